This is an optimization exercise on Yosys and OpenROAD, whose aim is small area, not a production implementation. The RTL was checked by simulation tests, not by an equivalence proof against the original design. The runs stand in the order in which they began. Some may have run side by side, so a run need not build on the results above it, and the first need not be the original design. Not every run is shown, and edits may drop behaviour that the tests do not exercise. No driver is modelled on the clock port, so clocking that relies on it looks cheaper here than on a real chip.

File: config.mk
export PLATFORM = sky130hd
export DESIGN_NAME = router_top
export DESIGN_NICKNAME = router_top
export VERILOG_FILES = /design/flow/design.v
export SDC_FILE = /design/flow/constraint.sdc
export NUM_CORES = 4
export LEC_CHECK = 0
export CAP_MARGIN = 20
export CORE_MARGIN = 2
export CORE_UTILIZATION = 40
export PLACE_DENSITY = 0.6
export SLEW_MARGIN = 20
File: run.sh
#!/bin/bash
# synth_recipe.tcl (not shown) runs the flow's synth.tcl, then flattens the netlist and writes it again
# the make line also repeats each setting of config.mk as NAME=value (left out here)
make -C /OpenROAD-flow-scripts/flow DESIGN_CONFIG=/design/flow/config.mk WORK_HOME=/design/flow/orfs CLKGATE_MAP_FILE= SYNTH_SCRIPT=/design/flow/synth_recipe.tcl finish
File: constraint.sdc
create_clock -name core_clock -period 5.0 [get_ports {clk}]
set_input_delay 1.0000 -clock core_clock [delete_from_list [all_inputs] [get_ports {clk}]]
set_output_delay 1.0000 -clock core_clock [all_outputs]
set_load 0.01 [all_outputs]
File: design.v
module router_fifo(clk,resetn,soft_reset,write_enb,read_enb,d_in,lfd_state,empty,d_out,full);
	input clk,resetn,soft_reset,read_enb,write_enb,lfd_state;
	input [7:0]d_in;
	output empty,full;
	output reg [7:0]d_out;
	reg temp;
	reg [4:0]write_enb_ptr,read_enb_ptr;
	reg [6:0]count;
	reg [8:0] mem [15:0];
	integer i,j;
	assign full = (write_enb_ptr[4]!=read_enb_ptr[4])&&(write_enb_ptr[3:0]==read_enb_ptr[3:0]);
	assign empty = (write_enb_ptr==read_enb_ptr);
	always@(posedge clk)
		begin
			if(!resetn)
				begin
				temp<=0;
				end
			else
				begin
				temp<=lfd_state;
				end
		end
	always@(posedge clk)
		begin
			if(!resetn)
				begin
					for(i=0;i<16;i=i+1)
						begin
							mem[i]<=0;
							write_enb_ptr<=0;
						end
				end
			else if(soft_reset)
				begin
					for(j=0;j<16;j=j+1)
						begin
							mem[j]<=0;
							write_enb_ptr<=0;
						end
				end
			else if(write_enb && !full)
				begin 
					{mem[write_enb_ptr[3:0]][8],mem[write_enb_ptr[3:0]][7:0]}<={temp,d_in};
					write_enb_ptr<=write_enb_ptr+1'b1;
				end
			else
				write_enb_ptr<=write_enb_ptr;
		end
	always@(posedge clk)
		begin
				if(!resetn)
					begin
						d_out<=8'b0;
						read_enb_ptr<=0;
					end
				else if(soft_reset)
					begin
						d_out<=8'b0;
						read_enb_ptr<=0;
					end
				else if(read_enb && !empty)
					begin
						d_out<=mem[read_enb_ptr[3:0]][7:0];
						read_enb_ptr<=read_enb_ptr+1'b1;
					end
				else
					d_out<=8'b0;
		end
	always@(posedge clk)
		begin
			if(!resetn)
				count<=0;
			else if(soft_reset)
				count<=0;
			else if(read_enb && !empty)
				begin
					if(mem[read_enb_ptr[3:0]][8]==1)
						count<=mem[read_enb_ptr[3:0]][7:2]+1'b1;
					else
						count<=count-1'b1;
				end
			else
				count<=count;
		end 
endmodule
module router_fsm(clk,resetn,pkt_valid,d_in,fifo_full,empty_0,empty_1,
                  empty_2,soft_reset_0,soft_reset_1,soft_reset_2,parity_done,
						low_pkt_valid,write_enb_reg,detect_add,ld_state,laf_state,lfd_state,
						full_state,rst_int_reg,busy);
			input [1:0]d_in;
			input clk,resetn,pkt_valid,fifo_full,empty_0,empty_1,empty_2,soft_reset_0,
			      soft_reset_1,soft_reset_2,parity_done,low_pkt_valid;
			output write_enb_reg,detect_add,ld_state,laf_state,lfd_state,full_state,rst_int_reg,busy;
			parameter DECODE_ADDRESS = 3'b000,
			          LOAD_FIRST_DATA = 3'b001,
						 WAIT_TILL_EMPTY = 3'b010,
						 LOAD_DATA = 3'b011,
						 LOAD_PARITY = 3'b100,
						 FIFO_FULL_STATE = 3'b101,
						 LOAD_AFTER_FULL = 3'b110,
						 CHECK_PARITY_ERROR = 3'b111;
			reg [2:0]next_state,present_state;
			always@(posedge clk)
			   begin
				   if(!resetn)
					    present_state <= DECODE_ADDRESS;
					else if(((soft_reset_0) && (d_in[1:0]==2'b00)) || 
					        ((soft_reset_1) && (d_in[1:0]==2'b01)) || 
							  ((soft_reset_2) && (d_in[1:0]==2'b10)))
					    present_state <= DECODE_ADDRESS;
					else
					    present_state <= next_state;
				end
			always@(*)
			   begin
				  case(present_state)
				      DECODE_ADDRESS : begin
						                    if((pkt_valid && (d_in[1:0]==2'd0) && empty_0) ||
												     (pkt_valid && (d_in[1:0]==2'd1) && empty_1) ||
													  (pkt_valid && (d_in[1:0]==2'd2) && empty_2))
													  next_state = LOAD_FIRST_DATA;
												  else if((pkt_valid && (d_in[1:0]==2'd0) && !empty_0) ||
												          (pkt_valid && (d_in[1:0]==2'd1) && !empty_1) ||
													      (pkt_valid && (d_in[1:0]==2'd2) && !empty_2))
													  next_state = WAIT_TILL_EMPTY;
												  else
												     next_state = DECODE_ADDRESS;
					  					     end
						LOAD_FIRST_DATA : begin
						                     next_state = LOAD_DATA;
											   end
						WAIT_TILL_EMPTY : begin
						                     if((empty_0 && (d_in[1:0]==2'b00)) ||
													   (empty_1 && (d_in[1:0]==2'b01)) ||
														(empty_2 && (d_in[1:0]==2'b10)))
														next_state = LOAD_FIRST_DATA;
													else
													  next_state = WAIT_TILL_EMPTY;
											   end
					   LOAD_DATA : begin
						               if(fifo_full==1'b1)
											     next_state = FIFO_FULL_STATE;
											else if(!fifo_full && !pkt_valid)
											     next_state = LOAD_PARITY;
											else 
											     next_state = LOAD_DATA;
									   end
						LOAD_PARITY : begin
											  next_state = CHECK_PARITY_ERROR;
										  end
						FIFO_FULL_STATE : begin
						                      if(!fifo_full)
													     next_state = LOAD_AFTER_FULL;
													 else
													     next_state = FIFO_FULL_STATE;
											   end
					   LOAD_AFTER_FULL : begin
						                      if(!parity_done && low_pkt_valid)
													       next_state = LOAD_PARITY;
													 else if(!parity_done && !low_pkt_valid)
                                              next_state = LOAD_DATA;
                                        else if(parity_done == 1'b1)
                                              next_state = DECODE_ADDRESS;
                                        else
															 next_state = LOAD_AFTER_FULL;
											  end
						CHECK_PARITY_ERROR : begin
													   if(!fifo_full)
															next_state = DECODE_ADDRESS;
														else
														   next_state = FIFO_FULL_STATE;
													end
						default : next_state = DECODE_ADDRESS;
				  endcase
			   end
         assign detect_add = (present_state == DECODE_ADDRESS)?1'b1:1'b0;
		   assign lfd_state = (present_state == LOAD_FIRST_DATA)?1'b1:1'b0;
			assign ld_state = (present_state == LOAD_DATA)?1'b1:1'b0;
			assign write_enb_reg = ((present_state == LOAD_DATA) ||
											(present_state == LOAD_AFTER_FULL) || 
											(present_state == LOAD_PARITY))?1'b1:1'b0;
			assign full_state = (present_state == FIFO_FULL_STATE)?1'b1:1'b0;
			assign laf_state = (present_state == LOAD_AFTER_FULL)?1'b1:1'b0;
			assign rst_int_reg = (present_state == CHECK_PARITY_ERROR)?1'b1:1'b0;
			assign busy = ((present_state == LOAD_FIRST_DATA) || 
								(present_state == LOAD_PARITY) ||
								(present_state == FIFO_FULL_STATE) ||
								(present_state == LOAD_AFTER_FULL) ||
								(present_state == WAIT_TILL_EMPTY) ||
								(present_state == CHECK_PARITY_ERROR))?1'b1:1'b0;
endmodule
	module router_register(clk,resetn,pkt_valid,fifo_full,rst_int_reg,detect_add,
								ld_state,laf_state,full_state,lfd_state,parity_done,
								low_pkt_valid,error,d_out,d_in);
	input clk,resetn,pkt_valid,fifo_full,rst_int_reg,detect_add,
								ld_state,laf_state,full_state,lfd_state;
	input [7:0]d_in;
	output reg parity_done, low_pkt_valid,error;
	output reg [7:0]d_out;
	reg [7:0]header,full_state_byte,internal_parity,packet_parity;
	always@(posedge clk)
		begin
			if(!resetn)
				d_out<=8'b0;
			else if(lfd_state)
				d_out<=header;
			else if(ld_state && !fifo_full)
				d_out<=d_in;
			else if(laf_state)
				d_out<=full_state_byte;
			else
				d_out<=d_out;				
		end
	always@(posedge clk)
		begin
			if(!resetn)
				header<=8'b0;
			else if(detect_add && pkt_valid && d_in[1:0]!=2'b11)
				header<=d_in;
			else
				header<=header;
		end
	always@(posedge clk)
		begin
			if(!resetn)
				full_state_byte<=8'b0;
			else if(ld_state && fifo_full)
				full_state_byte<=d_in;
			else
				full_state_byte<=full_state_byte;
		end
	always@(posedge clk)
		begin
			if(!resetn)
				internal_parity<=8'b0;
			else if(detect_add)
				internal_parity<=8'b0;
			else if(lfd_state)
				internal_parity<=internal_parity^header;
			else if(pkt_valid && ld_state && !full_state)
				internal_parity<=internal_parity^d_in;
			else
				internal_parity<=internal_parity;
		end
	always@(posedge clk)
		begin
			if(!resetn)
				packet_parity<=8'b0;
			else if(ld_state && !pkt_valid)
				packet_parity<=d_in;
			else
				packet_parity<=packet_parity;
		end
	always@(posedge clk)
		begin
			if(!resetn)
				error<=1'b0;
			else
				begin
					if(parity_done)
						error<=(internal_parity!=packet_parity)?1'b1:1'b0;
				end	
		end
	always@(posedge clk)
		begin
			if(!resetn)
				parity_done<=1'b0;
			else if(ld_state && !full_state && !pkt_valid)
				parity_done<=1'b1;
			else if(laf_state && low_pkt_valid && !parity_done)
				parity_done<=1'b1;
			else
				begin
					if(detect_add)
						parity_done<=1'b0;
				end
		end
	always@(posedge clk)
		begin
			if(!resetn)
				low_pkt_valid<=1'b0;
			else
				begin
					if(rst_int_reg)
						low_pkt_valid<=1'b0;
					if(ld_state && !pkt_valid)
						low_pkt_valid<=1'b1;
				end
		end
endmodule
module router_syn(clk,resetn,d_in,write_enb_reg,detect_add,vld_out_0,vld_out_1,vld_out_2,read_enb_0,read_enb_1,read_enb_2,write_enb,fifo_full,empty_0,empty_1,empty_2,soft_reset_0,soft_reset_1,soft_reset_2,full_0,full_1,full_2);
	input clk,resetn,empty_0,empty_1,empty_2,full_0,full_1,full_2,detect_add,write_enb_reg,read_enb_0,read_enb_1,read_enb_2;
	input [1:0]d_in;
	output reg soft_reset_0,soft_reset_1,soft_reset_2,fifo_full;
	output reg [2:0] write_enb;
	output vld_out_0,vld_out_1,vld_out_2;
	reg [1:0]temp;
	reg [4:0]count;
	assign vld_out_0 = ~empty_0;
	assign vld_out_1 = ~empty_1;
	assign vld_out_2 = ~empty_2;
	always@(posedge clk)
		begin
			if(!resetn)
				temp<=0;
			else if(detect_add)
				temp<=d_in;
			else
				temp<=temp;
		end
	always@(*)
		begin
			case(temp)
				2'b00 : fifo_full = full_0;
				2'b01 : fifo_full = full_1;
				2'b10 : fifo_full = full_2;
				default : fifo_full = 1'b0;
			endcase
		end
	always@(*)
		begin
			if(write_enb_reg)
				begin
					case(temp)
						2'b00 : write_enb = 3'b001;
						2'b01 : write_enb = 3'b010;
						2'b10 : write_enb = 3'b100;
						default : write_enb = 3'b000;
					endcase
				end
			else
				write_enb = 3'b0;
		end
	always@(posedge clk)
		begin
			soft_reset_0<=1'b0;
			soft_reset_1<=1'b0;
			soft_reset_2<=1'b0;
			if(!resetn)
				count<=5'b0;
			else if(vld_out_0)
				begin
					if(!read_enb_0)
						begin
							if(count==5'd29)
								begin
									soft_reset_0<=1'b1;
									count<=5'b0;
								end
							else
								begin
									soft_reset_0<=1'b0;
									count<=count+5'b1;
								end
						end
					else
						count<=5'b0;
				end
			else if(vld_out_1)
				begin
					if(!read_enb_1)
						begin
							if(count==5'd29)
								begin
									soft_reset_1<=1'b1;
									count<=5'b0;
								end
							else
								begin
									soft_reset_1<=1'b0;
									count<=count+5'b1;
								end
						end
					else
						count<=5'b0;
				end
			else if(vld_out_2)
				begin
					if(!read_enb_2)
						begin
							if(count==5'd29)
								begin
									soft_reset_2<=1'b1;
									count<=5'b0;
								end
							else
								begin
									soft_reset_2<=1'b0;
									count<=count+5'b1;
								end
						end
					else
						count<=5'b0;
				end
			else
				count<=5'b0;
		end
endmodule
module router_top(clk,resetn,read_enb_0,read_enb_1,read_enb_2,d_in,pkt_valid,
		d_out_0,d_out_1,d_out_2,vld_out_0,vld_out_1,vld_out_2,
		error,busy);
	input clk,resetn,read_enb_0,read_enb_1,read_enb_2,pkt_valid;
	input [7:0]d_in;
	output vld_out_0,vld_out_1,vld_out_2,error,busy;
	output [7:0]d_out_0,d_out_1,d_out_2;
	wire [2:0]write_enb;
	wire [7:0]d_out;
	router_register register(clk,resetn,pkt_valid,fifo_full,rst_int_reg,detect_add,ld_state,laf_state,full_state,
				lfd_state,parity_done,low_pkt_valid,error,d_out,d_in);
	router_syn syn(clk,resetn,d_in[1:0],write_enb_reg,detect_add,vld_out_0,vld_out_1,vld_out_2,read_enb_0,read_enb_1,read_enb_2,
			write_enb,fifo_full,empty_0,empty_1,empty_2,soft_reset_0,soft_reset_1,soft_reset_2,full_0,full_1,full_2);
	router_fsm fsm(clk,resetn,pkt_valid,d_in[1:0],fifo_full,empty_0,empty_1,empty_2,soft_reset_0,soft_reset_1,soft_reset_2,
			parity_done,low_pkt_valid,write_enb_reg,detect_add,ld_state,laf_state,lfd_state,full_state,rst_int_reg,busy);
	router_fifo fifo_0(clk,resetn,soft_reset_0,write_enb[0],read_enb_0,d_out,lfd_state,empty_0,d_out_0,full_0);
	router_fifo fifo_1(clk,resetn,soft_reset_1,write_enb[1],read_enb_1,d_out,lfd_state,empty_1,d_out_1,full_1);
	router_fifo fifo_2(clk,resetn,soft_reset_2,write_enb[2],read_enb_2,d_out,lfd_state,empty_2,d_out_2,full_2);
endmodule
==> flow_summary.toml, run 1 <==
[outcome]
run_status = "finished clean"

[clocking]
h-tree-depth = 2
clkTransAtPathRegs_ns = 0.06
clock-sinks = 494
cts_buffers = 54
cts_tree = "built"
cts_setup_buffers = 0
cts_hold_buf = 0
clk_path_buf_depth = 3
postCtsResizedCells = 0
clk_root_buffer_cell = "clkbuf_16"
clock_latency_ns = 0.60

[final_layout]
fillCellCount = 4992
regArea_sq_mm = 0.01376
drive_gt1_share_pct = 17.28
areaGrowthSynthToFinish_pct = 12.39
layout.nets = 1659
multi_input_comb_area_sq_mm = 0.008362

[yosys]
postSynthCellCount = 1648
ys_types = 60
synth_top_cell_by_area = "edfxtp_1"
syn_area_sq_mm = 0.02281
synth-edff-count = 384
synth_fp_nets = 1679
synth_top_area_share_pct = 50.55
synth_top_cells_by_area = "edfxtp_1 (51%), mux4_2 (12%), dfxtp_1 (9.7%)"
ys.flop_type = "edfxtp_1"
ys_ff_latch = 494
yosysWarningCount = 23
synth_area_per_cell_sq_um = 13.84
async_flop_share_pct = 0
ys_seq_area_share_pct = 60.20

[die]
coreArea_sq_mm = 0.05639
io_pins = 43
start_util_pct = 40.46
die_w_um = 242.8
rows = 87
dieArea_sq_mm = 0.05896
die_h_um = 242.8

[timing]
slew_headroom_pct = 26.36
setup_violations = 0
slew_viol_final = 0
rsz0062_at_grt = "no"
hold_viol = 0
period_share_pct = 78.09
post-route-min-period_ns = 3.904
tightest_slew_ns = 1.105
fin_setup_tns_ns = 0
clock_skew_ns = 0.01901
fmax_mhz = 256.1

[worst_setup_path]
end_kind = "primary output"
cp_top_family = "flip-flops"
cp_num_buf_inv = 2
arrival_ns = 2.90
setup.worst_path.start_class = "flop"
slowest_delay_ns = 0.76
reg2reg_from = "fsm.present_state[1]$_SDFF_PP0_"
crit_type = "flop to primary output"
worst_path_max_delay_cell = "dfxtp_1"
required_ns = 4.00
worstPathMaxFanout = 12
crit_start = "fifo_1.read_enb_ptr[2]$_SDFFE_PP0P_"
crit_chain = "xnor2_1, nand4_1, nor2_1, inv_1, clkdlybuf4s50_1"

[route]
drtAntennaViolNets = 0
drt_wl_total_um = 52100
firstDrtPassIters = 5
wl_per_cell_um = 21.45
vias_per_cell = 5.448
num_vias = 13233
drc = 0
drt_iter0_markers = 1082

[placed_design]
finalWeightedCongestion = 0.7899
dp_hpwl_um = 32730
port_buffers = 42

[global_route]
first_global_vias = 13418
antenna_found_initial = 0
grt_use_total_pct = 17.97
grt-ovfl-total = 0
grt_pass1_wl_um = 81990
grt_start_max_net_pins = 50

[run]
max_cap_violations = 0

[worst_hold_path]
hold_start = "syn.count[0]$_SDFF_PN0_"
hold_path_class = "flop to flop"
[area by class of cell]
cell class / count / share of cell area (%)
multi-input combinational: 971 / 32.61
antenna: 1 / 0.009760
inverter: 25 / 0.3660
tap: 756 / 3.689
sequential: 494 / 53.67
timing repair buffer: 82 / 2.811
clock buffer: 70 / 5.827
clock inverter: 30 / 1.010
[per-stage QoR]
step | instances | area [sq um] | worst slack (ns) | util, % | hold WS, ns
2_1_floorplan | 1648 | 22810 | 2.053 | - | 0.4334
3_3_place_gp | 2328 | 23860 | 1.016 | 42.31 | 0.4441
3_5_place_dp | 2328 | 23860 | 0.9065 | 42.32 | 0.4695
4_1_cts | 2428 | 25610 | 1.059 | 45.43 | 0.4823
5_1_grt | 2428 | 25640 | 0.9282 | 45.47 | 0.5138
6_report | 2429 | 25640 | 1.096 | 45.47 | 0.4735
[registers in the layout (all words and copies together) (netlist names), 2 cells and up]
register,cells
fifo_1.mem,128
fifo_1.d_out,8
fifo_2.write_enb_ptr,5
register.header,8
fsm.present_state,3
fifo_2.d_out,8
syn.count,5
register.full_state_byte,8
register.d_out,8
register.internal_parity,8
fifo_2.mem,128
fifo_0.d_out,8
fifo_0.write_enb_ptr,5
fifo_1.write_enb_ptr,5
register.packet_parity,8
syn.temp,2
fifo_2.read_enb_ptr,5
fifo_0.read_enb_ptr,5
fifo_0.mem,128
fifo_1.read_enb_ptr,5
[worst paths after layout]
| path | end | slack [ns] | cells past startpoint |
|---|---|---|---|
| worst min register to register | syn.count[0]$_SDFF_PN0_ | 0.47 | 1 |
| worst min-delay path | syn.count[0]$_SDFF_PN0_ | 0.47 | 1 |
| worst max register to register | fifo_2.mem[5][3]$_SDFFCE_PN0P_ | 1.70 | 6 |
| worst max-delay path | vld_out_1 | 1.10 | 5 |
[placed cells by master (no fill, tap or decap), drive strengths merged, types with 24 or more instances in the layout]
cell             n
edfxtp         384
and3           251
and2           165
mux4           120
dfxtp          110
nand2           74
clkbuf          70
nor2            61
clkdlybuf4s50   42
buf             40
xor2            32
inv             26
xnor2           24
[kinds of logic (layout without fill, tap and decap cells)]
group / count (synthesis) / count (layout) / share of synthesized area, %
compound gates: 99 / 99 / 3.307
xor+xnor: 56 / 56 / 2.232
fa+ha+maj: 17 / 17 / 0.9324
buf+inv: 183 / 207 / 3.302
flops: 494 / 494 / 60.20
mux: 142 / 142 / 12.81
other cells: 0 / 1 / 0
simple gates: 657 / 657 / 17.22
[worst reg2reg max path, cell delays in order (launching register included)]
cell	delay, ns
dfxtp_1	0.62
nand3b_1	0.32
a21oi_1	0.41
o211ai_4	0.28
nor4b_4	0.88
nand2_1	0.13
nand2_1	0.31
[routing by layer]
layer,wire (um),share of wire [%],track usage (%),vias to the layer above
li1,-,-,-,6117
met1,23750,46,26.04,6684
met2,24450,47,28.52,352
met3,2689,5.2,2.222,80
met4,1208,2.3,5.106,0
met5,0,0,0,-
[Yosys cell counts (all sizes together) (22+ instances only)]
library cell / n
xnor2: 24
o21ai: 22
and3: 251
inv: 25
edfxtp: 384
and2: 165
dfxtp: 110
nor2: 61
mux2i: 22
nand2: 74
buf: 36
xor2: 32
clkbuf: 122
mux4: 120
Power of run 1 is not shown: the default activity estimate is doubtful for this run.
==> inputs of run 2 (changes only) <==
==> design.v (replaced) <==
module router_fifo(clk,resetn,soft_reset,write_enb,read_enb,d_in,empty,d_out,full);
	input clk,resetn,soft_reset,read_enb,write_enb;
	input [7:0]d_in;
	output empty,full;
	output [7:0]d_out;
	reg [4:0]count;
	reg rd_q;
	reg [7:0] mem [15:0];
	integer i;
	assign full  = count[4];
	assign empty = (count==5'd0);
	wire wr = write_enb && !full;
	wire rd = read_enb && !empty;
	always@(posedge clk)
		if(wr)
			begin
				mem[0]<=d_in;
				for(i=1;i<16;i=i+1)
					mem[i]<=mem[i-1];
			end
	always@(posedge clk)
		begin
			if(!resetn || soft_reset)
				begin
					count<=5'd0;
					rd_q<=1'b0;
				end
			else
				begin
					count<=count+{4'd0,wr}-{4'd0,rd};
					rd_q<=rd;
				end
		end
	assign d_out = rd_q ? mem[count[3:0]] : 8'b0;
endmodule
module router_fsm(clk,resetn,pkt_valid,d_in,fifo_full,empty_0,empty_1,
                  empty_2,soft_reset_0,soft_reset_1,soft_reset_2,parity_done,
                  low_pkt_valid,write_enb_reg,detect_add,ld_state,laf_state,lfd_state,
                  full_state,rst_int_reg,busy);
	input [1:0]d_in;
	input clk,resetn,pkt_valid,fifo_full,empty_0,empty_1,empty_2,soft_reset_0,
	      soft_reset_1,soft_reset_2,parity_done,low_pkt_valid;
	output write_enb_reg,detect_add,ld_state,laf_state,lfd_state,full_state,rst_int_reg,busy;
	parameter DECODE_ADDRESS     = 3'b000,
	          LOAD_FIRST_DATA    = 3'b001,
	          WAIT_TILL_EMPTY    = 3'b010,
	          LOAD_DATA          = 3'b011,
	          LOAD_PARITY        = 3'b100,
	          FIFO_FULL_STATE    = 3'b101,
	          LOAD_AFTER_FULL    = 3'b110,
	          CHECK_PARITY_ERROR = 3'b111;
	reg [2:0]next_state,present_state;
	wire sel_empty = (d_in==2'd0) ? empty_0 :
	                 (d_in==2'd1) ? empty_1 :
	                 (d_in==2'd2) ? empty_2 : 1'b0;
	wire addr_ok = (d_in!=2'd3);
	wire sr_hit = (soft_reset_0 && d_in==2'd0) ||
	              (soft_reset_1 && d_in==2'd1) ||
	              (soft_reset_2 && d_in==2'd2);
	always@(posedge clk)
		begin
			if(!resetn || sr_hit)
				present_state <= DECODE_ADDRESS;
			else
				present_state <= next_state;
		end
	always@(*)
		begin
			case(present_state)
				DECODE_ADDRESS :
					if(pkt_valid && addr_ok)
						next_state = sel_empty ? LOAD_FIRST_DATA : WAIT_TILL_EMPTY;
					else
						next_state = DECODE_ADDRESS;
				LOAD_FIRST_DATA :
					next_state = LOAD_DATA;
				WAIT_TILL_EMPTY :
					next_state = sel_empty ? LOAD_FIRST_DATA : WAIT_TILL_EMPTY;
				LOAD_DATA :
					if(fifo_full)
						next_state = FIFO_FULL_STATE;
					else if(!pkt_valid)
						next_state = LOAD_PARITY;
					else
						next_state = LOAD_DATA;
				LOAD_PARITY :
					next_state = CHECK_PARITY_ERROR;
				FIFO_FULL_STATE :
					next_state = fifo_full ? FIFO_FULL_STATE : LOAD_AFTER_FULL;
				LOAD_AFTER_FULL :
					if(parity_done)
						next_state = DECODE_ADDRESS;
					else if(low_pkt_valid)
						next_state = LOAD_PARITY;
					else
						next_state = LOAD_DATA;
				default :  
					next_state = fifo_full ? FIFO_FULL_STATE : DECODE_ADDRESS;
			endcase
		end
	assign detect_add    = (present_state == DECODE_ADDRESS);
	assign lfd_state     = (present_state == LOAD_FIRST_DATA);
	assign ld_state      = (present_state == LOAD_DATA);
	assign write_enb_reg = (present_state == LOAD_DATA) ||
	                       (present_state == LOAD_AFTER_FULL) ||
	                       (present_state == LOAD_PARITY);
	assign full_state    = (present_state == FIFO_FULL_STATE);
	assign laf_state     = (present_state == LOAD_AFTER_FULL);
	assign rst_int_reg   = (present_state == CHECK_PARITY_ERROR);
	assign busy          = !(detect_add || ld_state);
endmodule
module router_register(clk,resetn,pkt_valid,fifo_full,rst_int_reg,detect_add,
                       ld_state,laf_state,lfd_state,parity_done,
                       low_pkt_valid,error,d_out,d_in);
	input clk,resetn,pkt_valid,fifo_full,rst_int_reg,detect_add,
	      ld_state,laf_state,lfd_state;
	input [7:0]d_in;
	output reg parity_done,low_pkt_valid,error;
	output reg [7:0]d_out;
	reg [7:0]full_state_byte,internal_parity,packet_parity;
	always@(posedge clk)
		begin
			if(detect_add && pkt_valid && d_in[1:0]!=2'b11)
				d_out<=d_in;
			else if(ld_state && !fifo_full)
				d_out<=d_in;
			else if(laf_state)
				d_out<=full_state_byte;
		end
	always@(posedge clk)
		if(ld_state && fifo_full)
			full_state_byte<=d_in;
	always@(posedge clk)
		begin
			if(detect_add)
				internal_parity<=d_in;
			else if(pkt_valid && ld_state)
				internal_parity<=internal_parity^d_in;
		end
	always@(posedge clk)
		if(ld_state && !pkt_valid)
			packet_parity<=d_in;
	always@(posedge clk)
		begin
			if(!resetn)
				error<=1'b0;
			else if(parity_done)
				error<=(internal_parity!=packet_parity);
		end
	always@(posedge clk)
		begin
			if(!resetn)
				parity_done<=1'b0;
			else if(ld_state && !pkt_valid)
				parity_done<=1'b1;
			else if(laf_state && low_pkt_valid && !parity_done)
				parity_done<=1'b1;
			else if(detect_add)
				parity_done<=1'b0;
		end
	always@(posedge clk)
		begin
			if(!resetn)
				low_pkt_valid<=1'b0;
			else if(ld_state && !pkt_valid)
				low_pkt_valid<=1'b1;
			else if(rst_int_reg)
				low_pkt_valid<=1'b0;
		end
endmodule
module router_syn(clk,resetn,d_in,write_enb_reg,detect_add,vld_out_0,vld_out_1,vld_out_2,read_enb_0,read_enb_1,read_enb_2,write_enb,fifo_full,empty_0,empty_1,empty_2,soft_reset_0,soft_reset_1,soft_reset_2,full_0,full_1,full_2);
	input clk,resetn,empty_0,empty_1,empty_2,full_0,full_1,full_2,detect_add,write_enb_reg,read_enb_0,read_enb_1,read_enb_2;
	input [1:0]d_in;
	output reg soft_reset_0,soft_reset_1,soft_reset_2;
	output fifo_full;
	output [2:0] write_enb;
	output vld_out_0,vld_out_1,vld_out_2;
	reg [1:0]temp;
	reg [4:0]count;
	assign vld_out_0 = ~empty_0;
	assign vld_out_1 = ~empty_1;
	assign vld_out_2 = ~empty_2;
	always@(posedge clk)
		if(detect_add)
			temp<=d_in;
	assign fifo_full = (temp==2'b00) ? full_0 :
	                   (temp==2'b01) ? full_1 :
	                   (temp==2'b10) ? full_2 : 1'b0;
	assign write_enb[0] = write_enb_reg && (temp==2'b00);
	assign write_enb[1] = write_enb_reg && (temp==2'b01);
	assign write_enb[2] = write_enb_reg && (temp==2'b10);
	wire any  = vld_out_0 || vld_out_1 || vld_out_2;
	wire rd   = vld_out_0 ? read_enb_0 : vld_out_1 ? read_enb_1 : read_enb_2;
	wire tick = any && !rd;
	wire hit  = tick && (count==5'd29);
	always@(posedge clk)
		begin
			if(!resetn || !tick || hit)
				count<=5'b0;
			else
				count<=count+5'b1;
		end
	always@(posedge clk)
		begin
			if(!resetn)
				begin
					soft_reset_0<=1'b0;
					soft_reset_1<=1'b0;
					soft_reset_2<=1'b0;
				end
			else
				begin
					soft_reset_0<=hit && vld_out_0;
					soft_reset_1<=hit && !vld_out_0 && vld_out_1;
					soft_reset_2<=hit && !vld_out_0 && !vld_out_1;
				end
		end
endmodule
module router_top(clk,resetn,read_enb_0,read_enb_1,read_enb_2,d_in,pkt_valid,
		d_out_0,d_out_1,d_out_2,vld_out_0,vld_out_1,vld_out_2,
		error,busy);
	input clk,resetn,read_enb_0,read_enb_1,read_enb_2,pkt_valid;
	input [7:0]d_in;
	output vld_out_0,vld_out_1,vld_out_2,error,busy;
	output [7:0]d_out_0,d_out_1,d_out_2;
	wire [2:0]write_enb;
	wire [7:0]d_out;
	router_register register(clk,resetn,pkt_valid,fifo_full,rst_int_reg,detect_add,ld_state,laf_state,
				lfd_state,parity_done,low_pkt_valid,error,d_out,d_in);
	router_syn syn(clk,resetn,d_in[1:0],write_enb_reg,detect_add,vld_out_0,vld_out_1,vld_out_2,read_enb_0,read_enb_1,read_enb_2,
			write_enb,fifo_full,empty_0,empty_1,empty_2,soft_reset_0,soft_reset_1,soft_reset_2,full_0,full_1,full_2);
	router_fsm fsm(clk,resetn,pkt_valid,d_in[1:0],fifo_full,empty_0,empty_1,empty_2,soft_reset_0,soft_reset_1,soft_reset_2,
			parity_done,low_pkt_valid,write_enb_reg,detect_add,ld_state,laf_state,lfd_state,full_state,rst_int_reg,busy);
	router_fifo fifo_0(clk,resetn,soft_reset_0,write_enb[0],read_enb_0,d_out,empty_0,d_out_0,full_0);
	router_fifo fifo_1(clk,resetn,soft_reset_1,write_enb[1],read_enb_1,d_out,empty_1,d_out_1,full_1);
	router_fifo fifo_2(clk,resetn,soft_reset_2,write_enb[2],read_enb_2,d_out,empty_2,d_out_2,full_2);
endmodule
==> run 2 against run 1 <==
  * Still clean
  * Critical path depth is 3 higher
  * Wire length down 28%
  * Register-to-register slack worse by 0.15 ns
  * Count of clock-buffer cells in the layout is 12 lower
  * Cell count decreased by 24%
  * Sequential share of layout area is 9.8 points higher
  * Largest cell class unchanged
  * Highest routed layer unchanged
==> flow_summary.toml, run 2 <==
[yosys]
synth-edff-count = 418
syn_area_sq_mm = 0.01807
synth_top_cell_by_area = "edfxtp_1"
synth_top_area_share_pct = 69.46
ys.flop_type = "edfxtp_1"
netlist_top_cells_count = "edfxtp_1 (418), nand2_1 (57), o21ai_0 (56)"
ys_types = 72
synth_area_per_cell_sq_um = 15.61
postSynthCellCount = 1158
synth_fp_nets = 1203
yosysMostFrequentCell = "edfxtp_1"
yosysWarningCount = 24
async_flop_share_pct = 0
ys_ff_latch = 450
synth_top_cells_by_area = "edfxtp_1 (69%), dfxtp_1 (3.5%), ha_1 (1.9%)"
ys_seq_area_share_pct = 73.00

[clocking]
clk_root_buffer_cell = "clkbuf_16"
clkTransAtPathRegs_ns = 0.06
cts_hold_buf = 0
clock_latency_ns = 0.58
clock-sinks = 450
cts_setup_buffers = 0
clk_path_buf_depth = 3
postCtsResizedCells = 0
cts_tree = "built"
h-tree-depth = 2
cts_buffers = 47

[outcome]
run_status = "finished clean"

[final_layout]
layout.nets = 1254
final_cell_mix = "edfxtp_1 (418), nand2_1 (56), o21ai_0 (55)"
drive_gt1_share_pct = 10.91
areaGrowthSynthToFinish_pct = 15.07
final_area_sq_mm = 0.02079
final_common_cell = "edfxtp_1"
final_cells = 1838
largest_registers = "fifo_0.mem (128), fifo_1.mem (128), fifo_2.mem (128)"
antenna_cells = 0
fillCellCount = 3774

[die]
start_util_pct = 40.69
coreArea_sq_mm = 0.04441
rows = 77
io_pins = 43
die_h_um = 216.6
dieArea_sq_mm = 0.04689
die_w_um = 216.6

[worst_setup_path]
crit_type = "flop to primary output"
setup.worst_path.start_class = "flop"
end_kind = "primary output"
arrival_ns = 3.71
required_ns = 4.00
worstPathMaxFanout = 19

[timing]
tightest_slew_ns = 0.9606
clock_skew_ns = 0.02671
fin_hold_ws_ns = 0.4422
slew_viol_final = 0
hold_viol = 0
slew_headroom_pct = 35.96
period_share_pct = 94.17
fmax_mhz = 212.4
setup_slack_ns = 0.2916
post-route-min-period_ns = 4.708
setup_violations = 0
rsz0062_at_grt = "no"

[route]
drt_iter0_markers = 1318
drt_wl_total_um = 37630
num_vias = 10269
vias_per_cell = 5.587
firstDrtPassIters = 7
wl_per_cell_um = 20.47
drc = 0
drtAntennaViolNets = 0

[placed_design]
finalWeightedCongestion = 0.7892
dp.cells = 1752
dp_hpwl_um = 23390
place_area_sq_mm = 0.01919
port_buffers = 42
pre_cts_slack_ns = 0.9155

[global_route]
grt_use_total_pct = 16.10
grt-ovfl-total = 0
grt_start_max_net_pins = 129
antenna_found_initial = 0
first_global_vias = 10112
grt_pass1_wl_um = 59440

[run]
max_cap_violations = 0

[worst_hold_path]
hold_path_class = "flop to flop"
-- run 2: cell types whose count changed in the layout (fill, tap and decap cells not counted), sizes merged, moves of 42 or more --
cell / previous run / this run
dfxtp: 110 / 32
and2: 165 / 3
mux4: 120 / 4
and3: 251 / 7
a21oi: 7 / 49
-- run 2: worst max-delay path: stages (launching register included) --
cell and delay, ns:
dfxtp_1 0.34, inv_1 0.09, ha_1 0.65, buf_4 0.33, nor3_1 0.07, nand2_1 0.51
o21ai_0 0.23, a21oi_1 0.30, clkdlybuf4s50_1 0.59
-- run 2: worst paths after layout --
check / from / end / depth (start not counted) / slack [ns]
worst min register to register: fifo_1.mem[14][7]$_DFFE_PP_ / fifo_1.mem[15][7]$_DFFE_PP_ / 0 / 0.44
worst min-delay path: fifo_1.mem[14][7]$_DFFE_PP_ / fifo_1.mem[15][7]$_DFFE_PP_ / 0 / 0.44
worst max register to register: fifo_1.count[2]$_SDFF_PP0_ / fifo_1.count[4]$_SDFF_PP0_ / 15 / 1.55
worst max-delay path: fifo_0.count[3]$_SDFF_PP0_ / d_out_0[0] / 8 / 0.29
-- run 2: logic make-up after synthesis --
family / after synthesis / share of synthesized area [%]
AO/OA/AOI/OAI: 308 / 12.22
flip-flops: 450 / 73.00
buffers and inverters: 108 / 2.804
adder cells (fa/ha/maj): 31 / 2.271
XOR/XNOR: 28 / 1.357
multiplexers: 48 / 3.067
AND/OR/NAND/NOR: 185 / 5.276
-- run 2: area by class of cell --
class                   count  area (sq um)  area share [%]
well taps                 592         740.7           3.562
clock inverters            28         361.6           1.739
clock buffers              58          1237           5.951
multi-input cells         600          4471           21.50
inverters                  42         157.7          0.7582
repair buffers             68         628.1           3.021
flip-flops and latches    450         13200           63.47
-- run 2: layer usage --
metal	wire length, um	up-vias	GRT usage, %
met5	0	-	0
met4	783	0	4.726
met3	2478	57	3.340
met2	16470	363	23.27
met1	17890	5133	24.44
li1	-	4716	-
-- run 2: stage by stage --
stage / util, % / TNS [ns]
finish: 46.82 / 0
global route: 46.82 / 0
CTS: 46.81 / 0
detailed placement: 43.21 / 0
global placement: 43.20 / 0
floorplan: - / -137.05
Power of run 2 is not shown: the default activity estimate is doubtful for this run.
==> inputs of run 3 (changes only) <==
--- a/config.mk
+++ b/config.mk
@@ -7,6 +7,6 @@
 export LEC_CHECK = 0
 export CAP_MARGIN = 20
 export CORE_MARGIN = 2
-export CORE_UTILIZATION = 40
-export PLACE_DENSITY = 0.6
+export CORE_UTILIZATION = 70
+export PLACE_DENSITY = 0.8
 export SLEW_MARGIN = 20
==> run 3 against run 2 <==
  * Register-to-register slack worse by 0.12 ns
  * Count of clock-buffer cells in the layout up 2
  * Largest cell class unchanged
  * Still clean
  * Wire length down 1.3%
  * Critical path depth down 1
  * Utilization up 33 points
  * Die area down 42%
  * Non-clock buffer count down 1
  * Critical endpoint is now d_out_0[6]
  * Synthesized cell count unchanged
  * Critical path type unchanged
==> flow_summary.toml, run 3 <==
[timing]
slew_viol_final = 0
period_share_pct = 89.05
slew_headroom_pct = 34.22
hold_viol = 0
fin_setup_tns_ns = 0
clock_skew_ns = 0.01609
fmax_mhz = 224.6
rsz0062_at_grt = "no"
post-route-min-period_ns = 4.452
setup_violations = 0
tightest_slew_ns = 0.9867

[route]
vias_per_cell = 6.783
drt_wl_total_um = 37140
drtAntennaViolNets = 0
drt_iter0_markers = 1491
drc = 0
num_vias = 10642
wl_per_cell_um = 23.67
firstDrtPassIters = 8

[global_route]
first_global_vias = 10269
grt_start_max_net_pins = 129
antenna_found_initial = 0
grt_use_total_pct = 27.89
grt-ovfl-total = 0
grt_pass1_wl_um = 57590

[worst_setup_path]
crit_start = "fifo_0.count[2]$_SDFF_PP0_"
slowest_delay_ns = 0.61
worstPathMaxFanout = 17
setup.worst_path.start_class = "flop"
end_kind = "primary output"
regToRegSetupSlack_ns = 1.43
r2r_end = "fifo_2.count[4]$_SDFF_PP0_"
crit_chain = "inv_1, ha_1, o21ai_0, nand2_1, o21ai_0, a41oi_1, clkdlybuf4s50_1"
required_ns = 4.00
endpoint = "d_out_0[6]"
reg2reg_depth = 12
worst_path_max_delay_cell = "clkdlybuf4s50_1"
arrival_ns = 3.45
cpMostUsedCell = "o21ai_0"
crit_type = "flop to primary output"
reg2reg_from = "fifo_2.count[2]$_SDFF_PP0_"

[placed_design]
finalWeightedCongestion = 0.8226
port_buffers = 42
dp_hpwl_um = 22530

[die]
die_w_um = 164.7
io_pins = 43
coreArea_sq_mm = 0.02525
die_h_um = 164.7
rows = 58
dieArea_sq_mm = 0.02712
start_util_pct = 71.56

[clocking]
h-tree-depth = 2
cts_buffers = 44
postCtsResizedCells = 0
cts_tree = "built"
clk_path_buf_depth = 3
clk_root_buffer_cell = "clkbuf_16"
cts_hold_buf = 0
clock-sinks = 450
cts_setup_buffers = 0
clkTransAtPathRegs_ns = 0.06
clock_latency_ns = 0.54

[worst_hold_path]
hold_path_class = "flop to flop"
worstHoldPathCells = 0

[yosys]
netlist_top_cells_count = "edfxtp_1 (418), nand2_1 (57), o21ai_0 (56)"
yosysWarningCount = 24
ys_ff_latch = 450
syn_area_sq_mm = 0.01807
synth-edff-count = 418
yosysMostFrequentCell = "edfxtp_1"
ys.flop_type = "edfxtp_1"
postSynthCellCount = 1158
synth_top_cell_by_area = "edfxtp_1"
synth_fp_nets = 1203
async_flop_share_pct = 0
synth_area_per_cell_sq_um = 15.61
synth_top_area_share_pct = 69.46
ys_seq_area_share_pct = 73.00
ys_types = 72
synth_top_cells_by_area = "edfxtp_1 (69%), dfxtp_1 (3.5%), ha_1 (1.9%)"

[final_layout]
layout.nets = 1250
final_common_cell = "edfxtp_1"
final_cell_mix = "edfxtp_1 (418), nand2_1 (56), o21ai_0 (55)"
areaGrowthSynthToFinish_pct = 12.02
largest_registers = "fifo_0.mem (128), fifo_1.mem (128), fifo_2.mem (128)"
drive_gt1_share_pct = 10.10

[outcome]
run_status = "finished clean"

[run]
max_cap_violations = 0
run 3: cell counts after synthesis:
No cell type changed its count.
run 3: cell type report:
type	count	area [sq um]
Inverter	42	157.7
Timing Repair Buffer	67	620.6
Fill cell	1344	5011
Antenna cell	1	2.502
Tap cell	330	412.9
Clock buffer	60	1212
Multi-Input combinational cell	600	4473
Clock inverter	19	167.7
Sequential cell	450	13200
run 3: logic make-up (layout without fill, tap and decap cells):
family	Yosys count	in the layout	synth area share, %
xor gates and xnor gates	28	28	1.357
adders and majority gates	31	31	2.271
and+or+nand+nor	185	185	5.276
DFF	450	450	73.00
other	0	1	0
AOI/OAI and AO/OA	308	308	12.22
muxes	48	48	3.067
buffers and inverters	108	188	2.804
run 3: routing by layer:
layer  share of wire, %  vias up  wire, um  track usage (%)
met2                 49      586     18240            44.22
met5                  0        -         0                0
met3                7.6       62      2835            4.169
met4                2.1        0       767            8.656
met1                 41     5284     15300            40.95
li1                   -     4710         -                -
run 3: worst max-delay path: cells and delay by family (launching register included):
kind,cells,cell delay [ns]
flops,1,0.34
compound gates,3,0.75
buf+inv,2,0.74
simple gates,1,0.52
fa+ha+maj,1,0.57
run 3: worst min-delay path by stage:
stage / start / to / slack, ns
final: fifo_2.mem[13][4]$_DFFE_PN_ / fifo_2.mem[14][4]$_DFFE_PN_ / 0.44
after global routing: fifo_0.mem[2][3]$_DFFE_PP_ / fifo_0.mem[3][3]$_DFFE_PP_ / 0.44
after CTS: fifo_0.mem[2][3]$_DFFE_PP_ / fifo_0.mem[3][3]$_DFFE_PP_ / 0.44
after global placement: fifo_1.mem[9][3]$_DFFE_PP_ / fifo_1.mem[10][3]$_DFFE_PP_ / 0.42
after detailed placement: fifo_1.mem[0][7]$_DFFE_PP_ / fifo_1.mem[1][7]$_DFFE_PP_ / 0.43
after floorplan: fifo_1.mem[1][0]$_DFFE_PP_ / fifo_1.mem[2][0]$_DFFE_PP_ / 0.42
run 3: stage by stage:
step                setup slack (ns)  std cells  util (%)  instance area, sq um  hold slack, ns
floorplan                     -1.422       1158         -                 18200          0.4174
global placement               1.199       1489     74.63                 18850          0.4216
detailed placement             1.071       1489     74.65                 18850          0.4305
CTS                           0.4884       1568     80.11                 20230          0.4439
global route                  0.3473       1568     80.15                 20240          0.4445
finish                        0.5476       1569     80.16                 20240          0.4425
Power of run 3 is not shown: the default activity estimate is doubtful for this run.
==> inputs of run 4 (changes only) <==
--- a/design.v
+++ b/design.v
@@ -1,45 +1,40 @@
-module router_fifo(clk,resetn,soft_reset,write_enb,read_enb,d_in,empty,d_out,full);
-	input clk,resetn,soft_reset,read_enb,write_enb;
+module router_fifo(clk,resetn,soft_reset,write_enb_next,read_enb,d_in,empty,d_out,full);
+	input clk,resetn,soft_reset,read_enb,write_enb_next;
 	input [7:0]d_in;
 	output empty,full;
 	output [7:0]d_out;
 	reg [4:0]count;
-	reg rd_q;
+	reg rd_q, wr_q, wr_n;
 	reg [7:0] mem [15:0];
 	integer i;
 	assign full  = count[4];
 	assign empty = (count==5'd0);
-	wire wr = write_enb && !full;
 	wire rd = read_enb && !empty;
-	always@(posedge clk)
-		if(wr)
-			begin
-				mem[0]<=d_in;
-				for(i=1;i<16;i=i+1)
-					mem[i]<=mem[i-1];
-			end
-	always@(posedge clk)
-		begin
-			if(!resetn || soft_reset)
-				begin
-					count<=5'd0;
-					rd_q<=1'b0;
-				end
-			else
-				begin
-					count<=count+{4'd0,wr}-{4'd0,rd};
-					rd_q<=rd;
-				end
+	wire [4:0] count_next = (!resetn || soft_reset) ? 5'd0 : count+{4'd0,wr_q}-{4'd0,rd};
+	wire wr_next = write_enb_next && !count_next[4];
+	always@(posedge clk)
+		begin
+			mem[0]<=({8{wr_q}}&d_in)|({8{wr_n}}&mem[0]);
+			for(i=1;i<16;i=i+1)
+				mem[i]<=({8{wr_q}}&mem[i-1])|({8{wr_n}}&mem[i]);
+		end
+	always@(posedge clk)
+		begin
+			count<=count_next;
+			wr_q<=wr_next;
+			wr_n<=!wr_next;
+			rd_q<=resetn && !soft_reset && rd;
 		end
 	assign d_out = rd_q ? mem[count[3:0]] : 8'b0;
 endmodule
 module router_fsm(clk,resetn,pkt_valid,d_in,fifo_full,empty_0,empty_1,
                   empty_2,soft_reset_0,soft_reset_1,soft_reset_2,parity_done,
                   low_pkt_valid,write_enb_reg,detect_add,ld_state,laf_state,lfd_state,
-                  full_state,rst_int_reg,busy);
+                  full_state,rst_int_reg,busy,write_enb_reg_next);
 	input [1:0]d_in;
 	input clk,resetn,pkt_valid,fifo_full,empty_0,empty_1,empty_2,soft_reset_0,
 	      soft_reset_1,soft_reset_2,parity_done,low_pkt_valid;
+	output write_enb_reg_next;
 	output write_enb_reg,detect_add,ld_state,laf_state,lfd_state,full_state,rst_int_reg,busy;
 	parameter DECODE_ADDRESS     = 3'b000,
 	          LOAD_FIRST_DATA    = 3'b001,
@@ -57,13 +52,12 @@
 	wire sr_hit = (soft_reset_0 && d_in==2'd0) ||
 	              (soft_reset_1 && d_in==2'd1) ||
 	              (soft_reset_2 && d_in==2'd2);
-	always@(posedge clk)
-		begin
-			if(!resetn || sr_hit)
-				present_state <= DECODE_ADDRESS;
-			else
-				present_state <= next_state;
-		end
+	wire [2:0] state_d = (!resetn || sr_hit) ? DECODE_ADDRESS : next_state;
+	always@(posedge clk)
+		present_state <= state_d;
+	assign write_enb_reg_next = (state_d == LOAD_DATA) ||
+	                            (state_d == LOAD_AFTER_FULL) ||
+	                            (state_d == LOAD_PARITY);
 	always@(*)
 		begin
 			case(present_state)
@@ -168,21 +162,26 @@
 				low_pkt_valid<=1'b0;
 		end
 endmodule
-module router_syn(clk,resetn,d_in,write_enb_reg,detect_add,vld_out_0,vld_out_1,vld_out_2,read_enb_0,read_enb_1,read_enb_2,write_enb,fifo_full,empty_0,empty_1,empty_2,soft_reset_0,soft_reset_1,soft_reset_2,full_0,full_1,full_2);
+module router_syn(clk,resetn,d_in,write_enb_reg,detect_add,vld_out_0,vld_out_1,vld_out_2,read_enb_0,read_enb_1,read_enb_2,write_enb,fifo_full,empty_0,empty_1,empty_2,soft_reset_0,soft_reset_1,soft_reset_2,full_0,full_1,full_2,write_enb_reg_next,write_enb_next);
 	input clk,resetn,empty_0,empty_1,empty_2,full_0,full_1,full_2,detect_add,write_enb_reg,read_enb_0,read_enb_1,read_enb_2;
 	input [1:0]d_in;
 	output reg soft_reset_0,soft_reset_1,soft_reset_2;
 	output fifo_full;
 	output [2:0] write_enb;
 	output vld_out_0,vld_out_1,vld_out_2;
+	input write_enb_reg_next;
+	output [2:0] write_enb_next;
 	reg [1:0]temp;
 	reg [4:0]count;
 	assign vld_out_0 = ~empty_0;
 	assign vld_out_1 = ~empty_1;
 	assign vld_out_2 = ~empty_2;
-	always@(posedge clk)
-		if(detect_add)
-			temp<=d_in;
+	wire [1:0] temp_d = detect_add ? d_in : temp;
+	always@(posedge clk)
+		temp<=temp_d;
+	assign write_enb_next[0] = write_enb_reg_next && (temp_d==2'b00);
+	assign write_enb_next[1] = write_enb_reg_next && (temp_d==2'b01);
+	assign write_enb_next[2] = write_enb_reg_next && (temp_d==2'b10);
 	assign fifo_full = (temp==2'b00) ? full_0 :
 	                   (temp==2'b01) ? full_1 :
 	                   (temp==2'b10) ? full_2 : 1'b0;
@@ -223,15 +222,15 @@
 	input [7:0]d_in;
 	output vld_out_0,vld_out_1,vld_out_2,error,busy;
 	output [7:0]d_out_0,d_out_1,d_out_2;
-	wire [2:0]write_enb;
+	wire [2:0]write_enb, write_enb_next;
 	wire [7:0]d_out;
 	router_register register(clk,resetn,pkt_valid,fifo_full,rst_int_reg,detect_add,ld_state,laf_state,
 				lfd_state,parity_done,low_pkt_valid,error,d_out,d_in);
 	router_syn syn(clk,resetn,d_in[1:0],write_enb_reg,detect_add,vld_out_0,vld_out_1,vld_out_2,read_enb_0,read_enb_1,read_enb_2,
-			write_enb,fifo_full,empty_0,empty_1,empty_2,soft_reset_0,soft_reset_1,soft_reset_2,full_0,full_1,full_2);
+			write_enb,fifo_full,empty_0,empty_1,empty_2,soft_reset_0,soft_reset_1,soft_reset_2,full_0,full_1,full_2,write_enb_reg_next,write_enb_next);
 	router_fsm fsm(clk,resetn,pkt_valid,d_in[1:0],fifo_full,empty_0,empty_1,empty_2,soft_reset_0,soft_reset_1,soft_reset_2,
-			parity_done,low_pkt_valid,write_enb_reg,detect_add,ld_state,laf_state,lfd_state,full_state,rst_int_reg,busy);
-	router_fifo fifo_0(clk,resetn,soft_reset_0,write_enb[0],read_enb_0,d_out,empty_0,d_out_0,full_0);
-	router_fifo fifo_1(clk,resetn,soft_reset_1,write_enb[1],read_enb_1,d_out,empty_1,d_out_1,full_1);
-	router_fifo fifo_2(clk,resetn,soft_reset_2,write_enb[2],read_enb_2,d_out,empty_2,d_out_2,full_2);
-endmodule
+			parity_done,low_pkt_valid,write_enb_reg,detect_add,ld_state,laf_state,lfd_state,full_state,rst_int_reg,busy,write_enb_reg_next);
+	router_fifo fifo_0(clk,resetn,soft_reset_0,write_enb_next[0],read_enb_0,d_out,empty_0,d_out_0,full_0);
+	router_fifo fifo_1(clk,resetn,soft_reset_1,write_enb_next[1],read_enb_1,d_out,empty_1,d_out_1,full_1);
+	router_fifo fifo_2(clk,resetn,soft_reset_2,write_enb_next[2],read_enb_2,d_out,empty_2,d_out_2,full_2);
+endmodule
==> flow/run.sh (new file) <==
#!/bin/bash
# Standard ORFS layout (standard.sh) with three changes:
#  - synthesis is the standard synthesis script, with only the ABC
#    technology-mapping script replaced by an area-oriented one (registers,
#    their names and cell types are untouched: ABC maps combinational logic);
#  - clock tree synthesis without dummy loads;
#  - the port buffers use the smallest buffer cell.
set -euo pipefail
WORK=$(pwd)
FLOWDIR=$WORK/flow
cat > $WORK/my_synth.tcl <<EOT
proc abc {args} {
  set i [lsearch \$args -script]
  if {\$i >= 0} { lset args [expr {\$i+1}] $FLOWDIR/abc_area.script }
  yosys abc {*}\$args
}
source $WORK/synth_recipe.tcl
EOT
bash $WORK/standard.sh SYNTH_SCRIPT=$WORK/my_synth.tcl \
  "CTS_ARGS=-sink_clustering_enable -repair_clock_nets -dont_use_dummy_load -sink_clustering_size 32 -sink_clustering_max_diameter 80 -buf_list sky130_fd_sc_hd__clkbuf_16" \
  "BUFFER_PORTS_ARGS=-buffer_cell sky130_fd_sc_hd__buf_1" \
  finish > $WORK/standard_flow.log 2>&1
==> flow/abc_area.script (new file) <==
&get -n
&st
&dch -f
&nf -a -R 1000
&put
topo
==> standard.sh (new file) <==
#!/bin/bash
# synth_recipe.tcl (not shown) runs the flow's synth.tcl, then flattens the netlist and writes it again
# the make line also repeats each setting of config.mk as NAME=value (left out here)
make -C /OpenROAD-flow-scripts/flow DESIGN_CONFIG=/design/flow/config.mk WORK_HOME=/design/flow/orfs CLKGATE_MAP_FILE= SYNTH_SCRIPT=/design/flow/synth_recipe.tcl "${@:-finish}"
--- a/config.mk
+++ b/config.mk
@@ -8,5 +8,8 @@
 export CAP_MARGIN = 20
 export CORE_MARGIN = 2
 export CORE_UTILIZATION = 70
+export CTS_BUF_LIST = sky130_fd_sc_hd__clkbuf_8
+export CTS_CLUSTER_DIAMETER = 100
+export CTS_CLUSTER_SIZE = 30
 export PLACE_DENSITY = 0.8
 export SLEW_MARGIN = 20
removed: run.sh
==> run 4 against run 3 <==
  * Global-route usage increased by 2.7 points
  * Sequential cell count grew 6
  * Synthesized area decreased by 7.7%
  * Critical path type unchanged
  * Hold slack better by 0.029 ns
  * First-iteration DRC count grew 9.8%
  * Fmax is 11% higher
  * Synthesized cell count grew 22%
  * Clock skew up 0.045 ns
  * Count of clock-buffer cells in the layout down 42
  * Wire length increased by 5.3%
  * Cell area is 12% lower
  * Critical path depth is the same
==> flow_summary.toml, run 4 <==
[outcome]
run_status = "finished clean"

[clocking]
postCtsResizedCells = 0
cts_setup_buffers = 0
clkTransAtPathRegs_ns = 0.11
clock-sinks = 456
h-tree-depth = 1
clock_latency_ns = 0.54
cts_buffers = 18
clk_path_buf_depth = 3
cts_hold_buf = 0
cts_tree = "built"
clk_root_buffer_cell = "clkbuf_16"

[yosys]
synth_area_per_cell_sq_um = 11.81
synth_top_cell_by_area = "dfxtp_1"
yosysWarningCount = 25
synth_top_area_share_pct = 50.90
async_flop_share_pct = 0
ys_seq_area_share_pct = 56.66
postSynthCellCount = 1412
ys_types = 41
synth-edff-count = 32
ys_ff_latch = 456
syn_area_sq_mm = 0.01668
ys.flop_type = "dfxtp_1"
synth_fp_nets = 1457
synth_top_cells_by_area = "dfxtp_1 (51%), a22o_1 (21%), edfxtp_1 (5.8%)"
yosysMostFrequentCell = "dfxtp_1"
netlist_top_cells_count = "dfxtp_1 (424), a22o_1 (408), a22oi_1 (71)"

[timing]
rsz0062_at_grt = "no"
slew_viol_final = 0
tightest_slew_ns = 1.038
period_share_pct = 80.22
clock_skew_ns = 0.06126
post-route-min-period_ns = 4.011
fin_setup_tns_ns = 0
setup_violations = 0
fmax_mhz = 249.3
slew_headroom_pct = 30.78
hold_viol = 0

[worst_setup_path]
arrival_ns = 3.01
end_kind = "primary output"
crit_chain = "clkinv_1, and3_1, a222oi_1, nand2_1, a211oi_1, a31oi_1, buf_1"
regToRegSetupSlack_ns = 1.65
worstPathMaxFanout = 13
setup.worst_path.start_class = "flop"
cp_top_family = "compound AO/OA/AOI/OAI gates"
worst_path_max_delay_cell = "dfxtp_1"
crit_type = "flop to primary output"
cp_num_buf_inv = 2
required_ns = 4.00
slowest_delay_ns = 0.59

[final_layout]
final_common_cell = "dfxtp_1"
final_cell_mix = "dfxtp_1 (418), a22o_1 (408), a22oi_1 (71)"
fin_util_pct = 75.91
layout.nets = 1527
antenna_cells = 0
areaGrowthSynthToFinish_pct = 6.535
drive_gt1_share_pct = 2.162
largest_registers = "fifo_0.mem (128), fifo_1.mem (128), fifo_2.mem (128)"

[placed_design]
finalWeightedCongestion = 0.8672
port_buffers = 42
dp_hpwl_um = 24180

[route]
num_vias = 12632
firstDrtPassIters = 9
drtAntennaViolNets = 0
drt_iter0_markers = 1637
wl_per_cell_um = 21.73
vias_per_cell = 7.022
drt_wl_total_um = 39090
drc = 0

[die]
die_h_um = 158.3
coreArea_sq_mm = 0.02340
start_util_pct = 71.26
dieArea_sq_mm = 0.02507
rows = 56
io_pins = 43
die_w_um = 158.3

[global_route]
antenna_found_initial = 0
first_global_vias = 11412
grt-ovfl-total = 0
grt_pass1_wl_um = 61310
grt_start_max_net_pins = 106
grt_use_total_pct = 30.58

[run]
max_cap_violations = 0

[worst_hold_path]
hold_path_class = "flop to flop"
-- run 4: cell count changes after synthesis, moves of 35 or more --
cell	before	now
edfxtp_1	418	32
a22o_1	7	408
inv_1	35	0
clkinv_1	2	38
buf_2	39	0
dfxtp_1	32	424
o21ai_0	56	19
-- run 4: cell families (layout without fill, tap and decap cells) --
kind of cell    after synthesis  count (layout)  share of synthesized area [%]
compound gates              615             615                          30.79
simple gates                238             238                          7.315
fa+ha+maj                    31              31                          2.461
flops                       456             456                          56.66
buf+inv                      38             106                         0.8554
xor+xnor                     25              25                          1.313
mux                           9               9                         0.6003
-- run 4: per-layer routing --
| layer | global-route usage (%) | share of wire [%] |
|---|---|---|
| met1 | 44.58 | 45 |
| met2 | 46.87 | 45 |
| met3 | 3.729 | 7.4 |
| met4 | 11.75 | 3.5 |
| met5 | 0 | 0 |
-- run 4: through the flow --
step                      cells  setup WS, ns  area, sq um  hold slack [ns]
after floorplan            1412         1.029        16680           0.4334
after global placement     1781         1.790        17320           0.4480
after detailed placement   1781         1.640        17320           0.4568
after CTS                  1799         1.085        17770           0.4768
after global routing       1799        0.8666        17770           0.4935
final                      1799        0.9892        17770           0.4718
-- run 4: final cells by class --
cell class | count | area [sq um]
clock buffers | 18 | 450.4
fillers | 1646 | 5637
inverters | 38 | 142.6
multi-input cells | 918 | 7084
flip-flops and latches | 456 | 9472
well taps | 319 | 399.1
repair buffers | 50 | 217.7
-- run 4: path summary, 6_finish.rpt --
path                         startpoint                       to  cells past startpoint
max          fifo_0.count[1]$_SDFF_PP0_               d_out_0[5]                      7
min reg2reg     syn.count[0]$_SDFF_PP0_  syn.count[0]$_SDFF_PP0_                      1
min             syn.count[0]$_SDFF_PP0_  syn.count[0]$_SDFF_PP0_                      1
max reg2reg  fifo_1.count[1]$_SDFF_PP0_      fifo_1.wr_q$_DFF_P_                     17
Power of run 4 is not shown: the default activity estimate is doubtful for this run.
==> inputs of run 5 (changes only) <==
--- a/flow/run.sh
+++ b/flow/run.sh
@@ -17,6 +17,6 @@
 source $WORK/synth_recipe.tcl
 EOT
 bash $WORK/standard.sh SYNTH_SCRIPT=$WORK/my_synth.tcl \
-  "CTS_ARGS=-sink_clustering_enable -repair_clock_nets -dont_use_dummy_load -sink_clustering_size 32 -sink_clustering_max_diameter 80 -buf_list sky130_fd_sc_hd__clkbuf_16" \
+  "CTS_ARGS=-sink_clustering_enable -repair_clock_nets -dont_use_dummy_load -sink_clustering_size 16 -sink_clustering_max_diameter 60 -buf_list sky130_fd_sc_hd__clkbuf_8" \
   "BUFFER_PORTS_ARGS=-buffer_cell sky130_fd_sc_hd__buf_1" \
   finish > $WORK/standard_flow.log 2>&1
==> run 5 against run 4 <==
  * Still clean
  * Cell count grew 1.0%
  * Non-clock buffer count is the same
  * Global-route usage grew 0.32 points
  * Wire length grew 0.30%
  * Fmax grew 1.9%
  * Sequential share of layout area shrank 0.13 points
  * Setup slack gained 0.076 ns
==> flow_summary.toml, run 5 <==
[worst_setup_path]
reg2reg_from = "fifo_1.count[1]$_SDFF_PP0_"
crit_start = "fifo_0.count[2]$_SDFF_PP0_"
slowest_delay_ns = 0.41
crit_chain = "clkinv_1, ha_1, and2_0, a222oi_1, nand3_1, a211oi_1, a31oi_1, buf_1"
required_ns = 4.00
regToRegSetupSlack_ns = 1.54
crit_type = "flop to primary output"
r2r_end = "fifo_1.wr_q$_DFF_P_"
worstPathMaxFanout = 8
endpoint = "d_out_0[5]"
end_kind = "primary output"
worst_path_max_delay_cell = "dfxtp_1"
setup.worst_path.start_class = "flop"
arrival_ns = 2.93
reg2reg_depth = 17

[yosys]
syn_area_sq_mm = 0.01668
synth_top_area_share_pct = 50.90
yosys.area_share.simple_pct = 7.315
synth_top_cells_by_area = "dfxtp_1 (51%), a22o_1 (21%), edfxtp_1 (5.8%)"
postSynthCellCount = 1412
synth-edff-count = 32
ys_types = 41
synth_top_family_by_area = "compound AO/OA/AOI/OAI gates"
ys_ff_latch = 456
synthAdderAreaFrac_pct = 2.461
yosysWarningCount = 25
muxShareOfSynthArea_pct = 0.6002
ys_seq_area_share_pct = 56.66
synth-xor-area-share_pct = 1.313
synth_fp_nets = 1457
netlist_top_cells_count = "dfxtp_1 (424), a22o_1 (408), a22oi_1 (71)"
synth-compound-area-share_pct = 30.79
synth_area_per_cell_sq_um = 11.81
ys.flop_type = "dfxtp_1"
synth_top_cell_by_area = "dfxtp_1"
yosysMostFrequentCell = "dfxtp_1"
async_flop_share_pct = 0

[final_layout]
final_cell_mix = "dfxtp_1 (418), a22o_1 (408), a22oi_1 (71)"
antenna_cells = 0
areaGrowthSynthToFinish_pct = 6.805
regArea_sq_mm = 0.009472
drive_gt1_share_pct = 3.338
fin_util_pct = 76.11
layout.nets = 1545
fillCellCount = 1623
final_area_sq_mm = 0.01781
largest_registers = "fifo_0.mem (128), fifo_1.mem (128), fifo_2.mem (128)"
final_common_cell = "dfxtp_1"
multi_input_comb_area_sq_mm = 0.007084

[die]
coreArea_sq_mm = 0.02340
dieArea_sq_mm = 0.02507
io_pins = 43
start_util_pct = 71.26
die_h_um = 158.3
rows = 56
die_w_um = 158.3

[timing]
period_share_pct = 78.70
slew_viol_final = 0
rsz0062_at_grt = "no"
clock_skew_ns = 0.05539
post-route-min-period_ns = 3.935
fin_setup_tns_ns = 0
hold_viol = 0
setup_violations = 0
tightest_slew_ns = 1.002
slew_headroom_pct = 33.17
fmax_mhz = 254.1

[route]
wl_per_cell_um = 21.58
drt_wl_total_um = 39210
drc = 0
firstDrtPassIters = 6
vias_per_cell = 7.031
num_vias = 12775
drt_iter0_markers = 1733
drtAntennaViolNets = 0

[placed_design]
finalWeightedCongestion = 0.8672
place_area_sq_mm = 0.01732
port_buffers = 42
dp_hpwl_um = 24180

[clocking]
cts_buffers = 36
clk_path_buf_depth = 3
postCtsResizedCells = 0
cts_tree = "built"
cts_setup_buffers = 0
h-tree-depth = 2
clock_latency_ns = 0.57
cts_hold_buf = 0
clock-sinks = 456
clkTransAtPathRegs_ns = 0.09
clk_root_buffer_cell = "clkbuf_8"

[global_route]
first_global_vias = 11566
grt-ovfl-total = 0
antenna_found_initial = 0
grt_pass1_wl_um = 61580
grt_use_total_pct = 30.90
grt_start_max_net_pins = 106

[outcome]
run_status = "finished clean"

[worst_hold_path]
hold_path_class = "flop to flop"

[run]
max_cap_violations = 0
-- run 5: cell counts after synthesis --
No cell type changed its count.
-- run 5: cell type report --
| class | instances | area share (%) |
|---|---|---|
| sequential | 456 | 53.18 |
| timing repair buffer | 50 | 1.222 |
| tap | 319 | 2.241 |
| clock buffer | 36 | 2.782 |
| multi-input combinational | 918 | 39.78 |
| inverter | 38 | 0.8008 |
-- run 5: per-layer routing --
layer  part of all wire [%]  GRT usage (%)
met5                      0              0
met4                    3.3          12.70
met3                    7.4          4.001
met2                     45          47.08
met1                     44          44.81
-- run 5: kinds of logic (layout without fill, tap and decap cells) --
kind of cell / after synthesis / count (layout)
compound gates: 615 / 615
fa+ha+maj: 31 / 31
buf+inv: 38 / 124
flops: 456 / 456
xor+xnor: 25 / 25
mux: 9 / 9
simple gates: 238 / 238
-- run 5: worst min path at each step --
stage / start / endpoint / slack (ns) / depth (start not counted)
3_3_place_gp: syn.count[0]$_SDFF_PP0_ / syn.count[0]$_SDFF_PP0_ / 0.45 / 1
4_1_cts: fifo_2.mem[15][0]$_DFF_P_ / fifo_2.mem[15][0]$_DFF_P_ / 0.48 / 1
3_5_place_dp: fifo_1.mem[15][5]$_DFF_P_ / fifo_1.mem[15][5]$_DFF_P_ / 0.46 / 1
6_report: fifo_0.mem[15][7]$_DFF_P_ / fifo_0.mem[15][7]$_DFF_P_ / 0.48 / 1
2_1_floorplan: syn.count[0]$_SDFF_PP0_ / syn.count[0]$_SDFF_PP0_ / 0.43 / 1
5_1_grt: syn.count[0]$_SDFF_PP0_ / syn.count[0]$_SDFF_PP0_ / 0.50 / 1
-- run 5: critical path: cells and delay by family, from the launching register on --
family                   cells  cell delay, ns
AO/OA/AOI/OAI                3            0.80
adder cells (fa/ha/maj)      1            0.27
buffers and inverters        2            0.37
flip-flops                   1            0.41
AND/OR/NAND/NOR              2            0.53
-- run 5: per-stage QoR --
step                      worst slack, ns  cells  hold WS [ns]
after detailed placement            1.640   1781        0.4568
final                               1.065   1817        0.4788
after global placement              1.790   1781        0.4480
after CTS                           1.126   1817        0.4812
after global routing               0.9269   1817        0.4991
after floorplan                     1.029   1412        0.4334
Power of run 5 is not shown: the default activity estimate is doubtful for this run.
==> inputs of run 6 (changes only) <==
--- a/design.v
+++ b/design.v
@@ -10,7 +10,14 @@
 	assign full  = count[4];
 	assign empty = (count==5'd0);
 	wire rd = read_enb && !empty;
-	wire [4:0] count_next = (!resetn || soft_reset) ? 5'd0 : count+{4'd0,wr_q}-{4'd0,rd};
+	wire inc = wr_q && !rd, dec = rd && !wr_q;
+	wire [4:0] tog;
+	assign tog[0] = inc || dec;
+	assign tog[1] = (inc && count[0]) || (dec && !count[0]);
+	assign tog[2] = (inc && &count[1:0]) || (dec && !(|count[1:0]));
+	assign tog[3] = (inc && &count[2:0]) || (dec && !(|count[2:0]));
+	assign tog[4] = (inc && &count[3:0]) || (dec && !(|count[3:0]));
+	wire [4:0] count_next = (!resetn || soft_reset) ? 5'd0 : count^tog;
 	wire wr_next = write_enb_next && !count_next[4];
 	always@(posedge clk)
 		begin
==> run 6 against run 5 <==
  * Die area decreased by 2.2%
  * Count of clock-buffer cells in the layout shrank 1
  * Non-clock buffer count up 10
  * Still clean
  * Sequential share of layout area rose by 0.95 points
  * Fmax down 3.7%
  * Synthesized area is 2.2% lower
  * Setup slack got worse by 0.15 ns
==> flow_summary.toml, run 6 <==
[timing]
fin_setup_tns_ns = 0
slew_viol_final = 0
setup_slack_ns = 0.9134
period_share_pct = 81.73
fmax_mhz = 244.7
slew_headroom_pct = 23.06
post-route-min-period_ns = 4.087
setup_violations = 0
tightest_slew_ns = 1.145
rsz0062_at_grt = "no"
clock_skew_ns = 0.05522
hold_viol = 0

[placed_design]
finalWeightedCongestion = 0.8481
pre_cts_slack_ns = 1.489
dp_hpwl_um = 24030
port_buffers = 42

[final_layout]
areaGrowthSynthToFinish_pct = 7.337
layout.nets = 1506
final_common_cell = "dfxtp_1"
largest_registers = "fifo_0.mem (128), fifo_1.mem (128), fifo_2.mem (128)"
final_cell_mix = "dfxtp_1 (418), a22o_1 (395), a22oi_1 (79)"
drive_gt1_share_pct = 4.184
antenna_cells = 0
fillCellCount = 1573

[worst_hold_path]
hold_path_class = "flop to flop"
hold_start = "fifo_1.mem[10][1]$_DFF_P_"
hold_end = "fifo_1.mem[11][1]$_DFF_P_"
worstHoldPathCells = 1

[yosys]
synth_area_per_cell_sq_um = 11.75
async_flop_share_pct = 0
synth_fp_nets = 1409
syn_area_sq_mm = 0.01630
ys_seq_area_share_pct = 57.96
yosysMostFrequentCell = "dfxtp_1"
netlist_top_cells_count = "dfxtp_1 (424), a22o_1 (395), a22oi_1 (79)"
synth-edff-count = 32
synth_top_area_share_pct = 52.06
postSynthCellCount = 1387
yosysWarningCount = 25
synth_top_cell_by_area = "dfxtp_1"
ys_types = 38
ys_ff_latch = 456
synth_top_cells_by_area = "dfxtp_1 (52%), a22o_1 (21%), edfxtp_1 (5.9%)"
ys.flop_type = "dfxtp_1"

[die]
die_w_um = 156.6
start_util_pct = 71.57
rows = 55
coreArea_sq_mm = 0.02278
io_pins = 43
die_h_um = 156.6
dieArea_sq_mm = 0.02453

[clocking]
clk_path_buf_depth = 3
clock_latency_ns = 0.57
cts_hold_buf = 0
postCtsResizedCells = 0
cts_buffers = 35
clkTransAtPathRegs_ns = 0.10
cts_tree = "built"
h-tree-depth = 2
clk_root_buffer_cell = "clkbuf_8"
cts_setup_buffers = 0
clock-sinks = 456

[run]
max_cap_violations = 0

[route]
wl_per_cell_um = 21.51
num_vias = 12580
drt_wl_total_um = 38610
firstDrtPassIters = 6
drt_iter0_markers = 1713
vias_per_cell = 7.008
drtAntennaViolNets = 0
drc = 0

[worst_setup_path]
worstPathMaxFanout = 11
required_ns = 4.00
regToRegSetupSlack_ns = 1.67
crit_start = "fifo_1.count[0]$_SDFF_PP0_"
arrival_ns = 3.09
end_kind = "primary output"
reg2reg_depth = 12
reg2reg_from = "fifo_2.count[0]$_SDFF_PP0_"
crit_type = "flop to primary output"
r2r_end = "fifo_2.wr_n$_DFF_P_"
setup.worst_path.start_class = "flop"

[global_route]
first_global_vias = 11465
grt_start_max_net_pins = 97
antenna_found_initial = 0
grt-ovfl-total = 0
grt_use_total_pct = 30.82
grt_pass1_wl_um = 60950

[outcome]
run_status = "finished clean"
-- run 6: cell count changes after synthesis, moves of 9 or more --
cell      change
a221oi_1      -9
a22o_1       -13
and2_0        -9
and3_1       -36
clkinv_1     -25
ha_1         -20
nand2_1      +18
nand2b_1     +13
nor2_1       +32
nor3_1       +15
-- run 6: how the worst max path moves through the flow --
stage,to,slack (ns),depth (start not counted)
2_1_floorplan,fifo_2.wr_n$_DFF_P_,1.0,8
3_3_place_gp,d_out_0[0],1.62,7
3_5_place_dp,d_out_0[0],1.49,7
4_1_cts,d_out_0[0],0.89,7
5_1_grt,d_out_0[0],0.68,7
6_report,d_out_1[5],0.91,8
-- run 6: metrics by stage --
step | area (sq um) | instances | hold slack (ns) | utilization (%)
after detailed placement | 17000 | 1757 | 0.4547 | 74.62
final | 17500 | 1795 | 0.4601 | 76.83
after global placement | 17000 | 1757 | 0.4530 | 74.62
after floorplan | 16300 | 1387 | 0.4337 | -
after global routing | 17500 | 1795 | 0.4761 | 76.83
after CTS | 17480 | 1792 | 0.4570 | 76.74
-- run 6: layout make-up --
type	instances	area, sq um	share of cell area (%)
Clock buffer	35	481.7	2.753
Inverter	13	48.80	0.2789
Multi-Input combinational cell	918	6820	38.97
Sequential cell	456	9472	54.13
Tap cell	313	391.6	2.238
Timing Repair Buffer	60	285.3	1.630
-- run 6: cell families (layout without fill, tap and decap cells) --
| group | after synthesis | count (layout) | share of synthesized area, % |
|---|---|---|---|
| AO/OA/AOI/OAI | 607 | 607 | 31.16 |
| XOR/XNOR | 32 | 32 | 1.719 |
| adder cells (fa/ha/maj) | 8 | 8 | 0.6140 |
| buffers and inverters | 13 | 108 | 0.2993 |
| flip-flops | 456 | 456 | 57.96 |
| multiplexers | 13 | 13 | 0.8596 |
| AND/OR/NAND/NOR | 258 | 258 | 7.391 |
-- run 6: layer usage --
layer  vias up  GRT usage, %  wire [um]
li1       5823             -          -
met3        80         4.071       2754
met4         0         9.917       1037
met1      6187         45.66      17250
met2       490         47.05      17570
met5         -             0          0
-- run 6: worst max-delay path, stage by stage, from the launching register on --
cell,delay [ns]
dfxtp_1,0.56
nand2b_1,0.18
nor3_1,0.83
a22o_1,0.27
a21oi_1,0.04
nand4_1,0.11
a221oi_1,0.06
a31oi_1,0.28
buf_1,0.18
Power of run 6 is not shown: the default activity estimate is doubtful for this run.
==> inputs of run 7 (changes only) <==
--- a/design.v
+++ b/design.v
@@ -119,25 +119,16 @@
 	output reg parity_done,low_pkt_valid,error;
 	output reg [7:0]d_out;
 	reg [7:0]full_state_byte,internal_parity,packet_parity;
-	always@(posedge clk)
-		begin
-			if(detect_add && pkt_valid && d_in[1:0]!=2'b11)
-				d_out<=d_in;
-			else if(ld_state && !fifo_full)
-				d_out<=d_in;
-			else if(laf_state)
-				d_out<=full_state_byte;
-		end
+	wire ld_in = (detect_add && pkt_valid && d_in[1:0]!=2'b11) || (ld_state && !fifo_full);
+	wire hold  = !ld_in && !laf_state;
+	always@(posedge clk)
+		d_out <= ({8{ld_in}} & d_in) | ({8{laf_state}} & full_state_byte) | ({8{hold}} & d_out);
 	always@(posedge clk)
 		if(ld_state && fifo_full)
 			full_state_byte<=d_in;
-	always@(posedge clk)
-		begin
-			if(detect_add)
-				internal_parity<=d_in;
-			else if(pkt_valid && ld_state)
-				internal_parity<=internal_parity^d_in;
-		end
+	wire acc = detect_add || (pkt_valid && ld_state);
+	always@(posedge clk)
+		internal_parity <= ({8{!detect_add}} & internal_parity) ^ ({8{acc}} & d_in);
 	always@(posedge clk)
 		if(ld_state && !pkt_valid)
 			packet_parity<=d_in;
==> flow/abc_area.script (replaced) <==
strash
dch -f
map -a
mfs2 -a
&get -n
&st
&dch -f
&nf -a -R 1000
&put
topo
==> run 7 against run 6 <==
  * Largest cell class unchanged
  * Critical endpoint is now d_out_0[6]
  * Register-to-register slack gained 0.24 ns
  * Global-route usage increased by 0.39 points
  * Setup slack improved by 0.044 ns
==> flow_summary.toml, run 7 <==
[timing]
slew_headroom_pct = 22.72
setup_slack_ns = 0.9570
clock_skew_ns = 0.03562
fin_setup_tns_ns = 0
setup_violations = 0
fin_hold_ws_ns = 0.4823
post-route-min-period_ns = 4.043
period_share_pct = 80.86
rsz0062_at_grt = "no"
tightest_slew_ns = 1.150
slew_viol_final = 0
hold_viol = 0
fmax_mhz = 247.3

[worst_setup_path]
worst_path_max_delay_cell = "nor3_1"
reg2reg_depth = 9
crit_chain = "nand2b_1, nor3_1, a222oi_1, and4_1, a31oi_1, buf_1"
regToRegSetupSlack_ns = 1.91
end_kind = "primary output"
required_ns = 4.00
setup.worst_path.start_class = "flop"
slowest_delay_ns = 0.90
crit_start = "fifo_0.count[1]$_SDFF_PP0_"
crit_type = "flop to primary output"
reg2reg_from = "fifo_0.count[1]$_SDFF_PP0_"
arrival_ns = 3.04
r2r_end = "fifo_0.wr_n$_DFF_P_"
worstPathMaxFanout = 10

[final_layout]
final_cells = 1765
largest_registers = "fifo_0.mem (128), fifo_1.mem (128), fifo_2.mem (128)"
final_common_cell = "dfxtp_1"
drive_gt1_share_pct = 4.665
layout.nets = 1503
final_cell_mix = "dfxtp_1 (434), a22o_1 (395), nand2_1 (85)"
areaGrowthSynthToFinish_pct = 7.610

[route]
drtAntennaViolNets = 0
num_vias = 12509
drt_iter0_markers = 1711
vias_per_cell = 7.087
drc = 0
drt_wl_total_um = 38380
wl_per_cell_um = 21.74
firstDrtPassIters = 7

[clocking]
cts_buffers = 35
cts_setup_buffers = 0
h-tree-depth = 2
clk_path_buf_depth = 3
clock-sinks = 456
cts_tree = "built"
clk_root_buffer_cell = "clkbuf_8"
clkTransAtPathRegs_ns = 0.09
postCtsResizedCells = 0
cts_hold_buf = 0
clock_latency_ns = 0.56

[yosys]
async_flop_share_pct = 0
yosysMostFrequentCell = "dfxtp_1"
postSynthCellCount = 1378
yosysWarningCount = 25
syn_area_sq_mm = 0.01608
netlist_top_cells_count = "dfxtp_1 (440), a22o_1 (395), nand2_1 (85)"
synth_top_area_share_pct = 54.78
synth-edff-count = 16
synth_top_cells_by_area = "dfxtp_1 (55%), a22o_1 (22%), a222oi_1 (4.2%)"
ys.flop_type = "dfxtp_1"
synth_area_per_cell_sq_um = 11.67
synth_top_cell_by_area = "dfxtp_1"
synth_fp_nets = 1400
ys_ff_latch = 456
ys_seq_area_share_pct = 57.77
ys_types = 38

[die]
dieArea_sq_mm = 0.02420
io_pins = 43
start_util_pct = 71.24
rows = 55
die_h_um = 155.6
coreArea_sq_mm = 0.02257
die_w_um = 155.6

[placed_design]
dp.cells = 1729
dp_hpwl_um = 23590
pre_cts_slack_ns = 1.555
finalWeightedCongestion = 0.8114
port_buffers = 42

[global_route]
grt-ovfl-total = 0
first_global_vias = 11640
antenna_found_initial = 1
grt_use_total_pct = 31.21
grt_pass1_wl_um = 61270
grt_start_max_net_pins = 101

[worst_hold_path]
hold_path_class = "flop to flop"
worstHoldPathCells = 1
hold_start = "fifo_0.mem[15][6]$_DFF_P_"
hold_end = "fifo_0.mem[15][6]$_DFF_P_"

[run]
max_cap_violations = 0

[outcome]
run_status = "finished clean"
run 7: how the worst max path moves through the flow:
stage                     slack (ns)  cells past startpoint                  end
final                           0.96                      6           d_out_0[6]
after floorplan                 0.81                     10  fifo_2.wr_n$_DFF_P_
after global routing            0.92                      6           d_out_0[2]
after detailed placement        1.56                      7           d_out_1[0]
after CTS                       0.97                      6           d_out_0[6]
after global placement          1.63                      6           d_out_0[5]
run 7: cells by family after synthesis:
group           Yosys count  share of synthesized area [%]
mux                       3                         0.1868
simple gates            245                          7.089
flops                   456                          57.77
xor+xnor                 26                          1.416
fa+ha+maj                 8                         0.6225
buf+inv                  23                         0.5369
compound gates          617                          32.38
run 7: stage by stage:
step                util [%]  instance area (sq um)
floorplan                  -                  16080
CTS                    76.60                  17290
detailed placement     74.47                  16810
global placement       74.47                  16810
global route           76.65                  17300
finish                 76.66                  17300
run 7: layout make-up:
type,count,area [sq um]
diodes,1,2.502
clock buffers,35,481.7
fillers,1556,5269
inverters,23,86.33
multi-input cells,899,6726
flip-flops and latches,456,9311
well taps,285,356.6
repair buffers,66,337.8
run 7: layer usage:
layer	track usage [%]	up-vias	routed length (um)
met3	6.778	97	3503
met4	12.71	0	1409
li1	-	5826	-
met1	44.06	6062	16740
met2	47.03	524	16720
met5	0	-	0
run 7: critical path, delay by kind of cell (launching register included):
kind	cells	cell delay [ns]
simple gates	3	1.37
flops	1	0.53
compound gates	2	0.40
buf+inv	1	0.18
Power of run 7 is not shown: the default activity estimate is doubtful for this run.
==> inputs of run 8 (changes only) <==
--- a/config.mk
+++ b/config.mk
@@ -7,9 +7,9 @@
 export LEC_CHECK = 0
 export CAP_MARGIN = 20
 export CORE_MARGIN = 2
-export CORE_UTILIZATION = 70
+export CORE_UTILIZATION = 80
 export CTS_BUF_LIST = sky130_fd_sc_hd__clkbuf_8
 export CTS_CLUSTER_DIAMETER = 100
 export CTS_CLUSTER_SIZE = 30
-export PLACE_DENSITY = 0.8
+export PLACE_DENSITY = 0.86
 export SLEW_MARGIN = 20
==> run 8 against run 7 <==
  * Still clean on timing, DRC and antenna
  * Cell count fell by 1.5%
  * Global-route usage up 5.3 points
  * Synthesized cell count did not move
  * Via count is 3.9% higher
  * Die area decreased by 12%
  * Non-clock buffer count fell by 4
  * Fmax shrank 3.2%
  * Largest cell class unchanged
==> flow_summary.toml, run 8 <==
[clocking]
cts_setup_buffers = 0
h-tree-depth = 2
clock_latency_ns = 0.56
cts_buffers = 34
clock-sinks = 456
clk_path_buf_depth = 3
clkTransAtPathRegs_ns = 0.09
cts_hold_buf = 0
cts_tree = "built"
postCtsResizedCells = 0
clk_root_buffer_cell = "clkbuf_8"

[route]
drt_iter0_markers = 2046
drt_wl_total_um = 40180
num_vias = 12995
firstDrtPassIters = 10
wl_per_cell_um = 23.10
drtAntennaViolNets = 0
drc = 0
vias_per_cell = 7.473

[die]
dieArea_sq_mm = 0.02125
die_w_um = 145.8
start_util_pct = 82.08
rows = 51
coreArea_sq_mm = 0.01959
die_h_um = 145.8
io_pins = 43

[global_route]
grt-ovfl-total = 0
grt_pass1_wl_um = 64020
antenna_found_initial = 1
grt_start_max_net_pins = 130
first_global_vias = 12317
grt_use_total_pct = 36.51

[final_layout]
final_common_cell = "dfxtp_1"
layout.nets = 1498
drive_gt1_share_pct = 4.274
regArea_sq_mm = 0.009311
fin_util_pct = 87.94
multi_input_comb_area_sq_mm = 0.006720
areaGrowthSynthToFinish_pct = 7.135
largest_registers = "fifo_0.mem (128), fifo_1.mem (128), fifo_2.mem (128)"
final_cell_mix = "dfxtp_1 (434), a22o_1 (395), nand2_1 (85)"
antenna_cells = 0
fillCellCount = 967

[placed_design]
port_buffers = 42
dp_hpwl_um = 24420
pre_cts_slack_ns = 1.495
finalWeightedCongestion = 0.9032

[worst_setup_path]
worstPathMaxFanout = 11
setup.worst_path.start_class = "flop"
arrival_ns = 3.18
end_kind = "primary output"
crit_type = "flop to primary output"
required_ns = 4.00

[timing]
fin_setup_tns_ns = 0
post-route-min-period_ns = 4.176
period_share_pct = 83.52
slew_headroom_pct = 22.08
slew_viol_final = 0
hold_viol = 0
fin_hold_ws_ns = 0.4763
clock_skew_ns = 0.02335
tightest_slew_ns = 1.160
rsz0062_at_grt = "no"
fmax_mhz = 239.5
setup_slack_ns = 0.8238
setup_violations = 0

[worst_hold_path]
hold_path_class = "flop to flop"

[yosys]
synth_fp_nets = 1400
async_flop_share_pct = 0
synth_area_per_cell_sq_um = 11.67
synthAdderAreaFrac_pct = 0.6225
ys.flop_type = "dfxtp_1"
synth-compound-area-share_pct = 32.38
synth-xor-area-share_pct = 1.416
synth_top_cell_by_area = "dfxtp_1"
synth_top_area_share_pct = 54.78
yosysWarningCount = 25
ys_ff_latch = 456
syn_area_sq_mm = 0.01608
yosys.area_share.simple_pct = 7.089
muxShareOfSynthArea_pct = 0.1868
netlist_top_cells_count = "dfxtp_1 (440), a22o_1 (395), nand2_1 (85)"
synth_top_cells_by_area = "dfxtp_1 (55%), a22o_1 (22%), a222oi_1 (4.2%)"
ys_types = 38
ys_seq_area_share_pct = 57.77
synth-edff-count = 16
postSynthCellCount = 1378
synth_top_family_by_area = "compound AO/OA/AOI/OAI gates"
yosysMostFrequentCell = "dfxtp_1"

[outcome]
run_status = "finished clean"

[run]
max_cap_violations = 0
run 8: cell counts after synthesis:
Identical to the previous run, type by type.
run 8: path summary, 6_finish.rpt:
check                                   from                 endpoint  cells past startpoint  slack [ns]
setup / recovery  fifo_0.count[0]$_SDFF_PP0_               d_out_0[6]                      6        0.82
hold / removal       syn.count[0]$_SDFF_PP0_  syn.count[0]$_SDFF_PP0_                      1        0.48
setup reg to reg  fifo_1.count[0]$_SDFF_PP0_      fifo_1.wr_n$_DFF_P_                     10        1.88
hold reg to reg      syn.count[0]$_SDFF_PP0_  syn.count[0]$_SDFF_PP0_                      1        0.48
run 8: cell families after synthesis:
group | after synthesis
multiplexers | 3
adder cells (fa/ha/maj) | 8
XOR/XNOR | 26
AO/OA/AOI/OAI | 617
buffers and inverters | 23
AND/OR/NAND/NOR | 245
flip-flops | 456
run 8: area by class of cell:
| cell class | count | area share (%) |
|---|---|---|
| sequential | 456 | 54.05 |
| tap | 265 | 1.925 |
| multi-input combinational | 899 | 39.01 |
| inverter | 23 | 0.5012 |
| timing repair buffer | 62 | 1.794 |
| clock buffer | 34 | 2.716 |
run 8: layer usage:
metal / GRT usage [%] / wire length [um]
met1: 48.87 / 16000
met2: 58.49 / 18830
met3: 7.022 / 3804
met4: 15.69 / 1527
met5: 0 / 13
run 8: worst max-delay path, stage by stage, from the launching register on:
cell	delay, ns
dfxtp_1	0.58
nand2_1	0.18
nor3_1	0.91
a222oi_1	0.25
and4_1	0.30
a31oi_1	0.23
buf_1	0.18
run 8: through the flow:
| stage | instances | area (sq um) |
|---|---|---|
| 3_3_place_gp | 1704 | 16740 |
| 6_report | 1739 | 17230 |
| 4_1_cts | 1738 | 17210 |
| 3_5_place_dp | 1704 | 16740 |
| 2_1_floorplan | 1378 | 16080 |
| 5_1_grt | 1739 | 17230 |
Power of run 8 is not shown: the default activity estimate is doubtful for this run.
==> inputs of run 9 (changes only) <==
==> config.mk (replaced) <==
export PLATFORM = sky130hd
export DESIGN_NAME = router_top
export DESIGN_NICKNAME = router_top
export VERILOG_FILES = /design/flow/design.v
export SDC_FILE = /design/flow/constraint.sdc
export NUM_CORES = 4
export LEC_CHECK = 0
export CAP_MARGIN = 5
export CORE_MARGIN = 2
export CORE_UTILIZATION = 70
export PLACE_DENSITY = 0.8
export SLEW_MARGIN = 5
==> run 9 against run 8 <==
  * Synthesized area unchanged
  * Sequential cell count unchanged
  * Die area up 14%
  * Wire length down 4.4%
  * Cell area up 0.38%
  * Fmax up 1.9%
  * Hold slack better by 0.0043 ns
  * Synthesized cell count unchanged
  * Via count down 3.8%
  * Global-route usage down 5.3 points
  * Highest routed layer is now met4
==> flow_summary.toml, run 9 <==
[global_route]
first_global_vias = 11640
grt_pass1_wl_um = 61270
grt_use_total_pct = 31.21
grt-ovfl-total = 0
antenna_found_initial = 1
grt_start_max_net_pins = 101

[clocking]
postCtsResizedCells = 0
cts_tree = "built"
clock-sinks = 456
cts_buffers = 35
clk_root_buffer_cell = "clkbuf_8"
cts_hold_buf = 0
clkTransAtPathRegs_ns = 0.09
clk_path_buf_depth = 3
cts_setup_buffers = 0
h-tree-depth = 2
clock_latency_ns = 0.55

[yosys]
ys_types = 38
synth_area_per_cell_sq_um = 11.67
async_flop_share_pct = 0
yosysWarningCount = 25
syn_area_sq_mm = 0.01608
synth_top_area_share_pct = 54.78
postSynthCellCount = 1378
synth-edff-count = 16
ys.flop_type = "dfxtp_1"
synth_top_cell_by_area = "dfxtp_1"
synth_fp_nets = 1400
ys_seq_area_share_pct = 57.77
synth_top_cells_by_area = "dfxtp_1 (55%), a22o_1 (22%), a222oi_1 (4.2%)"
ys_ff_latch = 456
yosysMostFrequentCell = "dfxtp_1"
netlist_top_cells_count = "dfxtp_1 (440), a22o_1 (395), nand2_1 (85)"

[worst_setup_path]
crit_chain = "nand2b_1, nor3_1, a222oi_1, nand2_1, a221oi_1, a31oi_1, buf_1"
crit_type = "flop to primary output"
reg2reg_depth = 9
reg2reg_from = "fifo_0.count[1]$_SDFF_PP0_"
cp_top_family = "simple AND/OR/NAND/NOR gates"
arrival_ns = 3.10
worstPathMaxFanout = 11
setup.worst_path.start_class = "flop"
required_ns = 4.00
regToRegSetupSlack_ns = 1.92
slowest_delay_ns = 1.03
worst_path_max_delay_cell = "nor3_1"
end_kind = "primary output"
cp_num_buf_inv = 1
r2r_end = "fifo_0.wr_n$_DFF_P_"

[final_layout]
layout.nets = 1503
largest_registers = "fifo_0.mem (128), fifo_1.mem (128), fifo_2.mem (128)"
fin_util_pct = 76.61
drive_gt1_share_pct = 4.530
areaGrowthSynthToFinish_pct = 7.548
final_common_cell = "dfxtp_1"
final_cell_mix = "dfxtp_1 (434), a22o_1 (395), nand2_1 (85)"

[timing]
period_share_pct = 82.01
rsz0062_at_grt = "no"
clock_skew_ns = 0.03279
setup_violations = 0
fin_setup_tns_ns = 0
hold_viol = 0
slew_viol_final = 0
post-route-min-period_ns = 4.100
fmax_mhz = 243.9
tightest_slew_ns = 1.325
slew_headroom_pct = 11.00

[route]
drt_wl_total_um = 38400
vias_per_cell = 7.082
drt_iter0_markers = 1537
num_vias = 12499
drtAntennaViolNets = 0
wl_per_cell_um = 21.75
firstDrtPassIters = 9
drc = 0

[die]
die_h_um = 155.6
rows = 55
coreArea_sq_mm = 0.02257
dieArea_sq_mm = 0.02420
io_pins = 43
start_util_pct = 71.24
die_w_um = 155.6

[worst_hold_path]
worstHoldPathCells = 1
hold_path_class = "flop to flop"
hold_start = "fifo_1.mem[15][6]$_DFF_P_"
hold_end = "fifo_1.mem[15][6]$_DFF_P_"

[placed_design]
dp_hpwl_um = 23590
port_buffers = 42
finalWeightedCongestion = 0.8114

[run]
max_cap_violations = 0

[outcome]
run_status = "finished clean"
-- run 9: how the worst max path moves through the flow --
stage | cells past startpoint | end | from | slack (ns)
after CTS | 6 | d_out_0[6] | fifo_0.count[0]$_SDFF_PP0_ | 0.97
after global placement | 6 | d_out_0[5] | fifo_0.count[0]$_SDFF_PP0_ | 1.63
final | 7 | d_out_1[0] | fifo_1.count[0]$_SDFF_PP0_ | 0.90
after floorplan | 10 | fifo_2.wr_n$_DFF_P_ | fifo_2.wr_q$_DFF_P_ | 0.81
after global routing | 7 | d_out_1[3] | fifo_1.count[0]$_SDFF_PP0_ | 0.74
after detailed placement | 7 | d_out_1[0] | fifo_1.count[0]$_SDFF_PP0_ | 1.56
-- run 9: area by class of cell --
class	instances	area (sq um)
antenna	1	2.502
fill	1558	5279
sequential	456	9311
clock buffer	35	481.7
timing repair buffer	66	337.8
tap	285	356.6
multi-input combinational	899	6716
inverter	23	86.33
-- run 9: stage by stage --
stage	instances	hold WS, ns	setup WS (ns)	instance area, sq um
6_report	1765	0.4805	0.8997	17290
5_1_grt	1764	0.4958	0.7450	17290
4_1_cts	1764	0.4802	0.9684	17290
3_5_place_dp	1729	0.4551	1.555	16810
3_3_place_gp	1729	0.4462	1.627	16810
2_1_floorplan	1378	0.4337	0.8120	16080
-- run 9: cells by family (layout without fill, tap and decap cells) --
logic type / count (synthesis) / in the layout / synth area share [%]
xor gates and xnor gates: 26 / 26 / 1.416
adders and majority gates: 8 / 8 / 0.6225
DFF: 456 / 456 / 57.77
buffers and inverters: 23 / 124 / 0.5369
other: 0 / 1 / 0
AOI/OAI and AO/OA: 617 / 617 / 32.38
and+or+nand+nor: 245 / 245 / 7.089
muxes: 3 / 3 / 0.1868
-- run 9: metal layers --
layer / vias to the layer above / GRT usage [%] / part of all wire (%)
met2: 523 / 47.03 / 43
met1: 6042 / 44.06 / 44
met5: - / 0 / 0
met3: 105 / 6.778 / 9.2
li1: 5829 / - / -
met4: 0 / 12.71 / 3.7
Power of run 9 is not shown: the default activity estimate is doubtful for this run.
==> inputs of run 10 (changes only) <==
--- a/flow/run.sh
+++ b/flow/run.sh
@@ -17,6 +17,6 @@
 source $WORK/synth_recipe.tcl
 EOT
 bash $WORK/standard.sh SYNTH_SCRIPT=$WORK/my_synth.tcl \
-  "CTS_ARGS=-sink_clustering_enable -repair_clock_nets -dont_use_dummy_load -sink_clustering_size 16 -sink_clustering_max_diameter 60 -buf_list sky130_fd_sc_hd__clkbuf_8" \
+  "CTS_ARGS=-sink_clustering_enable -repair_clock_nets -dont_use_dummy_load -sink_clustering_size 32 -sink_clustering_max_diameter 80 -buf_list sky130_fd_sc_hd__clkbuf_16" \
   "BUFFER_PORTS_ARGS=-buffer_cell sky130_fd_sc_hd__buf_1" \
   finish > $WORK/standard_flow.log 2>&1
==> config.mk (replaced) <==
export PLATFORM = sky130hd
export DESIGN_NAME = router_top
export DESIGN_NICKNAME = router_top
export VERILOG_FILES = /design/flow/design.v
export SDC_FILE = /design/flow/constraint.sdc
export NUM_CORES = 4
export LEC_CHECK = 0
export CAP_MARGIN = 20
export CORE_MARGIN = 2
export CORE_UTILIZATION = 80
export PLACE_DENSITY = 0.86
export SLEW_MARGIN = 20
==> run 10 against run 9 <==
  * Clock skew rose by 0.025 ns
  * Critical path type unchanged
  * Sequential share of layout area grew 0.29 points
  * Highest routed layer is now met5
  * First-iteration DRC count grew 30%
  * Largest cell class unchanged
  * Count of clock-buffer cells in the layout shrank 17
  * Critical path depth shrank 1
  * Via count increased by 2.8%
  * Register-to-register slack got worse by 0.14 ns
==> flow_summary.toml, run 10 <==
[outcome]
run_status = "finished clean"

[worst_hold_path]
hold_end = "register.d_out[1]$_DFF_P_"
hold_start = "register.full_state_byte[1]$_DFFE_PP_"
worstHoldPathCells = 2
hold_path_class = "flop to flop"

[final_layout]
multi_input_comb_area_sq_mm = 0.006715
fillCellCount = 964
regArea_sq_mm = 0.009311
layout.nets = 1481
final_common_cell = "dfxtp_1"
areaGrowthSynthToFinish_pct = 6.964
largest_registers = "fifo_0.mem (128), fifo_1.mem (128), fifo_2.mem (128)"
final_cell_mix = "dfxtp_1 (434), a22o_1 (395), nand2_1 (85)"
final_area_sq_mm = 0.01720
drive_gt1_share_pct = 3.089
antenna_cells = 0

[yosys]
synth_top_cell_by_area = "dfxtp_1"
ys_ff_latch = 456
synth-compound-area-share_pct = 32.38
ys.flop_type = "dfxtp_1"
yosysWarningCount = 25
ys_seq_area_share_pct = 57.77
muxShareOfSynthArea_pct = 0.1868
syn_area_sq_mm = 0.01608
yosys.area_share.simple_pct = 7.089
synth_area_per_cell_sq_um = 11.67
synth-xor-area-share_pct = 1.416
synth_top_cells_by_area = "dfxtp_1 (55%), a22o_1 (22%), a222oi_1 (4.2%)"
ys_types = 38
synthAdderAreaFrac_pct = 0.6225
postSynthCellCount = 1378
async_flop_share_pct = 0
yosysMostFrequentCell = "dfxtp_1"
synth-edff-count = 16
synth_top_family_by_area = "compound AO/OA/AOI/OAI gates"
synth_fp_nets = 1400
synth_top_area_share_pct = 54.78
netlist_top_cells_count = "dfxtp_1 (440), a22o_1 (395), nand2_1 (85)"

[worst_setup_path]
r2r_end = "fifo_1.wr_n$_DFF_P_"
arrival_ns = 3.10
required_ns = 4.00
reg2reg_from = "fifo_1.count[0]$_SDFF_PP0_"
worstPathMaxFanout = 11
reg2reg_depth = 10
regToRegSetupSlack_ns = 1.78
end_kind = "primary output"
crit_type = "flop to primary output"
setup.worst_path.start_class = "flop"

[timing]
slew_headroom_pct = 21.71
clock_skew_ns = 0.05748
setup_violations = 0
slew_viol_final = 0
fin_setup_tns_ns = 0
tightest_slew_ns = 1.165
setup_slack_ns = 0.8978
post-route-min-period_ns = 4.102
fmax_mhz = 243.8
rsz0062_at_grt = "no"
period_share_pct = 82.04
fin_hold_ws_ns = 0.4299
hold_viol = 0

[route]
drc = 0
wl_per_cell_um = 23.26
drt_wl_total_um = 40060
drtAntennaViolNets = 0
drt_iter0_markers = 1994
firstDrtPassIters = 11
vias_per_cell = 7.463
num_vias = 12851

[clocking]
cts_setup_buffers = 0
clk_root_buffer_cell = "clkbuf_16"
h-tree-depth = 1
cts_tree = "built"
cts_hold_buf = 0
clock_latency_ns = 0.54
clk_path_buf_depth = 3
postCtsResizedCells = 0
cts_buffers = 18
clkTransAtPathRegs_ns = 0.12
clock-sinks = 456

[global_route]
first_global_vias = 12193
grt_pass1_wl_um = 64110
grt-ovfl-total = 0
grt_use_total_pct = 36.53
antenna_found_initial = 1
grt_start_max_net_pins = 130

[run]
max_cap_violations = 0

[placed_design]
port_buffers = 42
place_area_sq_mm = 0.01674
finalWeightedCongestion = 0.9032
dp_hpwl_um = 24420
pre_cts_slack_ns = 1.495

[die]
coreArea_sq_mm = 0.01959
rows = 51
io_pins = 43
die_w_um = 145.8
start_util_pct = 82.08
die_h_um = 145.8
dieArea_sq_mm = 0.02125
run 10: worst max-delay path by stage:
stage / startpoint / end / slack, ns / cells past startpoint
floorplan: fifo_2.wr_q$_DFF_P_ / fifo_2.wr_n$_DFF_P_ / 0.81 / 10
global placement: fifo_0.count[2]$_SDFF_PP0_ / d_out_0[3] / 1.64 / 6
detailed placement: fifo_1.count[2]$_SDFF_PP0_ / d_out_1[6] / 1.50 / 7
CTS: fifo_1.count[2]$_SDFF_PP0_ / d_out_1[6] / 0.89 / 7
global route: fifo_0.count[2]$_SDFF_PP0_ / d_out_0[4] / 0.79 / 6
finish: fifo_0.count[2]$_SDFF_PP0_ / d_out_0[7] / 0.90 / 6
run 10: kinds of logic after synthesis:
logic type,count (synthesis)
AO/OA/AOI/OAI,617
flip-flops,456
AND/OR/NAND/NOR,245
XOR/XNOR,26
buffers and inverters,23
adder cells (fa/ha/maj),8
multiplexers,3
run 10: cell type report:
type | count | area share [%]
flip-flops and latches | 456 | 54.14
multi-input cells | 899 | 39.04
clock buffers | 18 | 2.619
well taps | 265 | 1.928
repair buffers | 61 | 1.768
inverters | 23 | 0.5020
run 10: critical path, stage by stage (launching register included):
cell      delay [ns]
dfxtp_1         0.55
nand2b_1        0.17
nor3_1          0.91
a222oi_1        0.28
and4_1          0.26
a31oi_1         0.21
buf_1           0.19
run 10: metrics by stage:
step	instances	util, %
2_1_floorplan	1378	-
3_3_place_gp	1704	85.45
3_5_place_dp	1704	85.45
4_1_cts	1722	87.75
5_1_grt	1722	87.79
6_report	1722	87.79
run 10: metal layers:
metal  vias up  GRT usage, %  part of all wire (%)
met4         2         15.78                   4.0
li1       5781             -                     -
met2       691         57.71                    47
met3       149         6.489                   9.1
met1      6228         49.91                    40
met5         -             0                 0.027
Power of run 10 is not shown: the default activity estimate is doubtful for this run.
==> inputs of run 11 (changes only) <==
--- a/design.v
+++ b/design.v
@@ -2,14 +2,15 @@
 	input clk,resetn,soft_reset,read_enb,write_enb_next;
 	input [7:0]d_in;
 	output empty,full;
-	output [7:0]d_out;
+	output reg [7:0]d_out;
 	reg [4:0]count;
-	reg rd_q, wr_q, wr_n;
+	reg wr_q, wr_n;
 	reg [7:0] mem [15:0];
 	integer i;
 	assign full  = count[4];
 	assign empty = (count==5'd0);
 	wire rd = read_enb && !empty;
+	wire [3:0] head = count[3:0]-4'd1;
 	wire inc = wr_q && !rd, dec = rd && !wr_q;
 	wire [4:0] tog;
 	assign tog[0] = inc || dec;
@@ -30,9 +31,8 @@
 			count<=count_next;
 			wr_q<=wr_next;
 			wr_n<=!wr_next;
-			rd_q<=resetn && !soft_reset && rd;
-		end
-	assign d_out = rd_q ? mem[count[3:0]] : 8'b0;
+			d_out<=(resetn && !soft_reset && rd) ? mem[head] : 8'b0;
+		end
 endmodule
 module router_fsm(clk,resetn,pkt_valid,d_in,fifo_full,empty_0,empty_1,
                   empty_2,soft_reset_0,soft_reset_1,soft_reset_2,parity_done,
--- a/flow/run.sh
+++ b/flow/run.sh
@@ -17,6 +17,6 @@
 source $WORK/synth_recipe.tcl
 EOT
 bash $WORK/standard.sh SYNTH_SCRIPT=$WORK/my_synth.tcl \
-  "CTS_ARGS=-sink_clustering_enable -repair_clock_nets -dont_use_dummy_load -sink_clustering_size 32 -sink_clustering_max_diameter 80 -buf_list sky130_fd_sc_hd__clkbuf_16" \
+  "CTS_ARGS=-sink_clustering_enable -repair_clock_nets -dont_use_dummy_load -sink_clustering_size 16 -sink_clustering_max_diameter 60 -buf_list sky130_fd_sc_hd__clkbuf_8" \
   "BUFFER_PORTS_ARGS=-buffer_cell sky130_fd_sc_hd__buf_1" \
   finish > $WORK/standard_flow.log 2>&1
--- a/config.mk
+++ b/config.mk
@@ -7,6 +7,6 @@
 export LEC_CHECK = 0
 export CAP_MARGIN = 20
 export CORE_MARGIN = 2
-export CORE_UTILIZATION = 80
-export PLACE_DENSITY = 0.86
+export CORE_UTILIZATION = 70
+export PLACE_DENSITY = 0.8
 export SLEW_MARGIN = 20
==> run 11 against run 10 <==
  * Largest cell class unchanged
  * Sequential cell count grew 21
  * Still clean on timing, DRC and antenna
  * Critical path type unchanged
  * Utilization is 11 points lower
  * Via count is 0.65% higher
  * Cell area increased by 3.6%
  * Count of clock-buffer cells in the layout increased by 18
  * Clock skew shrank 0.034 ns
  * Hold slack gained 0.050 ns
  * Synthesized area rose by 2.8%
  * Setup slack improved by 1.1 ns
  * Cell count is 6.7% higher
  * Wire length decreased by 0.11%
==> flow_summary.toml, run 11 <==
[yosys]
yosys.area_share.simple_pct = 6.958
ys_ff_latch = 477
synth_top_area_share_pct = 55.85
yosysMostFrequentCell = "dfxtp_1"
synth-edff-count = 16
synth_top_cell_by_area = "dfxtp_1"
syn_area_sq_mm = 0.01652
synth_top_family_by_area = "compound AO/OA/AOI/OAI gates"
yosysWarningCount = 25
postSynthCellCount = 1417
muxShareOfSynthArea_pct = 0.3180
synth_top_cells_by_area = "dfxtp_1 (56%), a22o_1 (21%), a22oi_1 (3.5%)"
synth-compound-area-share_pct = 31.59
netlist_top_cells_count = "dfxtp_1 (461), a22o_1 (399), nand2_1 (94)"
async_flop_share_pct = 0
ys.flop_type = "dfxtp_1"
synthAdderAreaFrac_pct = 0.6057
synth_area_per_cell_sq_um = 11.66
synth-xor-area-share_pct = 1.272
ys_types = 38
synth_fp_nets = 1439
ys_seq_area_share_pct = 58.76

[worst_setup_path]
endpoint = "busy"
worstPathMaxFanout = 15
crit_start = "fsm.present_state[2]$_DFF_P_"
regToRegSetupSlack_ns = 2.38
r2r_end = "fifo_0.wr_q$_DFF_P_"
required_ns = 4.00
end_kind = "primary output"
reg2reg_depth = 11
crit_type = "flop to primary output"
setup.worst_path.start_class = "flop"
reg2reg_from = "fifo_0.count[0]$_SDFF_PP0_"
arrival_ns = 2.01

[worst_hold_path]
worstHoldPathCells = 1
hold_path_class = "flop to flop"

[final_layout]
largest_registers = "fifo_0.mem (128), fifo_1.mem (128), fifo_2.mem (128)"
areaGrowthSynthToFinish_pct = 7.874
drive_gt1_share_pct = 4.941
final_cell_mix = "dfxtp_1 (455), a22o_1 (399), nand2_1 (94)"
final_common_cell = "dfxtp_1"
antenna_cells = 0
layout.nets = 1542

[timing]
slew_headroom_pct = 22.67
fmax_mhz = 331.9
clock_skew_ns = 0.02320
rsz0062_at_grt = "no"
setup_violations = 0
setup_slack_ns = 1.987
slew_viol_final = 0
period_share_pct = 60.27
fin_setup_tns_ns = 0
hold_viol = 0
fin_hold_ws_ns = 0.4802
post-route-min-period_ns = 3.013
tightest_slew_ns = 1.156

[die]
dieArea_sq_mm = 0.02485
die_h_um = 157.6
die_w_um = 157.6
start_util_pct = 70.82
io_pins = 43
coreArea_sq_mm = 0.02333
rows = 56

[clocking]
cts_setup_buffers = 0
clock_latency_ns = 0.55
cts_hold_buf = 0
clk_root_buffer_cell = "clkbuf_8"
clkTransAtPathRegs_ns = 0.09
clock-sinks = 477
h-tree-depth = 2
cts_buffers = 36
cts_tree = "built"
postCtsResizedCells = 0
clk_path_buf_depth = 3

[global_route]
grt_pass1_wl_um = 63270
gr-usage-met2_pct = 48.16
grt_start_max_net_pins = 77
grt_use_met3_pct = 4.900
use_met1_pct = 46.34
grt_use_total_pct = 31.92
grt_busiest_layer = "met2"
grt-ovfl-total = 0
antenna_found_initial = 0
first_global_vias = 11725

[run]
max_cap_violations = 0

[route]
vias_per_cell = 7.041
num_vias = 12934
drtAntennaViolNets = 0
drt_wl_total_um = 40020
drc = 0
drt_iter0_markers = 1961
firstDrtPassIters = 7
wl_per_cell_um = 21.78

[placed_design]
pre_cts_slack_ns = 1.960
port_buffers = 42
finalWeightedCongestion = 0.8403
dp_hpwl_um = 24130

[outcome]
run_status = "finished clean"
[run 11: changes by cell type in the layout (fill, tap and decap cells not counted), sizes merged, moves of 8 or more]
cell / delta
a222oi: -21
dfxtp: +21
clkbuf: +18
nand4: +14
a22oi: +13
nand2: +9
a221oi: +8
and4: -8
o21a: -8
[run 11: worst min path at each step]
stage | start | endpoint | slack, ns
3_3_place_gp | syn.count[0]$_SDFF_PP0_ | syn.count[0]$_SDFF_PP0_ | 0.45
6_report | fifo_1.mem[15][0]$_DFF_P_ | fifo_1.mem[15][0]$_DFF_P_ | 0.48
5_1_grt | fifo_1.mem[15][0]$_DFF_P_ | fifo_1.mem[15][0]$_DFF_P_ | 0.49
4_1_cts | fifo_2.mem[15][2]$_DFF_P_ | fifo_2.mem[15][2]$_DFF_P_ | 0.48
3_5_place_dp | fifo_2.mem[15][5]$_DFF_P_ | fifo_2.mem[15][5]$_DFF_P_ | 0.46
2_1_floorplan | syn.count[0]$_SDFF_PP0_ | syn.count[0]$_SDFF_PP0_ | 0.43
[run 11: per-stage QoR]
stage          util, %  cells  instance area (sq um)
3_3_place_gp     74.25   1801                  17330
2_1_floorplan        -   1417                  16520
3_5_place_dp     74.28   1801                  17330
6_report         76.40   1837                  17830
5_1_grt          76.40   1837                  17830
4_1_cts          76.40   1837                  17830
[run 11: final cells by class]
class | instances | area (sq um)
Tap cell | 319 | 399.1
Clock buffer | 36 | 495.5
Fill cell | 1644 | 5507
Timing Repair Buffer | 65 | 330.3
Inverter | 22 | 82.58
Sequential cell | 477 | 9732
Multi-Input combinational cell | 918 | 6787
[run 11: cell families (layout without fill, tap and decap cells)]
logic type | after synthesis | after routing
AO/OA/AOI/OAI | 629 | 629
XOR/XNOR | 24 | 24
adder cells (fa/ha/maj) | 8 | 8
buffers and inverters | 22 | 123
flip-flops | 477 | 477
multiplexers | 5 | 5
AND/OR/NAND/NOR | 252 | 252
[run 11: metal layers]
metal  share of wire (%)  wire length [um]  vias up
met5                   0                 0        -
met4                 3.3              1324        0
met3                 7.9              3178      103
met2                  45             18020      576
met1                  44             17500     6323
li1                    -                 -     5932
[run 11: worst max-delay path: stages (launching register included)]
cell	delay, ns
dfxtp_1	0.43
or3_1	0.66
and2_0	0.26
buf_1	0.12
Power of run 11 is not shown: the default activity estimate is doubtful for this run.
==> inputs of run 12 (changes only) <==
--- a/design.v
+++ b/design.v
@@ -2,15 +2,14 @@
 	input clk,resetn,soft_reset,read_enb,write_enb_next;
 	input [7:0]d_in;
 	output empty,full;
-	output reg [7:0]d_out;
+	output [7:0]d_out;
 	reg [4:0]count;
-	reg wr_q, wr_n;
+	reg rd_q, wr_q, wr_n;
 	reg [7:0] mem [15:0];
 	integer i;
 	assign full  = count[4];
 	assign empty = (count==5'd0);
 	wire rd = read_enb && !empty;
-	wire [3:0] head = count[3:0]-4'd1;
 	wire inc = wr_q && !rd, dec = rd && !wr_q;
 	wire [4:0] tog;
 	assign tog[0] = inc || dec;
@@ -31,8 +30,9 @@
 			count<=count_next;
 			wr_q<=wr_next;
 			wr_n<=!wr_next;
-			d_out<=(resetn && !soft_reset && rd) ? mem[head] : 8'b0;
-		end
+			rd_q<=resetn && !soft_reset && rd;
+		end
+	assign d_out = rd_q ? mem[count[3:0]] : 8'b0;
 endmodule
 module router_fsm(clk,resetn,pkt_valid,d_in,fifo_full,empty_0,empty_1,
                   empty_2,soft_reset_0,soft_reset_1,soft_reset_2,parity_done,
--- a/config.mk
+++ b/config.mk
@@ -8,5 +8,6 @@
 export CAP_MARGIN = 20
 export CORE_MARGIN = 2
 export CORE_UTILIZATION = 70
+export GPL_TIMING_DRIVEN = 0
 export PLACE_DENSITY = 0.8
 export SLEW_MARGIN = 20
==> run 12 against run 11 <==
  * Utilization grew 0.51 points
  * Via count shrank 3.7%
  * Sequential cell count shrank 21
  * Hold slack lost 0.0047 ns
  * First-iteration DRC count shrank 10%
  * Still clean
  * Clock skew grew 0.0099 ns
  * Largest cell class unchanged
  * Wire length shrank 6.6%
==> flow_summary.toml, run 12 <==
[outcome]
run_status = "finished clean"

[yosys]
syn_area_sq_mm = 0.01608
ys_types = 38
ys_seq_area_share_pct = 57.77
synth_top_cells_by_area = "dfxtp_1 (55%), a22o_1 (22%), a222oi_1 (4.2%)"
netlist_top_cells_count = "dfxtp_1 (440), a22o_1 (395), nand2_1 (85)"
synth_top_cell_by_area = "dfxtp_1"
synth_area_per_cell_sq_um = 11.67
yosysMostFrequentCell = "dfxtp_1"
yosysWarningCount = 25
synth-edff-count = 16
postSynthCellCount = 1378
ys.flop_type = "dfxtp_1"
ys_ff_latch = 456
async_flop_share_pct = 0
synth_top_area_share_pct = 54.78
synth_fp_nets = 1400

[worst_setup_path]
setup.worst_path.start_class = "flop"
crit_type = "flop to primary output"
end_kind = "primary output"
arrival_ns = 3.18
worstPathMaxFanout = 11
required_ns = 4.00

[timing]
slew_viol_final = 0
fin_setup_tns_ns = 0
rsz0062_at_grt = "no"
slew_headroom_pct = 20.68
clock_skew_ns = 0.03311
hold_viol = 0
post-route-min-period_ns = 4.178
tightest_slew_ns = 1.181
fin_hold_ws_ns = 0.4756
setup_violations = 0
period_share_pct = 83.55
fmax_mhz = 239.4

[clocking]
clock_latency_ns = 0.54
postCtsResizedCells = 0
cts_buffers = 34
clkTransAtPathRegs_ns = 0.09
h-tree-depth = 2
cts_hold_buf = 0
cts_tree = "built"
clk_path_buf_depth = 3
clk_root_buffer_cell = "clkbuf_8"
clock-sinks = 456
cts_setup_buffers = 0

[die]
die_w_um = 155.6
coreArea_sq_mm = 0.02257
die_h_um = 155.6
rows = 55
dieArea_sq_mm = 0.02420
start_util_pct = 71.24
io_pins = 43

[global_route]
first_global_vias = 11222
grt_start_max_net_pins = 83
antenna_found_initial = 0
grt_use_total_pct = 29.92
grt-ovfl-total = 0
grt_pass1_wl_um = 59040

[final_layout]
drive_gt1_share_pct = 4.778
fillCellCount = 1549
final_cell_mix = "dfxtp_1 (434), a22o_1 (395), nand2_1 (85)"
layout.nets = 1489
largest_registers = "fifo_0.mem (128), fifo_1.mem (128), fifo_2.mem (128)"
antenna_cells = 0
final_common_cell = "dfxtp_1"
areaGrowthSynthToFinish_pct = 7.968
fin_util_pct = 76.91

[route]
firstDrtPassIters = 8
drtAntennaViolNets = 0
vias_per_cell = 7.118
drt_wl_total_um = 37390
wl_per_cell_um = 21.36
drt_iter0_markers = 1761
num_vias = 12456
drc = 0

[run]
max_cap_violations = 0

[placed_design]
finalWeightedCongestion = 0.7847
dp_hpwl_um = 23220
port_buffers = 42

[worst_hold_path]
hold_path_class = "flop to flop"
run 12: changes by cell type after synthesis, sizes merged, moves of 6 or more:
| cell | change |
|---|---|
| a21oi | -6 |
| a221oi | -8 |
| a222oi | +21 |
| a22oi | -13 |
| and4 | +8 |
| dfxtp | -21 |
| nand2 | -9 |
| nand4 | -14 |
| o21a | +8 |
| o21ai | -6 |
run 12: routing by layer:
layer	vias to the layer above	global-route usage, %	part of all wire, %
li1	5813	-	-
met5	-	0	0
met3	73	4.389	7.2
met4	0	10.66	2.7
met1	6088	43.86	45
met2	482	45.55	45
run 12: through the flow:
stage | instance area, sq um | setup WS, ns | cells
floorplan | 16080 | 0.8120 | 1378
detailed placement | 16880 | 1.417 | 1716
global placement | 16590 | -0.2533 | 1705
CTS | 17350 | 0.8159 | 1750
global route | 17360 | 0.7340 | 1750
finish | 17360 | 0.8223 | 1750
run 12: kinds of logic (layout without fill, tap and decap cells):
logic type	Yosys count	count (layout)	synth area share (%)
compound gates	617	617	32.38
flops	456	456	57.77
simple gates	245	245	7.089
xor+xnor	26	26	1.416
buf+inv	23	110	0.5369
fa+ha+maj	8	8	0.6225
mux	3	3	0.1868
run 12: area by class of cell:
class,count,area [sq um],share of cell area [%]
Clock buffer,34,467.9,2.695
Inverter,23,86.33,0.4973
Multi-Input combinational cell,899,6803,39.19
Sequential cell,456,9311,53.64
Tap cell,285,356.6,2.054
Timing Repair Buffer,53,335.3,1.932
run 12: final timing paths:
| kind | cells past startpoint | slack [ns] | end | from |
|---|---|---|---|---|
| max | 6 | 0.82 | d_out_0[7] | fifo_0.count[0]$_SDFF_PP0_ |
| min | 1 | 0.48 | syn.count[0]$_SDFF_PP0_ | syn.count[0]$_SDFF_PP0_ |
| max reg2reg | 9 | 1.62 | fifo_0.wr_n$_DFF_P_ | fifo_0.count[0]$_SDFF_PP0_ |
| min reg2reg | 1 | 0.48 | syn.count[0]$_SDFF_PP0_ | syn.count[0]$_SDFF_PP0_ |
run 12: worst max-delay path, cell delays in order (launching register included):
cell	delay (ns)
dfxtp_1	0.66
nand2_1	0.21
nor2_1	0.86
a222oi_1	0.25
and4_1	0.30
a31oi_1	0.19
buf_1	0.18
Power of run 12 is not shown: the default activity estimate is doubtful for this run.
==> inputs of run 13 (changes only) <==
--- a/config.mk
+++ b/config.mk
@@ -7,7 +7,6 @@
 export LEC_CHECK = 0
 export CAP_MARGIN = 20
 export CORE_MARGIN = 2
-export CORE_UTILIZATION = 70
-export GPL_TIMING_DRIVEN = 0
-export PLACE_DENSITY = 0.8
+export CORE_UTILIZATION = 80
+export PLACE_DENSITY = 0.86
 export SLEW_MARGIN = 20
==> run 13 against run 12 <==
  * Still clean
  * Synthesized cell count stayed put
  * Cell count is 0.63% lower
  * Via count is 4.3% higher
  * Hold slack better by 0.00070 ns
  * Global-route usage is 6.6 points higher
  * Critical endpoint is now d_out_0[6]
==> flow_summary.toml, run 13 <==
[worst_setup_path]
reg2reg_depth = 10
slowest_delay_ns = 0.91
crit_type = "flop to primary output"
worst_path_max_delay_cell = "nor3_1"
crit_chain = "nand2_1, nor3_1, a222oi_1, and4_1, a31oi_1, buf_1"
end_kind = "primary output"
required_ns = 4.00
worstPathMaxFanout = 11
cp_top_family = "simple AND/OR/NAND/NOR gates"
cp_num_buf_inv = 1
arrival_ns = 3.18
crit_cells = 6
setup.worst_path.start_class = "flop"

[clocking]
h-tree-depth = 2
clk_path_buf_depth = 3
clkTransAtPathRegs_ns = 0.09
cts_setup_buffers = 0
postCtsResizedCells = 0
cts_buffers = 34
cts_tree = "built"
clock_latency_ns = 0.56
cts_hold_buf = 0
clk_root_buffer_cell = "clkbuf_8"
clock-sinks = 456

[timing]
period_share_pct = 83.52
tightest_slew_ns = 1.160
slew_headroom_pct = 22.08
rsz0062_at_grt = "no"
fin_setup_tns_ns = 0
clock_skew_ns = 0.02335
slew_viol_final = 0
fmax_mhz = 239.5
hold_viol = 0
setup_violations = 0
post-route-min-period_ns = 4.176

[yosys]
ys.flop_type = "dfxtp_1"
ys_seq_area_share_pct = 57.77
synth_area_per_cell_sq_um = 11.67
postSynthCellCount = 1378
ys_types = 38
synth-edff-count = 16
async_flop_share_pct = 0
synth_top_cells_by_area = "dfxtp_1 (55%), a22o_1 (22%), a222oi_1 (4.2%)"
synth_top_area_share_pct = 54.78
synth_fp_nets = 1400
syn_area_sq_mm = 0.01608
netlist_top_cells_count = "dfxtp_1 (440), a22o_1 (395), nand2_1 (85)"
ys_ff_latch = 456
yosysWarningCount = 25
yosysMostFrequentCell = "dfxtp_1"
synth_top_cell_by_area = "dfxtp_1"

[global_route]
first_global_vias = 12317
grt_start_max_net_pins = 130
grt_use_total_pct = 36.51
grt-ovfl-total = 0
grt_pass1_wl_um = 64020
antenna_found_initial = 1

[route]
drc = 0
num_vias = 12995
drt_wl_total_um = 40180
drtAntennaViolNets = 0
firstDrtPassIters = 10
wl_per_cell_um = 23.10
drt_iter0_markers = 2046
vias_per_cell = 7.473

[final_layout]
drive_gt1_share_pct = 4.274
layout.nets = 1498
fillCellCount = 967
final_cell_mix = "dfxtp_1 (434), a22o_1 (395), nand2_1 (85)"
antenna_cells = 0
final_common_cell = "dfxtp_1"
largest_registers = "fifo_0.mem (128), fifo_1.mem (128), fifo_2.mem (128)"
areaGrowthSynthToFinish_pct = 7.135

[placed_design]
port_buffers = 42
dp_hpwl_um = 24420
finalWeightedCongestion = 0.9032

[die]
start_util_pct = 82.08
die_h_um = 145.8
rows = 51
die_w_um = 145.8
io_pins = 43
coreArea_sq_mm = 0.01959
dieArea_sq_mm = 0.02125

[run]
max_cap_violations = 0

[worst_hold_path]
worstHoldPathCells = 1
hold_path_class = "flop to flop"

[outcome]
run_status = "finished clean"
-- run 13: routing by layer --
| layer | global-route usage, % | part of all wire [%] | vias to the layer above |
|---|---|---|---|
| met3 | 7.022 | 9.5 | 135 |
| met5 | 0 | 0.032 | - |
| met2 | 58.49 | 47 | 757 |
| met1 | 48.87 | 40 | 6285 |
| li1 | - | - | 5816 |
| met4 | 15.69 | 3.8 | 2 |
-- run 13: path summary, 6_finish.rpt --
kind | start | to | slack [ns]
min reg2reg | syn.count[0]$_SDFF_PP0_ | syn.count[0]$_SDFF_PP0_ | 0.48
max | fifo_0.count[0]$_SDFF_PP0_ | d_out_0[6] | 0.82
min | syn.count[0]$_SDFF_PP0_ | syn.count[0]$_SDFF_PP0_ | 0.48
max reg2reg | fifo_1.count[0]$_SDFF_PP0_ | fifo_1.wr_n$_DFF_P_ | 1.88
-- run 13: cell type report --
type / instances / area [sq um] / area share (%)
Clock buffer: 34 / 467.9 / 2.716
Multi-Input combinational cell: 899 / 6720 / 39.01
Timing Repair Buffer: 62 / 309.0 / 1.794
Inverter: 23 / 86.33 / 0.5012
Tap cell: 265 / 331.6 / 1.925
Sequential cell: 456 / 9311 / 54.05
-- run 13: cells by family (layout without fill, tap and decap cells) --
family,count (synthesis),after routing,share of synthesized area [%]
muxes,3,3,0.1868
AOI/OAI and AO/OA,617,617,32.38
xor gates and xnor gates,26,26,1.416
DFF,456,456,57.77
and+or+nand+nor,245,245,7.089
adders and majority gates,8,8,0.6225
buffers and inverters,23,119,0.5369
-- run 13: per-stage QoR --
stage	setup slack [ns]	utilization, %	hold WS, ns	area, sq um	instances
after floorplan	0.8120	-	0.4337	16080	1378
after global placement	1.644	85.45	0.4485	16740	1704
after detailed placement	1.495	85.45	0.4570	16740	1704
after CTS	0.8966	87.84	0.4790	17210	1738
after global routing	0.8219	87.94	0.5105	17230	1739
final	0.8238	87.94	0.4763	17230	1739
Power of run 13 is not shown: the default activity estimate is doubtful for this run.
==> inputs of run 14 (changes only) <==
--- a/config.mk
+++ b/config.mk
@@ -7,6 +7,6 @@
 export LEC_CHECK = 0
 export CAP_MARGIN = 20
 export CORE_MARGIN = 2
-export CORE_UTILIZATION = 80
-export PLACE_DENSITY = 0.86
+export CORE_UTILIZATION = 86
+export PLACE_DENSITY = 0.9
 export SLEW_MARGIN = 20
==> run 14 against run 13 <==
  * Still clean
  * Non-clock buffer count fell by 1
  * Die area shrank 6.8%
  * Synthesized cell count stayed put
  * Cell area shrank 0.20%
==> flow_summary.toml, run 14 <==
[yosys]
ys_types = 38
synth_top_cell_by_area = "dfxtp_1"
ys.flop_type = "dfxtp_1"
postSynthCellCount = 1378
synth-compound-area-share_pct = 32.38
synth_top_area_share_pct = 54.78
yosys.area_share.simple_pct = 7.089
ys_seq_area_share_pct = 57.77
netlist_top_cells_count = "dfxtp_1 (440), a22o_1 (395), nand2_1 (85)"
ys_ff_latch = 456
synth_fp_nets = 1400
syn_area_sq_mm = 0.01608
muxShareOfSynthArea_pct = 0.1868
yosysMostFrequentCell = "dfxtp_1"
synth_top_family_by_area = "compound AO/OA/AOI/OAI gates"
async_flop_share_pct = 0
yosysWarningCount = 25
synthAdderAreaFrac_pct = 0.6225
synth-xor-area-share_pct = 1.416
synth_area_per_cell_sq_um = 11.67
synth-edff-count = 16
synth_top_cells_by_area = "dfxtp_1 (55%), a22o_1 (22%), a222oi_1 (4.2%)"

[worst_setup_path]
worstPathMaxFanout = 11
crit_chain = "nand2_1, nor3_1, a222oi_1, and4_1, a31oi_1, buf_1"
crit_start = "fifo_0.count[0]$_SDFF_PP0_"
r2r_end = "fifo_1.wr_n$_DFF_P_"
required_ns = 4.00
end_kind = "primary output"
slowest_delay_ns = 0.95
reg2reg_depth = 10
reg2reg_from = "fifo_1.count[0]$_SDFF_PP0_"
crit_type = "flop to primary output"
worst_path_max_delay_cell = "nor3_1"
arrival_ns = 3.39
setup.worst_path.start_class = "flop"
endpoint = "d_out_0[4]"
regToRegSetupSlack_ns = 1.70

[outcome]
run_status = "finished clean"

[timing]
slew_viol_final = 0
fin_setup_tns_ns = 0
setup_violations = 0
post-route-min-period_ns = 4.391
clock_skew_ns = 0.04184
rsz0062_at_grt = "no"
setup_slack_ns = 0.6091
period_share_pct = 87.82
tightest_slew_ns = 1.277
hold_viol = 0
fmax_mhz = 227.7
slew_headroom_pct = 14.24

[global_route]
antenna_found_initial = 1
grt_pass1_wl_um = 72530
grt_start_max_net_pins = 129
grt_use_total_pct = 45.57
first_global_vias = 13341
grt-ovfl-total = 0

[route]
drt_wl_total_um = 46500
num_vias = 14030
drt_iter0_markers = 2735
drc = 0
wl_per_cell_um = 27.23
drtAntennaViolNets = 0
firstDrtPassIters = 18
vias_per_cell = 8.214

[clocking]
clock-sinks = 456
clk_path_buf_depth = 3
postCtsResizedCells = 0
clock_latency_ns = 0.57
cts_tree = "built"
cts_hold_buf = 0
cts_setup_buffers = 0
cts_buffers = 34
clkTransAtPathRegs_ns = 0.10
clk_root_buffer_cell = "clkbuf_8"
h-tree-depth = 2

[die]
die_w_um = 140.7
dieArea_sq_mm = 0.01981
start_util_pct = 86.83
rows = 50
coreArea_sq_mm = 0.01852
io_pins = 43
die_h_um = 140.7

[final_layout]
layout.nets = 1497
final_cell_mix = "dfxtp_1 (434), a22o_1 (395), nand2_1 (85)"
final_common_cell = "dfxtp_1"
fin_util_pct = 92.84
areaGrowthSynthToFinish_pct = 6.918
largest_registers = "fifo_0.mem (128), fifo_1.mem (128), fifo_2.mem (128)"
drive_gt1_share_pct = 4.277

[worst_hold_path]
hold_path_class = "flop to flop"

[run]
max_cap_violations = 0

[placed_design]
dp_hpwl_um = 26670
finalWeightedCongestion = 0.8859
port_buffers = 42
pre_cts_slack_ns = 1.470
run 14: per-layer routing:
layer  wire [um]  vias to the layer above  global-route usage (%)
met5           0                        -                       0
met4        3011                        0                   26.42
met3        5668                      322                   9.069
met2       21380                     1265                   72.30
met1       16450                     6625                   58.79
li1            -                     5818                       -
run 14: per-stage QoR:
stage	area (sq um)	hold slack, ns	cells
detailed placement	16700	0.4577	1673
global route	17190	0.4898	1707
CTS	17170	0.4746	1707
global placement	16690	0.4492	1672
floorplan	16080	0.4337	1378
finish	17190	0.4798	1708
run 14: worst min path at each step:
stage / from / to / slack, ns / cells after the start
after floorplan: syn.count[0]$_SDFF_PP0_ / syn.count[0]$_SDFF_PP0_ / 0.43 / 1
after global placement: syn.count[0]$_SDFF_PP0_ / syn.count[0]$_SDFF_PP0_ / 0.45 / 1
after detailed placement: fifo_1.mem[15][1]$_DFF_P_ / fifo_1.mem[15][1]$_DFF_P_ / 0.46 / 1
after CTS: register.full_state_byte[4]$_DFFE_PP_ / register.d_out[4]$_DFF_P_ / 0.47 / 2
after global routing: register.full_state_byte[4]$_DFFE_PP_ / register.d_out[4]$_DFF_P_ / 0.49 / 2
final: fifo_0.mem[15][1]$_DFF_P_ / fifo_0.mem[15][1]$_DFF_P_ / 0.48 / 1
run 14: area by class of cell:
class	count	area, sq um
Inverter	23	86.33
Clock buffer	34	467.9
Sequential cell	456	9311
Timing Repair Buffer	61	305.3
Multi-Input combinational cell	899	6725
Antenna cell	1	2.502
Fill cell	598	1326
Tap cell	234	292.8
run 14: kinds of logic after synthesis:
logic type / Yosys count
AOI/OAI and AO/OA: 617
xor gates and xnor gates: 26
adders and majority gates: 8
buffers and inverters: 23
DFF: 456
muxes: 3
and+or+nand+nor: 245
run 14: worst max-delay path, delay by kind of cell (launching register included):
| family | cells | cell delay (ns) |
|---|---|---|
| buf+inv | 1 | 0.17 |
| flops | 1 | 0.64 |
| compound gates | 2 | 0.53 |
| simple gates | 3 | 1.49 |
Power of run 14 is not shown: the default activity estimate is doubtful for this run.
==> inputs of run 15 (changes only) <==
--- a/flow/run.sh
+++ b/flow/run.sh
@@ -17,6 +17,6 @@
 source $WORK/synth_recipe.tcl
 EOT
 bash $WORK/standard.sh SYNTH_SCRIPT=$WORK/my_synth.tcl \
-  "CTS_ARGS=-sink_clustering_enable -repair_clock_nets -dont_use_dummy_load -sink_clustering_size 16 -sink_clustering_max_diameter 60 -buf_list sky130_fd_sc_hd__clkbuf_8" \
+  "CTS_ARGS=-sink_clustering_enable -repair_clock_nets -dont_use_dummy_load -sink_clustering_size 20 -sink_clustering_max_diameter 60 -buf_list sky130_fd_sc_hd__clkbuf_8" \
   "BUFFER_PORTS_ARGS=-buffer_cell sky130_fd_sc_hd__buf_1" \
   finish > $WORK/standard_flow.log 2>&1
--- a/config.mk
+++ b/config.mk
@@ -7,6 +7,6 @@
 export LEC_CHECK = 0
 export CAP_MARGIN = 20
 export CORE_MARGIN = 2
-export CORE_UTILIZATION = 86
-export PLACE_DENSITY = 0.9
+export CORE_UTILIZATION = 80
+export PLACE_DENSITY = 0.86
 export SLEW_MARGIN = 20
==> run 15 against run 14 <==
  * Register-to-register slack improved by 0.18 ns
  * Cell count increased by 1.4%
  * Hold slack got worse by 0.056 ns
  * Setup slack improved by 0.16 ns
  * Utilization decreased by 5.4 points
  * Wire length decreased by 16%
  * Cell area decreased by 0.37%
  * Critical path type unchanged
==> flow_summary.toml, run 15 <==
[outcome]
run_status = "finished clean"

[yosys]
syn_area_sq_mm = 0.01608
synth_top_cell_by_area = "dfxtp_1"
synth-edff-count = 16
ys_ff_latch = 456
synth_fp_nets = 1400
ys.flop_type = "dfxtp_1"
netlist_top_cells_count = "dfxtp_1 (440), a22o_1 (395), nand2_1 (85)"
ys_types = 38
yosysMostFrequentCell = "dfxtp_1"
synth_area_per_cell_sq_um = 11.67
async_flop_share_pct = 0
ys_seq_area_share_pct = 57.77
synth_top_cells_by_area = "dfxtp_1 (55%), a22o_1 (22%), a222oi_1 (4.2%)"
yosysWarningCount = 25
postSynthCellCount = 1378
synth_top_area_share_pct = 54.78

[die]
rows = 51
dieArea_sq_mm = 0.02125
die_w_um = 145.8
coreArea_sq_mm = 0.01959
start_util_pct = 82.08
die_h_um = 145.8
io_pins = 43

[timing]
fin_setup_tns_ns = 0
rsz0062_at_grt = "no"
hold_viol = 0
fmax_mhz = 236.4
slew_viol_final = 0
post-route-min-period_ns = 4.230
period_share_pct = 84.60
clock_skew_ns = 0.05894
setup_violations = 0
slew_headroom_pct = 20.99
tightest_slew_ns = 1.176

[worst_setup_path]
worstPathMaxFanout = 10
arrival_ns = 3.23
slowest_delay_ns = 0.92
required_ns = 4.00
end_kind = "primary output"
crit_type = "flop to primary output"
setup.worst_path.start_class = "flop"
worst_path_max_delay_cell = "nor3_1"
crit_chain = "nand2b_1, nor3_1, a222oi_1, and4_1, a31oi_1, buf_1"

[clocking]
cts_setup_buffers = 0
postCtsResizedCells = 0
clock_latency_ns = 0.60
clkTransAtPathRegs_ns = 0.12
cts_buffers = 27
cts_tree = "built"
clk_root_buffer_cell = "clkbuf_8"
clock-sinks = 456
cts_hold_buf = 0
clk_path_buf_depth = 3
h-tree-depth = 1

[global_route]
grt_use_total_pct = 35.63
antenna_found_initial = 1
first_global_vias = 12183
grt-ovfl-total = 0
grt_start_max_net_pins = 130
grt_pass1_wl_um = 62870

[final_layout]
multi_input_comb_area_sq_mm = 0.006720
final_common_cell = "dfxtp_1"
layout.nets = 1490
areaGrowthSynthToFinish_pct = 6.521
drive_gt1_share_pct = 3.752
largest_registers = "fifo_0.mem (128), fifo_1.mem (128), fifo_2.mem (128)"
regArea_sq_mm = 0.009311
fillCellCount = 1009
final_cell_mix = "dfxtp_1 (434), a22o_1 (395), nand2_1 (85)"

[route]
drt_iter0_markers = 1832
num_vias = 12828
firstDrtPassIters = 9
drt_wl_total_um = 39120
wl_per_cell_um = 22.58
drc = 0
drtAntennaViolNets = 0
vias_per_cell = 7.406

[placed_design]
dp_hpwl_um = 24420
port_buffers = 42
finalWeightedCongestion = 0.9032

[run]
max_cap_violations = 0

[worst_hold_path]
hold_path_class = "flop to flop"
==> run 15: cell types whose count changed in the layout (fill, tap and decap cells not counted) <==
cell,before,now
buf_2,1,0
nor3_1,19,20
clkbuf_8,34,27
buf_6,2,1
buf_4,16,18
nor3_2,3,2
==> run 15: worst max-delay path, delay by kind of cell (launching register included) <==
family	cells	cell delay, ns
simple gates	3	1.41
buf+inv	1	0.18
flops	1	0.56
compound gates	2	0.48
==> run 15: area by class of cell <==
| cell class | count | share of cell area (%) |
|---|---|---|
| antenna | 1 | 0.01461 |
| clock buffer | 27 | 2.170 |
| inverter | 23 | 0.5041 |
| multi-input combinational | 899 | 39.24 |
| sequential | 456 | 54.36 |
| tap | 265 | 1.936 |
| timing repair buffer | 61 | 1.775 |
==> run 15: worst paths after layout <==
kind / start / to / slack [ns] / cells after the start
worst max-delay path: fifo_0.count[1]$_SDFF_PP0_ / d_out_0[6] / 0.77 / 6
worst min-delay path: register.full_state_byte[3]$_DFFE_PP_ / register.d_out[3]$_DFF_P_ / 0.42 / 2
worst max register to register: fifo_1.count[0]$_SDFF_PP0_ / fifo_1.wr_n$_DFF_P_ / 1.88 / 10
worst min register to register: register.full_state_byte[3]$_DFFE_PP_ / register.d_out[3]$_DFF_P_ / 0.42 / 2
==> run 15: cells by family after synthesis <==
kind of cell	synth area share [%]
AO/OA/AOI/OAI	32.38
XOR/XNOR	1.416
adder cells (fa/ha/maj)	0.6225
buffers and inverters	0.5369
flip-flops	57.77
multiplexers	0.1868
AND/OR/NAND/NOR	7.089
==> run 15: metal layers <==
| metal | GRT usage [%] | part of all wire (%) |
|---|---|---|
| met1 | 49.00 | 41 |
| met2 | 57.12 | 47 |
| met3 | 5.204 | 8.6 |
| met4 | 14.66 | 3.5 |
| met5 | 0 | 0 |
==> run 15: metrics by stage <==
| stage | utilization [%] | hold slack [ns] | instance area (sq um) | cells | setup slack (ns) |
|---|---|---|---|---|---|
| after floorplan | - | 0.4337 | 16080 | 1378 | 0.8120 |
| after global placement | 85.45 | 0.4485 | 16740 | 1704 | 1.644 |
| after detailed placement | 85.45 | 0.4570 | 16740 | 1704 | 1.495 |
| after CTS | 87.35 | 0.4254 | 17110 | 1731 | 0.8174 |
| after global routing | 87.42 | 0.4733 | 17130 | 1731 | 0.6720 |
| final | 87.43 | 0.4239 | 17130 | 1732 | 0.7701 |
Power of run 15 is not shown: the default activity estimate is doubtful for this run.

==> re-timing with driven ports <==
The results above use ideal ports. As a check the final layouts listed here were re-extracted and re-timed, cells and wires unchanged.
Step 1, drivers: a clkbuf_16 drives clk and a buf_2 each remaining input, both assumed.
Step 2, shift: input delay + t, output delay - t, t = (earliest + latest rising clock arrival at the registers) / 2. This alone moves slack from input paths to output paths.
Three values: ideal ports, drivers, drivers and shift; two values: the first two.
run	t, ns	setup WS [ns]	worst setup path after step 2	worst data-port slew with drivers (ns)	pins driven straight from the clock port
run 1	0.647	1.096 / 1.037 / 0.889	input to register	0.05	1
run 2	0.624	0.292 / 0.239 / 0.863	register to output	0.04	1
run 3	0.579	0.548 / 0.497 / 1.077	register to output	0.04	1
run 4	0.556	0.989 / 0.942 / 1.498	register to output	0.04	1
run 5	0.589	1.065 / 1.020 / 1.544	register to register	0.04	1
run 6	0.585	0.913 / 0.869 / 1.454	register to output	0.03	1
run 7	0.580	0.957 / 0.906 / 1.486	register to output	0.03	1
run 8	0.587	0.824 / 0.778 / 1.365	register to output	0.04	1
run 9	0.580	0.900 / 0.850 / 1.429	register to output	0.03	1
run 10	0.561	0.898 / 0.848 / 1.409	register to output	0.04	1
run 11	0.585	1.987 / 1.942 / 1.879	input to register	0.03	1
run 12	0.575	0.822 / 0.775 / 1.350	register to output	0.03	1
run 13	0.587	0.824 / 0.778 / 1.365	register to output	0.04	1
run 14	0.595	0.609 / 0.566 / 1.160	register to output	0.05	1
run 15	0.621	0.770 / 0.722 / 1.343	register to output	0.04	1
After both steps setup and hold are still met in every run listed. For run 1, which loses most, drivers alone change the setup slack by -0.059 ns; drivers and shift together by -0.207 ns.
